Source: an optimization exercise on an open RTL-to-GDS flow (aim: small area, a short achievable clock period and few clock cycles). Production flows keep margins and buffers that such runs may drop. RTL that was checked went through simulation tests only; none was proved equivalent to the original. The runs stand in the order in which they began. Some may have run side by side, so a run need not build on the results above it, and the first need not be the original design. The series may have gaps, and a smaller design here may also do less where the tests do not look. No functional check of the RTL was part of run 2. Power is estimated from default activity; no workload was simulated.

==> design.v <==
module Decoder(
	input     [31:0] instr,       
	input            zero,        
	output reg       memtoreg,    
	output reg       memwrite,    
	output reg       dobranch,    
	output reg       alusrcbimm,  
	output reg       slt,		 
	output reg       shift16left,  
	output reg       zeroextend,  
	output reg [4:0] destreg,     
	output reg       regwrite,    
	output reg       dojal,   	  
	output reg       dojr,   	  
	output reg       dojump,      
	output reg [2:0] alucontrol   
);
	wire [5:0] op = instr[31:26];
	wire [5:0] funct = instr[5:0];
	always @*
	begin
		case (op)
			6'b000000:  
			if (funct == 6'b101011)  
					begin
						regwrite = 1;
						dojal = 0;
						dojr = 0;
						destreg = instr[15:11];
						alusrcbimm = 0;
						slt = 1;
						shift16left = 0;
						zeroextend = 0;
						dobranch = 0;
						memwrite = 0;
						memtoreg = 0;
						dojump = 0;
						alucontrol = 3'b000;  
					end
				else 
				if (funct == 6'b001000)  
				begin
					regwrite = 0;
					dojal = 0;
					dojr = 1;
					destreg = 5'b00000;
					alusrcbimm = 0;
					slt = 0;
					shift16left = 0;
					zeroextend = 0;
					dobranch = 0;
					memwrite = 0;
					memtoreg = 0;
					dojump = 0;
					alucontrol = 3'b000;  
				end
				else 
				begin
						regwrite = 1;
						dojal = 0;
						dojr = 0;
						destreg = instr[15:11];
						alusrcbimm = 0;
						slt = 0;
						shift16left = 0;
						zeroextend = 0;
						dobranch = 0;
						memwrite = 0;
						memtoreg = 0;
						dojump = 0;
						case (funct)
							6'b100001: alucontrol = 3'b010;  
							6'b100011: alucontrol = 3'b110;  
							6'b100100: alucontrol = 3'b000;  
							6'b100101: alucontrol = 3'b001;  
							6'b011011: alucontrol = 3'b111;  
							6'b010000: alucontrol = 3'b100;  
							6'b010010: alucontrol = 3'b101;  
							6'b011001: alucontrol = 4'b011;  
							default:   alucontrol = 3'b000;  
						endcase
				end
			6'b100011,  
			6'b101011:  
				begin
					regwrite = ~op[3];
					dojal = 0;
					dojr = 0;
					destreg = instr[20:16];
					alusrcbimm = 1;
					slt = 0;
					shift16left = 0;
					zeroextend = 0;
					dobranch = 0;
					memwrite = op[3];
					memtoreg = 1;
					dojump = 0;
					alucontrol = 3'b010; 
				end
			6'b000100:  
				begin
					regwrite = 0;
					dojal = 0;
					dojr = 0;
					destreg = 5'b00000;
					alusrcbimm = 0;
					slt = 0;
					shift16left = 0;
					zeroextend = 0;
					dobranch = zero;  
					memwrite = 0;
					memtoreg = 0;
					dojump = 0;
					alucontrol = 3'b110;  
				end
			6'b001001:  
				begin
					regwrite = 1;
					dojal = 0;
					dojr = 0;
					destreg = instr[20:16];
					alusrcbimm = 1;
					slt = 0;
					shift16left = 0;
					zeroextend = 0;
					dobranch = 0;
					memwrite = 0;
					memtoreg = 0;
					dojump = 0;
					alucontrol = 3'b010;  
				end
			6'b000010:  
				begin
					regwrite = 0;
					dojal = 0;
					dojr = 0;
					destreg = 5'b00000;
					alusrcbimm = 1;
					slt = 0;
					shift16left = 0;
					zeroextend = 0;
					dobranch = 0;
					memwrite = 0;
					memtoreg = 0;
					dojump = 1;
					alucontrol = 3'b000;  
				end
			6'b001101:  
				begin
					regwrite = 1;
					dojal = 0;
					dojr = 0;
					destreg = instr[20:16];
					alusrcbimm = 0;
					slt = 0;
					shift16left = 0;
					zeroextend = 1;
					dobranch = 0;
					memwrite = 0;
					memtoreg = 0;
					dojump = 0;
					alucontrol = 3'b001;
				end
			6'b001111:  
				begin
					regwrite = 1;
					dojal = 0;
					dojr = 0;
					destreg = instr[20:16];
					alusrcbimm = 0;
					slt = 0;
					shift16left = 1;
					zeroextend = 0;
					dobranch = 0;
					memwrite = 0;
					memtoreg = 0;
					dojump = 0;
					alucontrol = 3'b010;
				end
			6'b000001:  
				begin
					regwrite = 0;
					dojal = 0;
					dojr = 0;
					destreg = 5'b00000;
					alusrcbimm = 0;
					slt = 1;
					shift16left = 0;
					zeroextend = 0;
					dobranch = !zero;
					memwrite = 0;
					memtoreg = 0;
					dojump = 0;
					alucontrol = 3'b000;  
				end
			6'b000011:  
				begin
					regwrite = 0;
					dojal = 1;
					dojr = 0;
					destreg = 5'b00000;
					alusrcbimm = 1;
					slt = 0;
					shift16left = 0;
					zeroextend = 0;
					dobranch = 0;
					memwrite = 0;
					memtoreg = 0;
					dojump = 1;
					alucontrol = 3'b000;  
				end
			default:  
				begin
					regwrite = 1'b0;
					dojal = 1'b0;
					dojr = 1'b0;
					destreg = 5'b00000;
					alusrcbimm = 1'b0;
					slt = 1'b0;
					shift16left = 1'b0;
					zeroextend = 1'b0;
					dobranch = 1'b0;
					memwrite = 1'b0;
					memtoreg = 1'b0;
					dojump = 1'b0;
					alucontrol = 3'b000;  
				end
		endcase
	end
endmodule
module Datapath(
	input         clk, reset,
	input         memtoreg,
	input         dobranch,
	input         alusrcbimm,
	input 	      slt,
	input 	      shift16left,
	input 	      zeroextend,
	input  [4:0]  destreg,
	input         regwrite,
	input 	      dojal,
	input         dojr,
	input         jump,
	input  [2:0]  alucontrol,
	output        zero,
	output [31:0] pc,
	input  [31:0] instr,
	output [31:0] aluout,
	output [31:0] writedata,
	input  [31:0] readdata
);
	wire [31:0] signimm;
	wire [31:0] srca, srcb, srcbimm, pcjal, sltres;
	wire [31:0] result;
	wire [63:0]	hilo, hiloinp;
	wire        aluzero, sltzero;
	wire        hilowrite = (instr[31:26] == 6'b000000) &&
	                        (instr[5:0] == 6'b011001 || instr[5:0] == 6'b011011);
	ProgramCounter pcenv(clk, reset, dobranch, signimm, jump, instr[25:0], dojr, pcjal, pc);
	SignExtension se(instr[15:0], signimm);
	assign srcbimm = alusrcbimm ? signimm :
	shift16left ? {instr[15:0], 16'b0} :
	zeroextend ? {16'b0, instr[15:0]} : srcb;
	ArithmeticLogicUnit alu(srca, srcbimm, alucontrol, aluout, aluzero, hilo, hiloinp);
	Slt sltt(srca, srcbimm, sltzero, sltres);
	assign zero = slt ? ~srca[31] : aluzero;
	assign result = slt ? sltres : memtoreg ? readdata : aluout;
	assign writedata = srcb;
	RegisterFile gpr(pc, clk, regwrite, dojal, hilowrite, instr[25:21], instr[20:16],
				   destreg, result, srca, srcb, pcjal, hiloinp, hilo);
endmodule
module ProgramCounter(
	input         clk,
	input         reset,
	input         dobranch,
	input  [31:0] branchoffset,
	input         dojump,
	input  [25:0] jumptarget,
	input         dojr,  
	input  [31:0] pcjr,
	output [31:0] progcounter
);
	reg  [31:0] pc;
	wire [31:0] incpc, branchpc, nextpc;
	Adder pcinc(.a(pc), .b(32'b100), .cin(1'b0), .y(incpc));
	Adder pcbranch(.a(incpc), .b({branchoffset[29:0], 2'b00}), .cin(1'b0), .y(branchpc));
	assign nextpc = dojr ? pcjr :
					dojump   ? {incpc[31:28], jumptarget, 2'b00} :
					dobranch ? branchpc :
							   incpc;
	always @(posedge clk)
	begin
		if (reset) begin  
			pc <= 'h00400000;
		end else begin
			pc <= nextpc;
		end
	end
	assign progcounter = pc;
endmodule
module RegisterFile(
	input [31:0]  pc,
	input         clk,
	input         we3,  
	input         dojal,
	input         hilowe,
	input  [4:0]  ra1, ra2, wa3,  
	input  [31:0] wd3,  
	output [31:0] rd1, rd2,  
	output [31:0] pcjal,  
	input [63:0] hiloinp,  
	output [63:0] hilo  
);
	reg [31:0] registers[31:0];
	reg [63:0] hiloreg;
	always @(posedge clk)
		if (hilowe)
			hiloreg <= hiloinp;
	always @(posedge clk)
		if (we3 == 1) begin
			registers[wa3] <= wd3;
		end
		else if (dojal == 1) begin
			registers[31] <= pc + 4;
		end
	assign rd1 = (ra1 != 0) ? registers[ra1] : 0;
	assign rd2 = (ra2 != 0) ? registers[ra2] : 0;
	assign pcjal = registers[31];
	assign hilo = hiloreg;
endmodule
module Adder(
	input  [31:0] a, b,
	input         cin,
	output [31:0] y,
	output        cout
);
	assign {cout, y} = a + b + cin;
endmodule
module SignExtension(
	input  [15:0] a,
	output [31:0] y
);
	assign y = {{16{a[15]}}, a};
endmodule
module ArithmeticLogicUnit(
	input  [31:0] a, b,
	input  [2:0]  alucontrol,
	output [31:0] result,
	output        zero,
	input [63:0] hilo,
	output [63:0] hiloout
);
	reg [31:0] RES;
	assign hiloout = alucontrol[2] ? ((b == 0) ? {a, 32'hffffffff} : {(a % b),(a / b)})
	                               : a * b;
	assign zero = (RES == 0);
	assign result = RES;
	always @(*) begin
		case (alucontrol)
			3'b000: RES = a & b;
			3'b001: RES = a | b;
			3'b010: RES = a + b;
			3'b110: RES = a - b;
			3'b100: RES = hilo[63:32];  
			3'b101: RES = hilo[31:0];  
			3'b011: RES = 0;  
			3'b111: RES = 0;  
			default: RES = 0;
		endcase
	end
endmodule
module Slt(
	input  [31:0] a, b,
	output        zero,
	output [31:0] sltres
);
	assign zero = (a < b) ? 0 : 1;
	assign sltres = {31'b0, (a < b)};
endmodule
module MIPScore(
	input clk,
	input reset,
	output [31:0] pc,
	input  [31:0] instr,
	output        memwrite,
	output [31:0] aluout, writedata,
	input  [31:0] readdata
);
	wire       memtoreg, alusrcbimm, shift16left, zeroextend, slt, dojump, dobranch, zero;
	wire       regwrite, dojal, dojr;
	wire [4:0] destreg;
	wire [2:0] alucontrol;
	Decoder decoder(instr, zero, memtoreg, memwrite,
					dobranch, alusrcbimm, slt, shift16left, zeroextend, destreg,
					regwrite, dojal, dojr, dojump, alucontrol);
	Datapath dp(clk, reset, memtoreg, dobranch,
				alusrcbimm, slt, shift16left, zeroextend, destreg, regwrite, dojal, dojr, dojump,
				alucontrol,
				zero, pc, instr,
				aluout, writedata, readdata);
endmodule
==> run.sh <==
#!/bin/bash
# synth_recipe.tcl (not shown) runs the flow's synth.tcl, then flattens the netlist and writes it again
# the make line also repeats each setting of config.mk as NAME=value (left out here)
make -C /OpenROAD-flow-scripts/flow DESIGN_CONFIG=/design/flow/config.mk WORK_HOME=/design/flow/orfs CLKGATE_MAP_FILE= SYNTH_SCRIPT=/design/flow/synth_recipe.tcl finish
==> config.mk <==
export PLATFORM = sky130hd
export DESIGN_NAME = MIPScore
export DESIGN_NICKNAME = MIPScore
export VERILOG_FILES = /design/flow/design.v
export SDC_FILE = /design/flow/constraint.sdc
export NUM_CORES = 4
export LEC_CHECK = 0
export CAP_MARGIN = 20
export CORE_MARGIN = 2
export CORE_UTILIZATION = 40
export SLEW_MARGIN = 20
==> constraint.sdc <==
create_clock -name core_clock -period 100.0 [get_ports {clk}]
set_input_delay 20.0000 -clock core_clock [delete_from_list [all_inputs] [get_ports {clk}]]
set_output_delay 20.0000 -clock core_clock [all_outputs]
set_load 0.01 [all_outputs]
==> flow_metrics.py, run 1 <==
metrics = {
    "critical_path": {
        "r2r_start": "dp.gpr.registers[31][25]",
        "cp.required_ns": 100.66,
        "rrSetupSlack_ns": 22.69,
        "ff2ff_path_depth": 346,
        "endpoint_kind": "flop",
        "start_kind": "input pin",
        "path_max_fanout": 28,
        "critPathMostFrequentCell": "ha_1",
        "r2r-end": "dp.gpr.hiloreg[54]",
        "cp_slowest_cell": "o41ai_1",
        "worstPathArrival_ns": 97.12,
        "critPathMaxStageDelay_ns": 0.66,
        "critPathKind": "input pin to flop",
    },
    "logic_synthesis": {
        "synth-seq-cells": 1120,
        "yosys.area_share.simple_pct": 13.1,
        "synth_common_cells": "nand2_1, inv_1, edfxtp_1, nor2_1, ha_1",
        "yosys.area_share.xor_xnor_pct": 3.33,
        "synthMuxAreaShare_pct": 12.0,
        "async_flop_share_pct": 0,
        "yosysWarningCount": 4,
        "yosysTopAreaCell": "edfxtp_1",
        "ys.flop_type": "edfxtp_1",
        "synth.top_cell.area_share_pct": 26.9,
        "synth_top_family_by_area": "adder cells",
        "synth-edff-count": 1088,
        "avgSynthCellArea_um2": 10.1,
        "postSynthCellCount": 12000,
        "syn_area_um2": 121000,
        "yosys.area_share.adder_pct": 24.3,
        "syn-num-nets": 13900,
        "synth_cell_types": 134,
        "post-synth-top-count-cell": "nand2_1",
        "yosys-top-cells-area": "edfxtp_1, fa_1, ha_1",
        "synth_compound_area_share_pct": 13.6,
        "seq_area_frac_synth_pct": 27.4,
    },
    "clock_tree": {
        "cts.path.max_buffers": 3,
        "cts_tree": "yes",
        "cts_buffers": 116,
        "clock_latency_ns": 0.84,
        "clk_pin_slew_ns": 0.07,
        "cts.sinks": 1120,
        "cts_hold_buffers": 0,
        "cts_max_level": 3,
        "cts_root_buf": "clkbuf_16",
    },
    "sta": {
        "worstMarginPinSlew_ns": 1.24,
        "fin_ws_ns": 3.54,
        "fmax_mhz": 10.4,
        "hold-worst-slack_ns": 0.585,
        "hold_viol_final": 0,
        "relSlewSlack_pct": 17.3,
        "slew_violations": 0,
        "setup_viol_count_final": 0,
        "fin_crit_ns": 96.46,
        "finalClockSkew_ns": 0.0754,
        "finalCritPeriodShare_pct": 96.5,
    },
    "layout": {
        "area_growth_pct": 12.7,
        "finalNetCount": 14300,
        "final_layout_size_suffix_gt1_share_pct": 15.6,
        "fill_cells": 28500,
        "final_area_um2": 137000,
        "final_util_pct": 45.2,
    },
    "detailed_routing": {
        "wl_per_cell_um": 32.4,
        "final_antenna_net_count": 0,
        "drt_iter0_drc": 11300,
        "via_per_inst": 6.33,
        "finalWirelength_um": 534000,
        "vias": 104000,
        "dr.pass1.iters": 6,
        "drc_errors": 0,
    },
    "die": {
        "fp-row-count": 202,
        "die_w_um": 555,
        "coreArea_um2": 303000,
        "dieArea_um2": 308000,
        "die_y_um": 555,
        "initial_core_util_pct": 40.1,
        "pin_count": 163,
    },
    "placement": {
        "place_area_um2": 132000,
        "portBuffers": 162,
        "dp_hpwl_um": 398000,
        "gp_congestion": 1.05,
        "post-place-ws_ns": -2.06,
    },
    "status": {
        "status": "finished clean",
    },
    "grt": {
        "grt_overflow": 0,
        "grt_use_total_pct": 34.0,
        "grt_pass1_vias": 103000,
        "grt_max_degree": 114,
        "grt_pass1_wl_um": 752000,
        "antenna_found_initial": 37,
    },
    "min_path": {
        "hold_depth": 2,
        "hold_class": "flop to flop",
        "hp-start": "dp.gpr.registers[31][16]",
        "worstHoldEndpoint": "dp.pcenv.pc[16]",
    },
    "flow_run": {
        "cap_violations": 0,
    },
}
[registers in the layout, summed over array words and instances, names as in the netlist]
name / cells
dp.gpr.registers: 1024
dp.gpr.hiloreg: 64
dp.pcenv.pc: 32
[cells in the final DEF, fill, tap and decap left out, types with 334 or more instances in the layout]
| master | count |
|---|---|
| ha_1 | 920 |
| nor2_1 | 888 |
| mux4_2 | 507 |
| a21oi_1 | 545 |
| inv_1 | 1235 |
| fa_1 | 900 |
| edfxtp_1 | 1088 |
| nand2_1 | 1428 |
| o21ai_0 | 334 |
| buf_4 | 625 |
[routing by layer]
metal / track usage (%) / vias up / wire (um)
met5: 0 / - / 267
met4: 24.3 / 40 / 47300
met3: 9.21 / 1678 / 59000
met2: 52.3 / 6203 / 234000
met1: 41.2 / 52300 / 193000
li1: - / 43900 / -
[stage by stage]
| step | setup TNS, ns | cells |
|---|---|---|
| after floorplan | 0 | 12000 |
| final | 0 | 16500 |
| after global routing | -1.06 | 16400 |
| after CTS | 0 | 16400 |
| after global placement | -14.39 | 16200 |
| after detailed placement | -49.12 | 16200 |
[worst max-delay path: cells and delay by family]
kind | cells | cell delay (ns)
buffers and inverters | 35 | 6.11
and+or+nand+nor | 91 | 18.15
AOI/OAI and AO/OA | 178 | 39.57
adders and majority gates | 31 | 9.69
xor gates and xnor gates | 2 | 0.36
muxes | 10 | 3.07
[worst max path at each step]
stage,start,end,slack (ns),depth (start not counted)
floorplan,instr[16],dp.gpr.hiloreg[63],0.05,394
global route,instr[28],dp.gpr.hiloreg[63],-0.29,360
CTS,instr[31],dp.gpr.hiloreg[54],0.05,360
global placement,instr[16],dp.gpr.hiloreg[63],-1.06,353
detailed placement,instr[31],dp.gpr.hiloreg[63],-2.06,354
finish,instr[18],dp.gpr.hiloreg[54],3.54,347
[area by class of cell]
type                            instances  area, um^2  area share [%]
Antenna cell                           19        47.5          0.0348
Clock buffer                          144        3050            2.23
Clock inverter                         67         657           0.480
Inverter                             1272        4780            3.50
Multi-Input combinational cell       9036       82900            60.6
Sequential cell                      1120       33300            24.4
Tap cell                             3978        4980            3.64
Timing Repair Buffer                  826        7110            5.20
[kinds of logic after synthesis]
logic type,Yosys count
compound gates,2415
buf+inv,1887
fa+ha+maj,1820
simple gates,3525
flops,1120
xor+xnor,462
mux,814
[timing repair]
action,4_1_cts,5_1_grt
setup endpoints to repair,33,34
gates resized for setup,25,199
cloned,1,6
setup buffers,1,25
pin swaps,0,36
Testbench counts, summed over its fixed seeds: cycles 40,178.
Power of run 1 is left out: the tool's default activity adds up to more than one toggle a clock period on the data nets, which glitch-free logic cannot reach.
==> run 2, diff against run 1 <==
==> design.v (replaced) <==
module MIPScore(
	input clk,
	input reset,
	output [31:0] pc,
	input  [31:0] instr,
	output        memwrite,
	output [31:0] aluout, writedata,
	input  [31:0] readdata
);
	parameter MUL_K = 8;    
	parameter DIV_K = 2;    
	reg  [31:0] pc_q, ir, res_q, wd_q;
	reg         ir_v, mw_q;
	reg         wb_en, wb_ld;
	reg  [4:0]  wb_rd;
	reg  [31:0] rf [1:31];
	reg  [31:0] hi, lo, md_b;
	reg         md_busy, md_div;
	reg  [5:0]  md_cnt;
	assign pc       = pc_q;
	assign aluout   = res_q;
	assign writedata = wd_q;
	assign memwrite = mw_q;
	wire [5:0]  op    = ir[31:26];
	wire [5:0]  fn    = ir[5:0];
	wire [4:0]  ra    = ir[25:21];
	wire [4:0]  rb    = ir[20:16];
	wire [4:0]  rdf   = ir[15:11];
	wire [15:0] imm   = ir[15:0];
	wire is_r    = (op == 6'h00);
	wire is_jr   = is_r & (fn[5:3] == 3'b001);
	wire is_md   = is_r & (fn[5:3] == 3'b011);           
	wire is_mf   = is_r & (fn[5:3] == 3'b010);           
	wire is_alur = is_r & fn[5];
	wire is_lw   = (op == 6'h23);
	wire is_sw   = (op == 6'h2b);
	wire is_beq  = (op == 6'h04);
	wire is_bltz = (op == 6'h01);
	wire is_j    = (op == 6'h02);
	wire is_jal  = (op == 6'h03);
	wire is_addi = (op == 6'h09);
	wire is_ori  = (op == 6'h0d);
	wire is_lui  = (op == 6'h0f);
	wire        uses_rb = is_r | is_sw | is_beq;
	wire        we      = is_alur | is_mf | is_lw | is_addi | is_ori | is_lui | is_jal;
	wire [4:0]  dst     = is_jal ? 5'd31 : is_r ? rdf : rb;
	wire [31:0] rfa = (ra == 5'd0) ? 32'd0 : rf[ra];
	wire [31:0] rfb = (rb == 5'd0) ? 32'd0 : rf[rb];
	wire fwa  = wb_en & (wb_rd == ra);
	wire fwb  = wb_en & (wb_rd == rb);
	wire fw31 = wb_en & (wb_rd == 5'd31);
	wire [31:0] a   = fwa  ? res_q : rfa;
	wire [31:0] b   = fwb  ? res_q : rfb;
	wire [31:0] r31 = fw31 ? res_q : rf[31];
	wire ld_haz = wb_en & wb_ld & (fwa | (fwb & uses_rb) | (fw31 & is_jr));
	wire md_haz = md_busy & (is_md | is_mf);
	wire stall  = ld_haz | md_haz;
	wire exec   = ir_v & ~stall;
	wire [31:0] bop = is_r   ? b :
	                  is_lui ? {imm, 16'd0} :
	                  is_ori ? {16'd0, imm} :
	                           {{16{imm[15]}}, imm};
	wire        sub = is_r & fn[1];                       
	wire [32:0] sum = {1'b0, a} + {1'b0, bop ^ {32{sub}}} + {32'd0, sub};
	wire        ltu = ~sum[32];
	reg  [31:0] res;
	always @* begin
		if (is_jal)                      res = pc_q;
		else if (is_mf)                  res = fn[1] ? lo : hi;
		else if (is_lui | is_ori)        res = a | bop;
		else if (is_r & fn[2] & ~fn[3])  res = fn[0] ? (a | b) : (a & b);
		else if (is_r & fn[3])           res = {31'd0, ltu};
		else                             res = sum[31:0];
	end
	wire        taken_br = (is_beq & (a == b)) | (is_bltz & a[31]);
	wire [31:0] br_tgt   = pc_q + {{14{imm[15]}}, imm, 2'b00};
	wire        redirect = exec & (taken_br | is_j | is_jal | is_jr);
	wire [31:0] tgt      = is_jr ? r31 :
	                       (is_j | is_jal) ? {pc_q[31:28], ir[25:0], 2'b00} : br_tgt;
	always @(posedge clk) begin
		if (reset) begin
			pc_q <= 32'h00400000;
			ir_v <= 1'b0;
		end else if (redirect) begin
			pc_q <= tgt;
			ir_v <= 1'b0;
		end else if (!(ir_v & stall)) begin
			pc_q <= pc_q + 32'd4;
			ir_v <= 1'b1;
		end
		if (!(ir_v & stall))
			ir <= instr;
	end
	always @(posedge clk) begin
		res_q <= res;
		wd_q  <= b;
		wb_rd <= dst;
		wb_ld <= is_lw;
		if (reset) begin
			mw_q  <= 1'b0;
			wb_en <= 1'b0;
		end else begin
			mw_q  <= exec & is_sw;
			wb_en <= exec & we & (dst != 5'd0);
		end
		if (wb_en)
			rf[wb_rd] <= wb_ld ? readdata : res_q;
	end
	wire [31+MUL_K:0] macc = {{MUL_K{1'b0}}, hi} + md_b * lo[MUL_K-1:0];
	reg [31:0] dh, dl;
	reg [32:0] ds, dd;
	integer i;
	always @* begin
		dh = hi; dl = lo;
		for (i = 0; i < DIV_K; i = i + 1) begin
			ds = {dh, dl[31]};
			dd = ds - {1'b0, md_b};
			dh = dd[32] ? ds[31:0] : dd[31:0];
			dl = {dl[30:0], ~dd[32]};
		end
	end
	always @(posedge clk) begin
		if (reset) begin
			md_busy <= 1'b0;
		end else if (exec & is_md) begin
			md_busy <= 1'b1;
			md_div  <= fn[1];
			md_cnt  <= fn[1] ? (32 / DIV_K - 1) : (32 / MUL_K - 1);
			hi      <= 32'd0;
			lo      <= a;
			md_b    <= b;
		end else if (md_busy) begin
			md_cnt <= md_cnt - 6'd1;
			if (md_cnt == 6'd0) md_busy <= 1'b0;
			if (md_div) begin
				hi <= dh;
				lo <= dl;
			end else begin
				hi <= macc[31+MUL_K:MUL_K];
				lo <= {macc[MUL_K-1:0], lo[31:MUL_K]};
			end
		end
	end
endmodule
==> run 2 against run 1 <==
Net effect: clock-buffer cell count increased by 35; synthesized cell count decreased by 51%; critical path depth decreased by 346; utilization increased by 0.075 points; first-iteration DRC count decreased by 43%; global-route usage decreased by 6.2 points; non-clock buffer count decreased by 477; fmax increased to 4.3 times the previous value; synthesized area decreased by 37%; worst hold slack got worse by 0.087 ns; sequential share of layout area increased by 18 points; highest routed layer unchanged.
==> flow_metrics.py, run 2 <==
metrics = {
    "sta": {
        "setup_tns_ns": 0,
        "fin_crit_ns": 22.18,
        "relSlewSlack_pct": 24.4,
        "finalClockSkew_ns": 0.0406,
        "worstMarginPinSlew_ns": 1.13,
        "rsz0062_at_grt": "false",
        "hold-worst-slack_ns": 0.499,
        "slew_violations": 0,
        "setup_viol_count_final": 0,
        "fmax_mhz": 45.1,
        "finalCritPeriodShare_pct": 22.2,
        "hold_viol_final": 0,
    },
    "detailed_routing": {
        "vias": 53800,
        "finalWirelength_um": 274000,
        "via_per_inst": 6.22,
        "wl_per_cell_um": 31.7,
        "drt_iter0_drc": 6398,
        "final_antenna_net_count": 0,
        "drc_errors": 0,
        "dr.pass1.iters": 9,
    },
    "layout": {
        "finalNetCount": 6542,
        "fin_cells": 8643,
        "largest_reg_flops": 992,
        "area_growth_pct": 12.6,
        "seqCellArea_um2": 36200,
        "top_register": "rf",
        "layout_commonest_cell": "edfxtp_1",
        "final_layout_size_suffix_gt1_share_pct": 18.0,
        "multiInputGateArea_um2": 37500,
        "mostFrequentLayoutCells": "edfxtp_1, mux4_2, nand2_1, inv_1, a21oi_1",
        "fill_cells": 16900,
    },
    "die": {
        "dieArea_um2": 195000,
        "fp-row-count": 160,
        "coreArea_um2": 190000,
        "die_w_um": 441,
        "initial_core_util_pct": 40.2,
        "pin_count": 163,
        "die_y_um": 441,
    },
    "clock_tree": {
        "cts_tree": "yes",
        "clock_latency_ns": 0.82,
        "cts_buffers": 140,
        "cts_root_buf": "clkbuf_16",
        "cts_max_level": 4,
        "cts_hold_buffers": 0,
        "cts.path.max_buffers": 3,
        "clk_pin_slew_ns": 0.06,
        "postCtsSetupRepairBufs": 0,
        "ctsResizeCount": 0,
        "cts.sinks": 1243,
    },
    "min_path": {
        "hold_class": "flop to flop",
        "hp-start": "pc_q[1]",
        "hold_depth": 2,
        "worstHoldEndpoint": "pc_q[1]",
    },
    "power_and_ir_drop": {
        "power.density_nw_per_um2": 16.1,
        "ir_worst_vdd_mv": 0.0189,
        "leakage_nw": 31.1,
    },
    "logic_synthesis": {
        "synth-edff-count": 1127,
        "async_flop_share_pct": 0,
        "synth_cell_types": 102,
        "synth-seq-cells": 1243,
        "synth_common_cells": "edfxtp_1, mux4_2, nand2_1, inv_1, a21oi_1",
        "yosys-top-cells-area": "edfxtp_1, mux4_2, fa_1",
        "synth.top_cell.area_share_pct": 44.2,
        "avgSynthCellArea_um2": 13.0,
        "ys.flop_type": "edfxtp_1",
        "syn-num-nets": 6409,
        "syn_area_um2": 76500,
        "yosysWarningCount": 1,
        "postSynthCellCount": 5876,
        "yosysTopAreaCell": "edfxtp_1",
        "seq_area_frac_synth_pct": 47.3,
        "post-synth-top-count-cell": "edfxtp_1",
    },
    "critical_path": {
        "endpoint_kind": "primary output",
        "path_max_fanout": 5,
        "crit_chain": "clkdlybuf4s50_1",
        "ff2ff_path_depth": 22,
        "cp_slowest_cell": "dfxtp_1",
        "start_kind": "flop",
        "worstPathArrival_ns": 2.18,
        "worst-path-buf-inv": 1,
        "rrSetupSlack_ns": 91.75,
        "r2r-end": "res_q[28]",
        "critPathMaxStageDelay_ns": 0.71,
        "cp.required_ns": 80.00,
        "cp_top_family": "flip-flops",
        "critPathKind": "flop to primary output",
    },
    "grt": {
        "grt_overflow": 0,
        "antenna_found_initial": 23,
        "grt_pass1_vias": 53600,
        "grt_max_degree": 128,
        "grt_pass1_wl_um": 387000,
        "grt_use_total_pct": 27.8,
    },
    "flow_run": {
        "cap_violations": 0,
    },
    "placement": {
        "portBuffers": 162,
        "dp.cells": 8377,
        "gp_congestion": 1.03,
        "dp_hpwl_um": 185000,
    },
    "status": {
        "status": "finished clean",
    },
}
==> run 2: metrics by stage <==
| stage | setup WS [ns] | total power [mW] | area (um^2) | utilization [%] |
|---|---|---|---|---|
| after detailed placement | 77.66 | 0.864 | 81500 | 42.8 |
| after global placement | 77.70 | 0.861 | 81400 | 42.8 |
| after CTS | 77.79 | 1.38 | 86100 | 45.3 |
| final | 77.82 | 1.38 | 86100 | 45.3 |
| after floorplan | 76.15 | 0.760 | 76500 | - |
| after global routing | 77.84 | 1.42 | 86100 | 45.3 |
==> run 2: cells by family (layout without fill, tap and decap cells) <==
kind of cell / Yosys count / count (layout) / synth area share (%)
other: 0 / 11 / 0
AOI/OAI and AO/OA: 1148 / 1148 / 9.31
adders and majority gates: 467 / 467 / 9.76
buffers and inverters: 771 / 1016 / 4.05
and+or+nand+nor: 1267 / 1267 / 7.79
DFF: 1243 / 1243 / 47.3
xor gates and xnor gates: 177 / 177 / 2.05
muxes: 803 / 803 / 19.8
==> run 2: worst max-delay path by stage <==
stage             start   endpoint  slack (ns)  cells after the start
3_3_place_gp      reset    md_b[6]       77.70                      4
5_1_grt        res_q[8]  aluout[8]       77.84                      1
2_1_floorplan     reset      hi[0]       76.15                      3
3_5_place_dp      reset   md_b[12]       77.66                      4
4_1_cts        res_q[8]  aluout[8]       77.79                      1
6_report       res_q[8]  aluout[8]       77.82                      1
==> run 2: per-layer routing <==
layer  GRT usage [%]  vias up  part of all wire [%]
met3            4.99      734                   7.9
li1                -    22600                     -
met1            32.9    27700                    36
met2            46.3     2814                    49
met4            19.2       14                   7.9
met5               0        -                 0.038
==> run 2: report_power, final <==
part | switching (mW) | internal, mW | leakage, nW
sequential | 0.0151 | 0.621 | 11.1
clock | 0.223 | 0.303 | 2.27
combinational | 0.145 | 0.0755 | 17.7
==> run 2: layout make-up <==
cell class / count / share of cell area [%]
Multi-Input combinational cell: 3862 / 43.6
Sequential cell: 1243 / 42.0
Inverter: 413 / 1.80
Antenna cell: 11 / 0.0320
Clock inverter: 75 / 0.969
Clock buffer: 179 / 4.43
Tap cell: 2511 / 3.65
Timing Repair Buffer: 349 / 3.54
==> run 3, diff against run 2 <==
==> design.v (replaced) <==
module MIPScore(
	input clk,
	input reset,
	output [31:0] pc,
	input  [31:0] instr,
	output        memwrite,
	output [31:0] aluout, writedata,
	input  [31:0] readdata
);
	parameter MUL_K = 4;    
	parameter DIV_K = 4;    
	reg  [31:0] pc_q, ir, link_q, res_q, wd_q;
	reg         ir_v, ir_pred, mw_q;
	reg         wb_en, wb_ld;
	reg  [4:0]  wb_rd;
	assign pc        = pc_q;
	assign aluout    = res_q;
	assign writedata = wd_q;
	assign memwrite  = mw_q;
	wire [5:0]  op    = ir[31:26];
	wire [5:0]  fn    = ir[5:0];
	wire [4:0]  ra    = ir[25:21];
	wire [4:0]  rb    = ir[20:16];
	wire [4:0]  rdf   = ir[15:11];
	wire [15:0] imm   = ir[15:0];
	wire is_r    = (op == 6'h00);
	wire is_jr   = is_r & (fn[5:3] == 3'b001);
	wire is_md   = is_r & (fn[5:3] == 3'b011);           
	wire is_mf   = is_r & (fn[5:3] == 3'b010);           
	wire is_alur = is_r & fn[5];
	wire is_lw   = (op == 6'h23);
	wire is_sw   = (op == 6'h2b);
	wire is_beq  = (op == 6'h04);
	wire is_bltz = (op == 6'h01);
	wire is_j    = (op == 6'h02);
	wire is_jal  = (op == 6'h03);
	wire is_addi = (op == 6'h09);
	wire is_ori  = (op == 6'h0d);
	wire is_lui  = (op == 6'h0f);
	wire        uses_rb = is_r | is_sw | is_beq;
	wire        we      = is_alur | is_mf | is_lw | is_addi | is_ori | is_lui | is_jal;
	wire [4:0]  dst     = is_jal ? 5'd31 : is_r ? rdf : rb;
	wire [31:0] rfa, rfb, rf31;
	wire [31:0] wbdata = wb_ld ? readdata : res_q;
	RegFile gpr(.clk(clk), .we(wb_en), .wa(wb_rd), .wd(wbdata),
	            .ra(ra), .rb(rb), .rda(rfa), .rdb(rfb), .rd31(rf31));
	wire fwa  = wb_en & (wb_rd == ra);
	wire fwb  = wb_en & (wb_rd == rb);
	wire fw31 = wb_en & (wb_rd == 5'd31);
	wire [31:0] a   = fwa  ? res_q : rfa;
	wire [31:0] b   = fwb  ? res_q : rfb;
	wire [31:0] r31 = fw31 ? res_q : rf31;
	wire md_busy;
	wire ld_haz = wb_en & wb_ld & (fwa | (fwb & uses_rb) | (fw31 & is_jr));
	wire md_haz = md_busy & is_mf;             
	wire stall  = ld_haz | md_haz;
	wire exec   = ir_v & ~stall;
	wire [31:0] hi, lo, res;
	Alu alu(.a(a), .b(b), .imm(imm), .fn(fn), .is_r(is_r), .is_lui(is_lui), .is_ori(is_ori),
	        .is_mf(is_mf), .is_jal(is_jal), .hi(hi), .lo(lo), .link(link_q), .res(res));
	wire [29:0] inc_w, br_w;
	Inc #(30) pinc(.a(pc_q[31:2]), .s(inc_w));
	Rca #(30) badd(.a(link_q[31:2]), .b({{14{imm[15]}}, imm}), .ci(1'b0), .s(br_w), .co());
	wire        taken_br = (is_beq & (a == b)) | (is_bltz & a[31]);
	wire        redirect = exec & (taken_br | (is_jr & ~ir_pred));
	wire        hold     = ir_v & stall;
	wire        f_j      = (instr[31:27] == 5'b00001);                               
	wire        f_jr     = (instr[31:26] == 6'd0) & (instr[5:3] == 3'b001);
	wire        r31_busy = (ir_v & we & (dst == 5'd31)) | (wb_en & wb_ld & (wb_rd == 5'd31));
	wire        f_ok     = ~reset & ~redirect & ~hold;
	wire        f_take_j  = f_ok & f_j;
	wire        f_take_jr = f_ok & f_jr & ~r31_busy;
	reg  [31:0] pc_s;
	always @* begin
		if (reset)         pc_s = 32'h00400000;
		else if (redirect) pc_s = is_jr ? r31 : {br_w, link_q[1:0]};
		else if (hold)     pc_s = pc_q;
		else               pc_s = {inc_w, pc_q[1:0]};
	end
	wire [31:0] pc_n = f_take_j  ? {inc_w[29:26], instr[25:0], 2'b00} :
	                   f_take_jr ? r31 : pc_s;
	always @(posedge clk) begin
		pc_q <= pc_n;
		if (reset | redirect)
			ir_v <= 1'b0;
		else
			ir_v <= 1'b1;
		if (!hold) begin
			ir      <= instr;
			ir_pred <= f_take_jr;
			link_q  <= {inc_w, pc_q[1:0]};
		end
	end
	always @(posedge clk) begin
		res_q <= res;
		wd_q  <= b;
		wb_rd <= dst;
		wb_ld <= is_lw;
		if (reset) begin
			mw_q  <= 1'b0;
			wb_en <= 1'b0;
		end else begin
			mw_q  <= exec & is_sw;
			wb_en <= exec & we & (dst != 5'd0);
		end
	end
	MulDiv #(.MUL_K(MUL_K), .DIV_K(DIV_K)) md(.clk(clk), .reset(reset),
	        .start(exec & is_md), .div(fn[1]), .a(a), .b(b), .busy(md_busy), .hi(hi), .lo(lo));
endmodule
module RegFile(
	input         clk,
	input         we,
	input  [4:0]  wa,
	input  [31:0] wd,
	input  [4:0]  ra, rb,
	output reg [31:0] rda, rdb,
	output [31:0] rd31
);
	reg  [31:0] rf [1:31];
	wire [31:0] sela = 32'd1 << ra;
	wire [31:0] selb = 32'd1 << rb;
	integer k;
	always @* begin
		rda = 32'd0;
		rdb = 32'd0;
		for (k = 1; k < 32; k = k + 1) begin
			rda = rda | (rf[k] & {32{sela[k]}});
			rdb = rdb | (rf[k] & {32{selb[k]}});
		end
	end
	assign rd31 = rf[31];
	always @(posedge clk)
		if (we)
			rf[wa] <= wd;
endmodule
module Alu(
	input  [31:0] a, b,
	input  [15:0] imm,
	input  [5:0]  fn,
	input         is_r, is_lui, is_ori, is_mf, is_jal,
	input  [31:0] hi, lo, link,
	output reg [31:0] res
);
	wire [31:0] bop = is_r   ? b :
	                  is_lui ? {imm, 16'd0} :
	                  is_ori ? {16'd0, imm} :
	                           {{16{imm[15]}}, imm};
	wire        sub = is_r & fn[1];                       
	wire [31:0] sum;
	wire        co;
	Rca #(32) add(.a(a), .b(bop ^ {32{sub}}), .ci(sub), .s(sum), .co(co));
	wire        ltu = ~co;
	always @* begin
		if (is_jal)                      res = link;
		else if (is_mf)                  res = fn[1] ? lo : hi;
		else if (is_lui | is_ori)        res = a | bop;
		else if (is_r & fn[2] & ~fn[3])  res = fn[0] ? (a | b) : (a & b);
		else if (is_r & fn[3])           res = {31'd0, ltu};
		else                             res = sum;
	end
endmodule
module MulDiv #(parameter MUL_K = 8, parameter DIV_K = 2) (
	input         clk, reset,
	input         start, div,
	input  [31:0] a, b,
	output reg    busy,
	output reg [31:0] hi, lo
);
	reg  [31:0] md_b;
	reg         md_div;
	reg  [5:0]  cnt;
	wire [31+MUL_K:0] macc = {{MUL_K{1'b0}}, hi} + md_b * lo[MUL_K-1:0];
	reg [31:0] dh, dl;
	reg [32:0] ds, dd;
	integer i;
	always @* begin
		dh = hi; dl = lo;
		for (i = 0; i < DIV_K; i = i + 1) begin
			ds = {dh, dl[31]};
			dd = ds - {1'b0, md_b};
			dh = dd[32] ? ds[31:0] : dd[31:0];
			dl = {dl[30:0], ~dd[32]};
		end
	end
	always @(posedge clk) begin
		if (reset) begin
			busy <= 1'b0;
		end else if (start) begin
			busy   <= 1'b1;
			md_div <= div;
			cnt    <= div ? (32 / DIV_K - 1) : (32 / MUL_K - 1);
			hi     <= 32'd0;
			lo     <= a;
			md_b   <= b;
		end else if (busy) begin
			cnt <= cnt - 6'd1;
			if (cnt == 6'd0) busy <= 1'b0;
			if (md_div) begin
				hi <= dh;
				lo <= dl;
			end else begin
				hi <= macc[31+MUL_K:MUL_K];
				lo <= {macc[MUL_K-1:0], lo[31:MUL_K]};
			end
		end
	end
endmodule
module Rca #(parameter W = 32) (
	input  [W-1:0] a, b,
	input          ci,
	output [W-1:0] s,
	output         co
);
	wire [W:0] c;
	assign c[0] = ci;
	genvar i;
	generate for (i = 0; i < W; i = i + 1) begin : g
		assign s[i]   = a[i] ^ b[i] ^ c[i];
		assign c[i+1] = (a[i] & b[i]) | (c[i] & (a[i] ^ b[i]));
	end endgenerate
	assign co = c[W];
endmodule
module Inc #(parameter W = 30) (
	input  [W-1:0] a,
	output [W-1:0] s
);
	wire [W:0] c;
	assign c[0] = 1'b1;
	genvar i;
	generate for (i = 0; i < W; i = i + 1) begin : g
		assign s[i]   = a[i] ^ c[i];
		assign c[i+1] = a[i] & c[i];
	end endgenerate
endmodule
==> run 3 against run 2 <==
Net effect: clock-buffer cell count decreased by 20; register-to-register slack got worse by 12 ns; highest routed layer unchanged; die area decreased by 8.0%; first-iteration DRC count increased by 91%; largest cell class is now sequential cells; via count increased by 16%; synthesized area decreased by 8.0%; utilization increased by 1.1 points; design area decreased by 6.1%.
==> flow_metrics.py, run 3 <==
metrics = {
    "critical_path": {
        "cp_top_family": "buffers and inverters",
        "cp.required_ns": 80.00,
        "worst-path-buf-inv": 1,
        "crit_chain": "clkdlybuf4s50_1",
        "r2r_start": "ir[19]",
        "path_max_fanout": 5,
        "endpoint_kind": "primary output",
        "rrSetupSlack_ns": 79.72,
        "critPathKind": "flop to primary output",
        "r2r-end": "res_q[31]",
        "worstPathArrival_ns": 2.35,
        "ff2ff_path_depth": 45,
        "start_kind": "flop",
        "cp_slowest_cell": "clkdlybuf4s50_1",
        "critPathMaxStageDelay_ns": 0.81,
    },
    "placement": {
        "portBuffers": 162,
        "gp_congestion": 1.02,
        "place_area_um2": 76300,
        "dp_hpwl_um": 223000,
    },
    "die": {
        "die_y_um": 423,
        "pin_count": 163,
        "initial_core_util_pct": 40.3,
        "fp-row-count": 153,
        "die_w_um": 423,
        "dieArea_um2": 179000,
        "coreArea_um2": 174000,
    },
    "clock_tree": {
        "clk_pin_slew_ns": 0.07,
        "clock_latency_ns": 0.84,
        "cts_hold_buffers": 0,
        "ctsResizeCount": 0,
        "cts_root_buf": "clkbuf_16",
        "cts_buffers": 132,
        "cts.path.max_buffers": 3,
        "cts.sinks": 1266,
        "postCtsSetupRepairBufs": 0,
        "cts_tree": "yes",
        "cts_max_level": 4,
    },
    "power_and_ir_drop": {
        "seq_power_share_pct": 47.2,
        "switching_share_pct": 28.2,
        "ir_worst_vdd_mv": 0.0137,
        "leakage_nw": 28.6,
        "switchingPower_uw": 389,
        "pwr-share-clk_pct": 37.8,
        "power_frac_comb_pct": 15.0,
        "power.density_nw_per_um2": 17.1,
        "p_int_uw": 992,
    },
    "detailed_routing": {
        "via_per_inst": 7.22,
        "wl_per_cell_um": 40.6,
        "final_antenna_net_count": 0,
        "dr.pass1.iters": 13,
        "finalWirelength_um": 350000,
        "drc_errors": 0,
        "drt_iter0_drc": 12200,
        "vias": 62400,
    },
    "sta": {
        "fin_crit_ns": 22.35,
        "setup_viol_count_final": 0,
        "rsz0062_at_grt": "false",
        "worstMarginPinSlew_ns": 1.31,
        "hold_viol_final": 0,
        "hold-worst-slack_ns": 0.470,
        "slew_violations": 0,
        "finalCritPeriodShare_pct": 22.4,
        "fmax_mhz": 44.7,
        "finalClockSkew_ns": 0.0383,
        "setup_tns_ns": 0,
        "relSlewSlack_pct": 11.8,
    },
    "layout": {
        "area_growth_pct": 14.9,
        "largest_reg_flops": 992,
        "multiInputGateArea_um2": 31400,
        "final_area_um2": 80900,
        "fill_cells": 15600,
        "layout_commonest_cell": "edfxtp_1",
        "finalNetCount": 6654,
        "mostFrequentLayoutCells": "edfxtp_1, a22oi_1, a21oi_1, nand2_1, inv_1",
        "final_layout_size_suffix_gt1_share_pct": 11.2,
        "seqCellArea_um2": 37300,
        "top_register": "gpr.rf",
    },
    "logic_synthesis": {
        "synth_cell_types": 85,
        "yosysWarningCount": 4,
        "postSynthCellCount": 5977,
        "synth.top_cell.area_share_pct": 50.8,
        "yosys-top-cells-area": "edfxtp_1, ha_1, a22oi_1",
        "synth-edff-count": 1190,
        "ys.flop_type": "edfxtp_1",
        "synth_common_cells": "edfxtp_1, a22oi_1, a21oi_1, nand2_1, nor2_1",
        "yosysTopAreaCell": "edfxtp_1",
        "async_flop_share_pct": 0,
        "syn-num-nets": 6464,
        "avgSynthCellArea_um2": 11.8,
        "post-synth-top-count-cell": "edfxtp_1",
        "syn_area_um2": 70400,
        "synth-seq-cells": 1266,
        "seq_area_frac_synth_pct": 53.0,
    },
    "grt": {
        "grt_pass1_vias": 58400,
        "grt_overflow": 0,
        "grt_pass1_wl_um": 474000,
        "grt_max_degree": 71,
        "grt_use_total_pct": 38.1,
        "antenna_found_initial": 51,
    },
    "min_path": {
        "hp-start": "pc_q[1]",
        "hold_depth": 0,
        "worstHoldEndpoint": "link_q[1]",
        "hold_class": "flop to flop",
    },
    "flow_run": {
        "cap_violations": 0,
    },
    "status": {
        "status": "finished clean",
    },
}
[run 3: how the worst max path moves through the flow]
| stage | cells after the start | to | start | slack, ns |
|---|---|---|---|---|
| floorplan | 4 | md.cnt[0] | reset | 77.67 |
| global route | 1 | aluout[4] | res_q[4] | 77.73 |
| finish | 1 | aluout[4] | res_q[4] | 77.65 |
| detailed placement | 10 | pc_q[21] | instr[5] | 77.22 |
| global placement | 10 | pc_q[21] | instr[5] | 77.31 |
| CTS | 1 | aluout[4] | res_q[4] | 77.80 |
[run 3: metal layers]
| layer | up-vias | global-route usage, % | wire length, um |
|---|---|---|---|
| met5 | - | 0.726 | 301 |
| met4 | 34 | 31.7 | 38200 |
| met3 | 2085 | 17.2 | 54700 |
| met2 | 6296 | 54.9 | 145000 |
| met1 | 30000 | 42.9 | 112000 |
| li1 | 23900 | - | - |
[run 3: power by group through the flow]
| stage | Clock [mW] | Combinational [mW] | Sequential [mW] |
|---|---|---|---|
| 6_report | 0.522 | 0.207 | 0.651 |
| 3_3_place_gp | 0 | 0.192 | 0.661 |
| 2_1_floorplan | 0 | 0.0875 | 0.659 |
| 5_1_grt | 0.541 | 0.212 | 0.652 |
| 4_1_cts | 0.520 | 0.195 | 0.650 |
| 3_5_place_dp | 0 | 0.195 | 0.661 |
[run 3: final cells by class]
cell class	count	share of cell area [%]
antenna	33	0.102
clock buffer	159	4.39
clock inverter	84	1.14
inverter	304	1.41
multi-input combinational	4035	38.8
sequential	1266	46.1
tap	2325	3.60
timing repair buffer	428	4.49
[run 3: logic make-up after synthesis]
kind of cell	Yosys count	share of synthesized area, %
simple gates	1284	8.79
mux	246	3.67
compound gates	1906	19.6
buf+inv	676	3.64
xor+xnor	178	2.24
flops	1266	53.0
fa+ha+maj	421	9.13
[run 3: through the flow]
stage	instances	total power, mW	setup slack, ns	utilization (%)
after floorplan	5977	0.746	77.67	-
after global placement	8356	0.853	77.31	43.7
after detailed placement	8356	0.856	77.22	43.7
after CTS	8599	1.37	77.80	46.3
after global routing	8605	1.40	77.73	46.3
final	8634	1.38	77.65	46.4
Testbench counts for the RTL of run 3, summed over its fixed seeds: cycles 43,835.
==> run 4, diff against run 3 <==
--- a/design.v
+++ b/design.v
@@ -8,10 +8,13 @@
 	input  [31:0] readdata
 );
-	parameter MUL_K = 4;    
-	parameter DIV_K = 4;    
+	parameter MD_K = 4;     
 	reg  [31:0] pc_q, ir, link_q, res_q, wd_q;
 	reg         ir_v, ir_pred, mw_q;
 	reg         wb_en, wb_ld;
 	reg  [4:0]  wb_rd;
+	reg  [31:0] rf [1:31];
+	reg  [31:0] hi, lo, md_b;
+	reg         md_busy, md_div;
+	reg  [4:0]  md_cnt;
 	assign pc        = pc_q;
 	assign aluout    = res_q;
@@ -33,5 +36,4 @@
 	wire is_beq  = (op == 6'h04);
 	wire is_bltz = (op == 6'h01);
-	wire is_j    = (op == 6'h02);
 	wire is_jal  = (op == 6'h03);
 	wire is_addi = (op == 6'h09);
@@ -41,8 +43,14 @@
 	wire        we      = is_alur | is_mf | is_lw | is_addi | is_ori | is_lui | is_jal;
 	wire [4:0]  dst     = is_jal ? 5'd31 : is_r ? rdf : rb;
-	wire [31:0] rfa, rfb, rf31;
-	wire [31:0] wbdata = wb_ld ? readdata : res_q;
-	RegFile gpr(.clk(clk), .we(wb_en), .wa(wb_rd), .wd(wbdata),
-	            .ra(ra), .rb(rb), .rda(rfa), .rdb(rfb), .rd31(rf31));
+	wire [32*31-1:0] rf_flat;
+	genvar g;
+	generate for (g = 1; g < 32; g = g + 1) begin : rfl
+		assign rf_flat[32*(g-1) +: 32] = rf[g];
+	end endgenerate
+	wire [31:0] sela = 32'd1 << ra;
+	wire [31:0] selb = 32'd1 << rb;
+	wire [31:0] rfa, rfb;
+	AndOr31 porta(.d(rf_flat), .s(sela[31:1]), .y(rfa));
+	AndOr31 portb(.d(rf_flat), .s(selb[31:1]), .y(rfb));
 	wire fwa  = wb_en & (wb_rd == ra);
 	wire fwb  = wb_en & (wb_rd == rb);
@@ -50,11 +58,11 @@
 	wire [31:0] a   = fwa  ? res_q : rfa;
 	wire [31:0] b   = fwb  ? res_q : rfb;
-	wire [31:0] r31 = fw31 ? res_q : rf31;
-	wire md_busy;
+	wire [31:0] r31 = fw31 ? res_q : rf[31];
 	wire ld_haz = wb_en & wb_ld & (fwa | (fwb & uses_rb) | (fw31 & is_jr));
-	wire md_haz = md_busy & is_mf;             
+	wire md_haz = md_busy & is_mf;
 	wire stall  = ld_haz | md_haz;
 	wire exec   = ir_v & ~stall;
-	wire [31:0] hi, lo, res;
+	wire hold   = ir_v & stall;
+	wire [31:0] res;
 	Alu alu(.a(a), .b(b), .imm(imm), .fn(fn), .is_r(is_r), .is_lui(is_lui), .is_ori(is_ori),
 	        .is_mf(is_mf), .is_jal(is_jal), .hi(hi), .lo(lo), .link(link_q), .res(res));
@@ -62,11 +70,10 @@
 	Inc #(30) pinc(.a(pc_q[31:2]), .s(inc_w));
 	Rca #(30) badd(.a(link_q[31:2]), .b({{14{imm[15]}}, imm}), .ci(1'b0), .s(br_w), .co());
-	wire        taken_br = (is_beq & (a == b)) | (is_bltz & a[31]);
-	wire        redirect = exec & (taken_br | (is_jr & ~ir_pred));
-	wire        hold     = ir_v & stall;
-	wire        f_j      = (instr[31:27] == 5'b00001);                               
-	wire        f_jr     = (instr[31:26] == 6'd0) & (instr[5:3] == 3'b001);
-	wire        r31_busy = (ir_v & we & (dst == 5'd31)) | (wb_en & wb_ld & (wb_rd == 5'd31));
-	wire        f_ok     = ~reset & ~redirect & ~hold;
+	wire        taken_br  = (is_beq & (a == b)) | (is_bltz & a[31]);
+	wire        redirect  = exec & (taken_br | (is_jr & ~ir_pred));
+	wire        f_j       = (instr[31:27] == 5'b00001);                              
+	wire        f_jr      = (instr[31:26] == 6'd0) & (instr[5:3] == 3'b001);
+	wire        r31_busy  = (ir_v & we & (dst == 5'd31)) | (wb_en & wb_ld & (wb_rd == 5'd31));
+	wire        f_ok      = ~reset & ~redirect & ~hold;
 	wire        f_take_j  = f_ok & f_j;
 	wire        f_take_jr = f_ok & f_jr & ~r31_busy;
@@ -104,33 +111,38 @@
 			wb_en <= exec & we & (dst != 5'd0);
 		end
-	end
-	MulDiv #(.MUL_K(MUL_K), .DIV_K(DIV_K)) md(.clk(clk), .reset(reset),
-	        .start(exec & is_md), .div(fn[1]), .a(a), .b(b), .busy(md_busy), .hi(hi), .lo(lo));
-endmodule
-module RegFile(
-	input         clk,
-	input         we,
-	input  [4:0]  wa,
-	input  [31:0] wd,
-	input  [4:0]  ra, rb,
-	output reg [31:0] rda, rdb,
-	output [31:0] rd31
-);
-	reg  [31:0] rf [1:31];
-	wire [31:0] sela = 32'd1 << ra;
-	wire [31:0] selb = 32'd1 << rb;
+		if (wb_en)
+			rf[wb_rd] <= wb_ld ? readdata : res_q;
+	end
+	wire [31:0] nhi, nlo;
+	MdSteps #(MD_K) mstep(.mul(~md_div), .hi(hi), .lo(lo), .b(md_b), .nhi(nhi), .nlo(nlo));
+	always @(posedge clk) begin
+		if (reset) begin
+			md_busy <= 1'b0;
+		end else if (exec & is_md) begin
+			md_busy <= 1'b1;
+			md_div  <= fn[1];
+			md_cnt  <= 32 / MD_K - 1;
+			hi      <= 32'd0;
+			lo      <= a;
+			md_b    <= b;
+		end else if (md_busy) begin
+			md_cnt <= md_cnt - 5'd1;
+			if (md_cnt == 5'd0) md_busy <= 1'b0;
+			hi <= nhi;
+			lo <= nlo;
+		end
+	end
+endmodule
+module AndOr31(
+	input  [32*31-1:0] d,
+	input  [30:0]      s,
+	output reg [31:0]  y
+);
 	integer k;
 	always @* begin
-		rda = 32'd0;
-		rdb = 32'd0;
-		for (k = 1; k < 32; k = k + 1) begin
-			rda = rda | (rf[k] & {32{sela[k]}});
-			rdb = rdb | (rf[k] & {32{selb[k]}});
-		end
-	end
-	assign rd31 = rf[31];
-	always @(posedge clk)
-		if (we)
-			rf[wa] <= wd;
+		y = 32'd0;
+		for (k = 0; k < 31; k = k + 1)
+			y = y | (d[32*k +: 32] & {32{s[k]}});
+	end
 endmodule
 module Alu(
@@ -160,46 +172,24 @@
 	end
 endmodule
-module MulDiv #(parameter MUL_K = 8, parameter DIV_K = 2) (
-	input         clk, reset,
-	input         start, div,
-	input  [31:0] a, b,
-	output reg    busy,
-	output reg [31:0] hi, lo
-);
-	reg  [31:0] md_b;
-	reg         md_div;
-	reg  [5:0]  cnt;
-	wire [31+MUL_K:0] macc = {{MUL_K{1'b0}}, hi} + md_b * lo[MUL_K-1:0];
-	reg [31:0] dh, dl;
-	reg [32:0] ds, dd;
+module MdSteps #(parameter K = 4) (
+	input         mul,
+	input  [31:0] hi, lo, b,
+	output reg [31:0] nhi, nlo
+);
+	reg [32:0] x, y;
+	reg [33:0] t;
 	integer i;
 	always @* begin
-		dh = hi; dl = lo;
-		for (i = 0; i < DIV_K; i = i + 1) begin
-			ds = {dh, dl[31]};
-			dd = ds - {1'b0, md_b};
-			dh = dd[32] ? ds[31:0] : dd[31:0];
-			dl = {dl[30:0], ~dd[32]};
-		end
-	end
-	always @(posedge clk) begin
-		if (reset) begin
-			busy <= 1'b0;
-		end else if (start) begin
-			busy   <= 1'b1;
-			md_div <= div;
-			cnt    <= div ? (32 / DIV_K - 1) : (32 / MUL_K - 1);
-			hi     <= 32'd0;
-			lo     <= a;
-			md_b   <= b;
-		end else if (busy) begin
-			cnt <= cnt - 6'd1;
-			if (cnt == 6'd0) busy <= 1'b0;
-			if (md_div) begin
-				hi <= dh;
-				lo <= dl;
+		nhi = hi; nlo = lo;
+		for (i = 0; i < K; i = i + 1) begin
+			x = mul ? {1'b0, nhi} : {nhi, nlo[31]};
+			y = mul ? {1'b0, b & {32{nlo[0]}}} : ~{1'b0, b};
+			t = {1'b0, x} + {1'b0, y} + {33'd0, ~mul};
+			if (mul) begin
+				nhi = t[32:1];
+				nlo = {t[0], nlo[31:1]};
 			end else begin
-				hi <= macc[31+MUL_K:MUL_K];
-				lo <= {macc[MUL_K-1:0], lo[31:MUL_K]};
+				nhi = t[33] ? t[31:0] : x[31:0];
+				nlo = {nlo[30:0], t[33]};
 			end
 		end
--- a/config.mk
+++ b/config.mk
@@ -8,4 +8,5 @@
 export CAP_MARGIN = 20
 export CORE_MARGIN = 2
-export CORE_UTILIZATION = 40
+export CORE_UTILIZATION = 50
+export CTS_BUF_LIST = sky130_fd_sc_hd__clkbuf_4 sky130_fd_sc_hd__clkbuf_8
 export SLEW_MARGIN = 20
==> run 4 against run 3 <==
Net effect: worst hold slack improved by 0.0014 ns; largest power group unchanged; still clean on timing, DRC and antenna; sequential share of layout area grew 1.7 points; clock-buffer cell count increased by 130; setup slack got worse by 0.11 ns; cell count is 7.3% lower; sequential power about the same; power fell by 2.6%; clock skew rose by 0.031 ns; utilization is 11 points higher; first-iteration DRC count grew 10%; global-route usage rose by 9.6 points.
==> flow_metrics.py, run 4 <==
metrics = {
    "status": {
        "status": "finished clean",
    },
    "detailed_routing": {
        "met1_length_um": 113000,
        "drc_errors": 0,
        "wl_per_cell_um": 42.7,
        "finalWirelength_um": 342000,
        "drt_iter0_drc": 13500,
        "via_per_inst": 7.74,
        "vias": 61900,
        "final_antenna_net_count": 0,
        "dr.pass1.iters": 13,
        "highest_layer": "met5",
        "dr_wl_met2_um": 139000,
        "dr_wl_met3_um": 56800,
    },
    "die": {
        "dieArea_um2": 140000,
        "pin_count": 163,
        "die_y_um": 374,
        "initial_core_util_pct": 50.4,
        "fp-row-count": 135,
        "coreArea_um2": 136000,
        "die_w_um": 374,
    },
    "placement": {
        "dp_hpwl_um": 214000,
        "gp_congestion": 1.05,
        "portBuffers": 162,
    },
    "logic_synthesis": {
        "synth-seq-cells": 1265,
        "yosys-top-cells-area": "edfxtp_1, a22oi_1, ha_1",
        "avgSynthCellArea_um2": 11.8,
        "postSynthCellCount": 5805,
        "ys.flop_type": "edfxtp_1",
        "yosysWarningCount": 4,
        "yosysTopAreaCell": "edfxtp_1",
        "async_flop_share_pct": 0,
        "syn-num-nets": 6159,
        "post-synth-top-count-cell": "edfxtp_1",
        "seq_area_frac_synth_pct": 54.5,
        "synth-edff-count": 1189,
        "syn_area_um2": 68300,
        "synth_common_cells": "edfxtp_1, nor2_1, a22oi_1, clkbuf_1, a21oi_1",
        "synth.top_cell.area_share_pct": 52.2,
        "synth_cell_types": 86,
    },
    "critical_path": {
        "worst-path-buf-inv": 1,
        "cp_top_family": "flip-flops",
        "endpoint_kind": "primary output",
        "crit_cells": 1,
        "critPathKind": "flop to primary output",
        "critPathMaxStageDelay_ns": 0.79,
        "start_kind": "flop",
        "path_max_fanout": 6,
        "cp_slowest_cell": "dfxtp_1",
        "crit_chain": "clkdlybuf4s50_1",
        "ff2ff_path_depth": 47,
        "cp.required_ns": 80.00,
        "worstPathArrival_ns": 2.46,
    },
    "clock_tree": {
        "clock_latency_ns": 1.01,
        "clk_pin_slew_ns": 0.06,
        "cts_hold_buffers": 0,
        "cts_buffers": 204,
        "cts_max_level": 4,
        "ctsResizeCount": 0,
        "cts.sinks": 1265,
        "postCtsSetupRepairBufs": 0,
        "cts.path.max_buffers": 3,
        "cts_tree": "yes",
        "cts_root_buf": "clkbuf_8",
    },
    "layout": {
        "finalNetCount": 6368,
        "fill_cells": 11300,
        "area_growth_pct": 14.0,
        "top_register": "rf",
        "layout_commonest_cell": "edfxtp_1",
        "final_layout_size_suffix_gt1_share_pct": 13.6,
        "largest_reg_flops": 992,
        "final_util_pct": 57.4,
        "mostFrequentLayoutCells": "edfxtp_1, a22oi_1, nor2_1, a21oi_1, a221oi_1",
    },
    "sta": {
        "fmax_mhz": 44.5,
        "setup_tns_ns": 0,
        "fin_crit_ns": 22.46,
        "finalCritPeriodShare_pct": 22.5,
        "setup_viol_count_final": 0,
        "worstMarginPinSlew_ns": 1.41,
        "finalClockSkew_ns": 0.0690,
        "relSlewSlack_pct": 6.27,
        "hold_viol_final": 0,
        "rsz0062_at_grt": "false",
        "slew_violations": 0,
    },
    "grt": {
        "antenna_found_initial": 26,
        "grt_pass1_vias": 57600,
        "grt_use_total_pct": 47.6,
        "grt_overflow": 0,
        "grt_pass1_wl_um": 462000,
        "grt_max_degree": 83,
    },
    "min_path": {
        "hold_class": "flop to flop",
        "hold_depth": 0,
    },
    "power_and_ir_drop": {
        "ir_worst_vdd_mv": 0.0146,
        "leakage_nw": 28.0,
        "power.density_nw_per_um2": 17.3,
    },
    "flow_run": {
        "cap_violations": 0,
    },
}
[run 4: layout make-up]
cell class	count	area [um^2]	area share, %
antenna	26	65.1	0.0835
clock buffer	289	3570	4.58
clock inverter	97	860	1.10
inverter	194	729	0.937
multi-input combinational	3953	29700	38.1
sequential	1265	37200	47.8
tap	1781	2230	2.86
timing repair buffer	396	3530	4.53
[run 4: layer usage]
metal / track usage [%] / vias to the layer above
met5: 0.515 / -
met4: 34.3 / 30
met1: 57.1 / 29900
met2: 67.3 / 6300
li1: - / 23600
met3: 21.9 / 1996
[run 4: path summary, 6_finish.rpt]
path              startpoint         to  slack [ns]
setup / recovery    res_q[5]  aluout[5]       77.54
hold / removal       pc_q[0]  link_q[0]        0.47
setup reg to reg      ir[17]  res_q[31]       80.10
hold reg to reg      pc_q[0]  link_q[0]        0.47
[run 4: report_power, final]
part | total [mW] | internal, mW | leakage, nW | switching, mW
registers | 0.653 | 0.638 | 11.6 | 0.0150
logic | 0.196 | 0.0551 | 14.1 | 0.141
clock network | 0.495 | 0.266 | 2.35 | 0.229
total | 1.34 | 0.959 | 28.0 | 0.385
[run 4: cells by family after synthesis]
family	after synthesis	share of synthesized area, %
buf+inv	587	3.30
mux	289	4.41
fa+ha+maj	288	6.01
xor+xnor	148	1.90
flops	1265	54.5
compound gates	1976	21.2
simple gates	1252	8.68
[run 4: metrics by stage]
| step | instance area [um^2] | hold WS, ns | setup WS [ns] | power [mW] | std cells |
|---|---|---|---|---|---|
| finish | 77900 | 0.471 | 77.54 | 1.34 | 8001 |
| global route | 77800 | 0.488 | 77.53 | 1.37 | 7980 |
| CTS | 77800 | 0.466 | 77.58 | 1.33 | 7975 |
| detailed placement | 73400 | 0.447 | 77.34 | 0.849 | 7589 |
| global placement | 73400 | 0.441 | 77.38 | 0.846 | 7588 |
| floorplan | 68300 | 0.438 | 77.36 | 0.746 | 5805 |
Testbench counts for the RTL of run 4, summed over its fixed seeds: cycles 43,835.
==> run 5, diff against run 4 <==
--- a/config.mk
+++ b/config.mk
@@ -8,5 +8,4 @@
 export CAP_MARGIN = 20
 export CORE_MARGIN = 2
-export CORE_UTILIZATION = 50
-export CTS_BUF_LIST = sky130_fd_sc_hd__clkbuf_4 sky130_fd_sc_hd__clkbuf_8
+export CORE_UTILIZATION = 40
 export SLEW_MARGIN = 20
==> run 5 against run 4 <==
Net effect: still clean on timing, DRC and antenna; register-to-register slack got worse by 0.09 ns; fmax increased by 0.17%; global-route usage decreased by 10 points; setup slack improved by 0.038 ns; non-clock buffer count increased by 11; clock skew decreased by 0.039 ns; clock-buffer cell count decreased by 111; power increased by 2.3%; critical endpoint is now aluout[18]; largest power group unchanged; highest routed layer unchanged.
==> flow_metrics.py, run 5 <==
metrics = {
    "status": {
        "status": "finished clean",
    },
    "clock_tree": {
        "ctsResizeCount": 0,
        "clk_pin_slew_ns": 0.06,
        "cts_root_buf": "clkbuf_16",
        "cts_hold_buffers": 0,
        "cts.path.max_buffers": 3,
        "cts_tree": "yes",
        "cts_max_level": 4,
        "cts_buffers": 140,
        "postCtsSetupRepairBufs": 0,
        "cts.sinks": 1265,
        "clock_latency_ns": 0.83,
    },
    "placement": {
        "portBuffers": 162,
        "dp_hpwl_um": 210000,
        "gp_congestion": 1.00,
    },
    "logic_synthesis": {
        "synth.top_cell.area_share_pct": 52.2,
        "synth_cell_types": 86,
        "synth-edff-count": 1189,
        "yosys-top-cells-area": "edfxtp_1, a22oi_1, ha_1",
        "synth-seq-cells": 1265,
        "post-synth-top-count-cell": "edfxtp_1",
        "syn_area_um2": 68300,
        "postSynthCellCount": 5805,
        "async_flop_share_pct": 0,
        "seq_area_frac_synth_pct": 54.5,
        "ys.flop_type": "edfxtp_1",
        "syn-num-nets": 6159,
        "yosysTopAreaCell": "edfxtp_1",
        "avgSynthCellArea_um2": 11.8,
        "synth_common_cells": "edfxtp_1, nor2_1, a22oi_1, clkbuf_1, a21oi_1",
        "yosysWarningCount": 4,
    },
    "layout": {
        "area_growth_pct": 14.9,
        "top_register": "rf",
        "finalNetCount": 6315,
        "layout_commonest_cell": "edfxtp_1",
        "largest_reg_flops": 992,
        "final_util_pct": 46.3,
        "final_layout_size_suffix_gt1_share_pct": 11.7,
        "mostFrequentLayoutCells": "edfxtp_1, a22oi_1, nor2_1, a21oi_1, a221oi_1",
    },
    "grt": {
        "grt_max_degree": 173,
        "grt_overflow": 0,
        "antenna_found_initial": 32,
        "grt_pass1_vias": 56900,
        "grt_use_total_pct": 37.4,
        "grt_pass1_wl_um": 455000,
    },
    "critical_path": {
        "path_max_fanout": 5,
        "ff2ff_path_depth": 48,
        "cp_slowest_cell": "dfxtp_1",
        "cp_top_family": "flip-flops",
        "critPathMaxStageDelay_ns": 0.91,
        "worst-path-buf-inv": 1,
        "endpoint_kind": "primary output",
        "critPathKind": "flop to primary output",
        "crit_chain": "clkdlybuf4s50_1",
        "endpoint": "aluout[18]",
        "worstPathArrival_ns": 2.42,
        "crit_path_start": "res_q[18]",
        "start_kind": "flop",
        "crit_cells": 1,
        "cp.required_ns": 80.00,
        "r2r_start": "ir[16]",
        "r2r-end": "res_q[30]",
        "rrSetupSlack_ns": 80.01,
    },
    "die": {
        "fp-row-count": 151,
        "initial_core_util_pct": 40.3,
        "die_w_um": 417,
        "die_y_um": 417,
        "dieArea_um2": 174000,
        "coreArea_um2": 169000,
        "pin_count": 163,
    },
    "power_and_ir_drop": {
        "switching_share_pct": 27.9,
        "p_int_uw": 991,
        "switchingPower_uw": 384,
        "power.density_nw_per_um2": 17.5,
        "seq_power_share_pct": 47.7,
        "leakage_nw": 27.9,
        "ir_worst_vdd_mv": 0.0211,
        "power_mw": 1.38,
        "power_frac_comb_pct": 14.0,
        "pwr-share-clk_pct": 38.3,
    },
    "detailed_routing": {
        "via_per_inst": 7.30,
        "wl_per_cell_um": 40.4,
        "drt_iter0_drc": 12700,
        "drc_errors": 0,
        "finalWirelength_um": 336000,
        "vias": 60700,
        "dr.pass1.iters": 10,
        "final_antenna_net_count": 0,
    },
    "sta": {
        "finalCritPeriodShare_pct": 22.4,
        "setup_tns_ns": 0,
        "relSlewSlack_pct": 19.0,
        "slew_violations": 0,
        "worstMarginPinSlew_ns": 1.21,
        "fmax_mhz": 44.6,
        "setup_viol_count_final": 0,
        "finalClockSkew_ns": 0.0300,
        "hold_viol_final": 0,
        "hold-worst-slack_ns": 0.473,
        "fin_crit_ns": 22.42,
        "rsz0062_at_grt": "false",
    },
    "min_path": {
        "hold_class": "flop to flop",
    },
    "flow_run": {
        "cap_violations": 0,
    },
}
==> run 5: cells by family (layout without fill, tap and decap cells) <==
group / count (synthesis) / in the layout / synth area share (%)
flip-flops: 1265 / 1265 / 54.5
AND/OR/NAND/NOR: 1252 / 1252 / 8.68
other: 0 / 22 / 0
adder cells (fa/ha/maj): 288 / 288 / 6.01
XOR/XNOR: 148 / 148 / 1.90
buffers and inverters: 587 / 859 / 3.30
multiplexers: 289 / 289 / 4.41
AO/OA/AOI/OAI: 1976 / 1976 / 21.2
==> run 5: cell type report <==
| cell class | instances | area [um^2] |
|---|---|---|
| Antenna cell | 22 | 55.1 |
| Clock buffer | 178 | 3810 |
| Clock inverter | 80 | 772 |
| Fill cell | 15200 | 90900 |
| Inverter | 194 | 729 |
| Multi-Input combinational cell | 3953 | 29700 |
| Sequential cell | 1265 | 37200 |
| Tap cell | 2218 | 2780 |
| Timing Repair Buffer | 407 | 3510 |
==> run 5: how the worst min path moves through the flow <==
stage	from	endpoint	slack [ns]	cells after the start
floorplan	link_q[1]	res_q[1]	0.44	2
global placement	pc_q[0]	link_q[0]	0.44	0
detailed placement	pc_q[0]	link_q[0]	0.45	0
CTS	pc_q[0]	link_q[0]	0.46	0
global route	pc_q[0]	link_q[0]	0.48	0
finish	pc_q[0]	link_q[0]	0.47	0
==> run 5: metal layers <==
| layer | wire length (um) | vias to the layer above | GRT usage, % |
|---|---|---|---|
| met1 | 110000 | 29200 | 43.6 |
| li1 | - | 23500 | - |
| met2 | 140000 | 6142 | 54.7 |
| met3 | 51700 | 1883 | 15.2 |
| met4 | 34100 | 30 | 29.1 |
| met5 | 248 | - | 0.306 |
==> run 5: through the flow <==
stage	std cells	setup slack (ns)	area (um^2)
final	8317	77.58	78500
after global routing	8297	77.60	78500
after CTS	8294	77.78	78500
after detailed placement	8036	77.36	73900
after global placement	8035	77.40	73900
after floorplan	5805	77.36	68300
==> run 5: power by group through the flow <==
stage	sequential [mW]	combinational (mW)	clock [mW]
CTS	0.654	0.185	0.525
global route	0.655	0.202	0.546
global placement	0.664	0.182	0
floorplan	0.659	0.0869	0
finish	0.656	0.193	0.527
detailed placement	0.665	0.185	0

==> what the ideal ports hide <==
How much do the figures lean on ideal ports? The routed layouts below were timed once more, with nothing changed but the port constraints.
Step 1 sets driving cells, clkbuf_16 on the clock port and buf_2 on the other inputs (assumed; they add their load-dependent delay and slew).
Step 2, shift: input delay + t, output delay - t, t = (earliest + latest rising clock arrival at the registers) / 2. This alone moves slack from input paths to output paths.
Three values: no drivers, after step 1, after step 2; two values: the first two.
run	t (ns)	slack for setup (ns)	hold WS [ns]	worst register clock-pin slew, ns	pins driven straight from the clock port
run 1	0.893	3.542 / 3.423 / 2.530	0.585 / 0.585 / 0.585	0.07 / 0.07	1
run 2	0.895	77.819 / 77.725 / 77.623	0.499 / 0.499 / 0.499	0.07 / 0.07	1
run 3	0.912	77.647 / 77.555 / 77.210	0.470 / 0.470 / 0.470	0.07 / 0.07	1
run 4	1.059	77.542 / 77.454 / 77.251	0.471 / 0.471 / 0.471	0.08 / 0.08	1
run 5	0.900	77.580 / 77.497 / 77.304	0.473 / 0.473 / 0.473	0.07 / 0.07	1
After both steps setup and hold are still met in every run listed. The setup slack of run 1, which loses most, moves by -0.119 ns with the drivers and by -1.012 ns with both steps.
